This design comes from an exercise in tuning for small area on the open sky130 flow, not from production work.
RTL that was checked went through simulation tests only; none was proved equivalent to the original.
Order is by start time. A run may have started before the one above it ended, and the first run may already hold edits.
Some runs may be left out. An edit can pass the tests and still lose a function that they never use.
Only the layout flow was run in runs 1 to 6; the RTL was not checked for function there.
Power and IR drop assume default switching activity.

==> flow/run.sh <==
#!/bin/bash
# synth_recipe.tcl (not shown) runs the flow's synth.tcl, then flattens the netlist and writes it again
# the make line also repeats each setting of config.mk as NAME=value (left out here)
make -C /OpenROAD-flow-scripts/flow DESIGN_CONFIG=/design/flow/config.mk WORK_HOME=/design/flow/orfs CLKGATE_MAP_FILE= SYNTH_SCRIPT=/design/flow/synth_recipe.tcl finish
==> flow/config.mk <==
export PLATFORM = sky130hd
export DESIGN_NAME = lidar_ground_segmentation_top
export DESIGN_NICKNAME = lidar_ground_segmentation_top
export VERILOG_FILES = /design/flow/design.v
export SDC_FILE = /design/flow/constraint.sdc
export NUM_CORES = 4
export LEC_CHECK = 0
export CAP_MARGIN = 20
export CORE_MARGIN = 2
export CORE_UTILIZATION = 40
export SLEW_MARGIN = 20
==> flow/constraint.sdc <==
create_clock -name core_clock -period 10.0 [get_ports {clk}]
set_input_delay 2.0000 -clock core_clock [delete_from_list [all_inputs] [get_ports {clk}]]
set_output_delay 2.0000 -clock core_clock [all_outputs]
set_load 0.01 [all_outputs]
==> flow/design.v <==
module window_buffer #(parameter DATA_WIDTH = 16)(
    input wire clk,
    input wire rst_n,
    input wire valid_in,
    input wire [DATA_WIDTH-1:0] data_in,
    output reg [DATA_WIDTH-1:0] p0, p1, p2, p3, p4,
    output reg valid_out
);
    reg [2:0] counter;
    always @(posedge clk or negedge rst_n) begin
        if (!rst_n) begin
            p0 <= 0; p1 <= 0; p2 <= 0; p3 <= 0; p4 <= 0;
            valid_out <= 0; counter <= 0;
        end else if (valid_in) begin
            p4 <= p3; p3 <= p2; p2 <= p1; p1 <= p0; p0 <= data_in;
            if (counter < 5) counter <= counter + 1;
            else valid_out <= 1;
        end
    end
endmodule
module savitzky_golay_filter #(parameter DATA_WIDTH = 16)(
    input wire clk, rst_n, valid_in,
    input wire signed [DATA_WIDTH-1:0] p0, p1, p2, p3, p4,
    output reg signed [DATA_WIDTH-1:0] filtered_val,
    output reg valid_out
);
    reg signed [DATA_WIDTH+5:0] sum;
    always @(posedge clk or negedge rst_n) begin
        if (!rst_n) begin
            sum <= 0; filtered_val <= 0; valid_out <= 0;
        end else if (valid_in) begin
            sum <= (17 * p2) + (12 * p3) + (12 * p1) - (3 * p4) - (3 * p0);
            filtered_val <= sum >>> 5; 
            valid_out <= 1;
        end else valid_out <= 0;
    end
endmodule
module segmentation_logic #(parameter DATA_WIDTH = 16, parameter SLOPE_THRESHOLD = 8)(
    input wire clk, rst_n, valid_in,
    input wire signed [DATA_WIDTH-1:0] current_z,
    input wire [DATA_WIDTH-1:0] current_r,
    output reg is_ground,
    output reg valid_out
);
    reg signed [DATA_WIDTH-1:0] prev_z;
    reg [DATA_WIDTH-1:0] prev_r;
    reg [DATA_WIDTH-1:0] delta_z, delta_r;
    always @(posedge clk or negedge rst_n) begin
        if (!rst_n) begin
            prev_z <= 0; prev_r <= 0; is_ground <= 0; valid_out <= 0;
        end else if (valid_in) begin
            prev_z <= current_z;
            prev_r <= current_r;
            delta_z = (current_z > prev_z) ? (current_z - prev_z) : (prev_z - current_z);
            delta_r = (current_r > prev_r) ? (current_r - prev_r) : (prev_r - current_r);
            if (delta_z < (delta_r * SLOPE_THRESHOLD)) 
                is_ground <= 1'b1; 
            else 
                is_ground <= 1'b0;
            valid_out <= 1'b1;
        end else valid_out <= 0;
    end
endmodule
module lidar_ground_segmentation_top #(parameter DATA_WIDTH = 16)(
    input wire clk,
    input wire rst_n,
    input wire data_valid_in,
    input wire [DATA_WIDTH-1:0] raw_z_in,
    input wire [DATA_WIDTH-1:0] raw_r_in,
    output wire segmentation_result,
    output wire result_valid
);
    wire [DATA_WIDTH-1:0] w_p0, w_p1, w_p2, w_p3, w_p4;
    wire buffer_valid, filter_valid;
    wire [DATA_WIDTH-1:0] filtered_z;
    window_buffer #(.DATA_WIDTH(DATA_WIDTH)) u_buffer (
        .clk(clk), .rst_n(rst_n), .valid_in(data_valid_in), .data_in(raw_z_in),
        .p0(w_p0), .p1(w_p1), .p2(w_p2), .p3(w_p3), .p4(w_p4),
        .valid_out(buffer_valid)
    );
    savitzky_golay_filter #(.DATA_WIDTH(DATA_WIDTH)) u_filter (
        .clk(clk), .rst_n(rst_n), .valid_in(buffer_valid),
        .p0(w_p0), .p1(w_p1), .p2(w_p2), .p3(w_p3), .p4(w_p4),
        .filtered_val(filtered_z),
        .valid_out(filter_valid)
    );
    segmentation_logic #(.DATA_WIDTH(DATA_WIDTH)) u_seg (
        .clk(clk), .rst_n(rst_n), .valid_in(filter_valid),
        .current_z(filtered_z), .current_r(raw_r_in), 
        .is_ground(segmentation_result), .valid_out(result_valid)
    );
endmodule
==> results of run 1 <==
## stage by stage
stage / cells / utilization / area, um2 / hold slack, ns / setup WS [ns]
after floorplan: 1601 / - / 15100 / 0.385 / 3.47
after global placement: 2115 / 0.427 / 16000 / 0.463 / 2.88
after detailed placement: 2115 / 0.427 / 16000 / 0.467 / 2.76
after CTS: 2145 / 0.443 / 16600 / 0.485 / 2.72
after global routing: 2145 / 0.443 / 16600 / 0.504 / 2.29
final: 2145 / 0.443 / 16600 / 0.478 / 2.79
## synth_stat cells (2+ instances only)
master | count | area share
dfrtp_1 | 151 | 0.25
nand2_1 | 105 | 0.026
nand3_1 | 18 | 0.0060
o21ai_0 | 108 | 0.036
o21a_1 | 18 | 0.0089
buf_2 | 10 | 0.0033
or2_2 | 4 | 0.0017
nor3_1 | 13 | 0.0043
inv_1 | 314 | 0.078
clkbuf_1 | 18 | 0.0045
a31oi_1 | 5 | 0.0021
nand4_1 | 3 | 0.0012
a21boi_0 | 2 | 0.00099
and3_1 | 8 | 0.0033
fa_1 | 91 | 0.12
nor2_1 | 49 | 0.012
ha_1 | 251 | 0.21
a41oi_1 | 2 | 0.0012
buf_1 | 6 | 0.0015
a211oi_1 | 12 | 0.0060
a2111oi_0 | 3 | 0.0017
o211ai_1 | 10 | 0.0050
a31o_2 | 2 | 0.0012
or3_1 | 4 | 0.0017
and2_1 | 4 | 0.0017
nand2b_1 | 11 | 0.0046
nor2b_1 | 15 | 0.0062
buf_4 | 3 | 0.0015
a21o_1 | 35 | 0.017
o21bai_1 | 10 | 0.0050
mux2_2 | 83 | 0.062
xor2_1 | 33 | 0.019
o31ai_1 | 4 | 0.0020
a21oi_1 | 89 | 0.029
xnor2_1 | 58 | 0.034
nor3b_1 | 2 | 0.00099
mux2i_1 | 16 | 0.011
## cells by family after synthesis
kind of cell	count (synthesis)
AOI/OAI and AO/OA	324
buffers and inverters	351
muxes	99
adders and majority gates	342
and+or+nand+nor	243
xor gates and xnor gates	91
DFF	151
## worst max path at each step
stage	from	endpoint	cells past startpoint	slack [ns]
final	u_buffer.p1[1]	u_filter.sum[20]	28	2.79
after CTS	u_buffer.p1[1]	u_filter.sum[20]	28	2.72
after floorplan	u_buffer.p1[1]	u_filter.sum[20]	28	3.47
after global placement	u_buffer.p1[1]	u_filter.sum[20]	28	2.88
after global routing	u_buffer.p4[2]	u_filter.sum[20]	29	2.29
after detailed placement	u_buffer.p1[1]	u_filter.sum[20]	28	2.76
## final cells by class
cell class / count / area (um2) / area share
clock buffer: 22 / 474 / 0.0286
clock inverter: 8 / 123 / 0.00740
sequential: 151 / 3780 / 0.228
multi-input combinational: 1099 / 9990 / 0.603
inverter: 314 / 1180 / 0.0711
tap: 511 / 639 / 0.0386
timing repair buffer: 40 / 393 / 0.0237
## worst min-delay path, delay by kind of cell, from the launching register on
kind / cells / cell delay (ns)
AO/OA/AOI/OAI: 1 / 0.06
AND/OR/NAND/NOR: 1 / 0.05
flip-flops: 1 / 0.34
## metal layers
metal  global-route usage  vias to the layer above  wire length, um
met2                0.268                       92            13700
met3               0.0264                       28              706
met4               0.0485                        0              442
met5                    0                        -                0
met1                0.218                     5092            14900
li1                     -                     5342                -
## flip-flops by register name (all words and copies together), names as in the netlist
signal                 count
u_buffer.p0               16
u_buffer.p1               16
u_buffer.p2               16
u_buffer.p3               16
u_buffer.p4               16
u_filter.filtered_val     16
u_filter.sum              16
u_seg.prev_r              16
u_seg.prev_z              16
u_buffer.counter           3
u_buffer.valid_out         1
u_filter.valid_out         1
u_seg.is_ground            1
u_seg.valid_out            1
==> flow_summary.json, run 1 <==
{
  "status": "finished clean",
  "async_flop_share": 1.00,
  "setup_tns_ns": 0,
  "r2r-start": "u_buffer.p1[1]",
  "fmax_mhz": 139,
  "grt-ovfl-total": 0,
  "grt_pass1_wl_um": 51000,
  "criticalPathCategory": "flop to flop",
  "setup_viol": 0,
  "antenna_found_initial": 0,
  "fin_nets": 2000,
  "min_from": "u_filter.sum[14]",
  "r2r-end": "u_filter.sum[20]",
  "hold_viol": 0,
  "io_pins": 37,
  "cts.reportedPaths.clkPinSlew_ns": 0.07,
  "yosys.area_share.xor_xnor": 0.0528,
  "crit_path_end_kind": "flop",
  "syn_nets": 1978,
  "gp_congestion": 0.854,
  "cts_resized": 0,
  "antenna_cells": 0,
  "slowest_delay_ns": 0.53,
  "root_buffer": "clkbuf_16",
  "start_util": 0.404,
  "synth_cells": 1601,
  "synth_fa_ha_area_frac": 0.329,
  "synth.avg_cell_area_um2": 9.44,
  "worst-path-buf-inv": 5,
  "drc_errors": 0,
  "synth_compound_area_frac": 0.133,
  "drt_iter0_markers": 417,
  "row_count": 71,
  "drtPass1Iterations": 5,
  "ys_seq_area_frac": 0.250,
  "mostFrequentLayoutCell": "inv_1",
  "start_kind": "flop",
  "port_buffers": 36,
  "hold_depth": 2,
  "whs_endpoint": "u_filter.filtered_val[9]",
  "rsz0062_at_grt": "false",
  "clock_sinks": 151,
  "track_usage": 0.162,
  "tightest_slew_ns": 0.982,
  "cts_setup_buffers": 0,
  "syn2layout_area_growth_pct": 9.72,
  "cts_hold_buf": 0,
  "synth_edf_count": 0,
  "worstHoldPathType": "flop to flop",
  "ys.flop_type": "dfrtp_1",
  "yosysWarningCount": 3,
  "htreeDepth": 4,
  "netlist-cell-type-count": 68,
  "dieArea_um2": 39300,
  "worstPathArrival_ns": 7.54,
  "ant_nets": 0,
  "cts_buffers": 17,
  "fillers": 3641,
  "synth_top_family_by_area": "adder cells",
  "required_ns": 10.33,
  "period_share": 0.721,
  "critical_path.slowest_cell": "fa_1",
  "r2r_cells": 28,
  "cts_tree": "done",
  "cpLargestDelayFamily": "adder cells",
  "via_per_inst": 4.92,
  "path_max_fanout": 4,
  "vias": 10554,
  "final_cell_mix": "inv_1 (314), ha_1 (251), dfrtp_1 (150)",
  "die_w_um": 198,
  "drt_wl_total_um": 29700,
  "core_um2": 37400,
  "final-max-slew-violation-count": 0,
  "ys_seq_elements": 151,
  "clk_latency_ns": 0.45,
  "wl_per_cell_um": 13.9,
  "hpwl_um": 23800,
  "fp.dieH_um": 198,
  "first_global_vias": 10742,
  "fin_skew_ns": 0.0144,
  "cts_buffer_depth": 2,
  "regToRegSetupSlack_ns": 2.79,
  "maxSlewHeadroom": 0.346,
  "period_needed_ns": 7.21,
  "synthMuxAreaShare": 0.0725,
  "synthSimpleGateAreaFrac": 0.0745,
  "max-cap-violations": 0,
  "grt_max_degree": 88,
  "mappedNetlistArea_um2": 15100,
  "drive_gt1_frac": 0.0814
}
Power of run 1 is not shown: default switching activity piles up to over one toggle a cycle in this logic, so the estimate is an artifact.
==> run 2: changes to the inputs <==
==> flow/design.v (replaced) <==
module lidar_fa (input wire a, b, c, output wire s, co);
    assign s  = a ^ b ^ c;
    assign co = (a & b) | (a & c) | (b & c);
endmodule
module lidar_ha (input wire a, b, output wire s, co);
    assign s  = a ^ b;
    assign co = a & b;
endmodule
module lidar_ground_segmentation_top #(parameter DATA_WIDTH = 16)(
    input wire clk,
    input wire rst_n,
    input wire data_valid_in,
    input wire [DATA_WIDTH-1:0] raw_z_in,
    input wire [DATA_WIDTH-1:0] raw_r_in,
    output wire segmentation_result,
    output wire result_valid
);
    genvar i;
    reg [3:0] st;
    wire st_inc = ~st[3] & (data_valid_in | (st[2] & st[1]));
    always @(posedge clk or negedge rst_n) begin
        if (!rst_n) st <= 4'd0;
        else if (st_inc) st <= st + 4'd1;
    end
    wire run = st[3] | st[0];
    reg [15:0] p0, p1, p2, p3, p4;
    always @(posedge clk) begin
        if (data_valid_in) begin
            p4 <= p3; p3 <= p2; p2 <= p1; p1 <= p0;
            p0 <= {~raw_z_in[15], raw_z_in[14:0]};
        end
    end
    wire [16:0] u, v;
    wire [16:0] cu, cv;
    lidar_ha hu0 (.a(p1[0]), .b(p3[0]), .s(u[0]), .co(cu[1]));
    lidar_ha hv0 (.a(p0[0]), .b(p4[0]), .s(v[0]), .co(cv[1]));
    generate for (i = 1; i < 16; i = i + 1) begin : g_uv
        lidar_fa fu (.a(p1[i]), .b(p3[i]), .c(cu[i]), .s(u[i]), .co(cu[i+1]));
        lidar_fa fv (.a(p0[i]), .b(p4[i]), .c(cv[i]), .s(v[i]), .co(cv[i+1]));
    end endgenerate
    assign u[16] = cu[16];
    assign v[16] = cv[16];
    wire [19:0] w;
    wire [19:0] cw;
    assign w[0] = v[0];
    assign w[1] = v[1] ^ v[0];
    assign cw[2] = ~(v[1] | v[0]);
    generate for (i = 2; i < 17; i = i + 1) begin : g_w
        lidar_fa fw (.a(u[i-2]), .b(~v[i]), .c(cw[i]), .s(w[i]), .co(cw[i+1]));
    end endgenerate
    lidar_ha hw17 (.a(u[15]), .b(cw[17]), .s(w[17]), .co(cw[18]));
    lidar_ha hw18 (.a(u[16]), .b(cw[18]), .s(w[18]), .co(w[19]));
    wire [20:0] t;
    wire [20:0] ct;
    assign t[0] = w[0];
    lidar_ha ht1 (.a(w[1]), .b(w[0]), .s(t[1]), .co(ct[2]));
    generate for (i = 2; i < 20; i = i + 1) begin : g_t
        lidar_fa ft (.a(w[i]), .b(w[i-1]), .c(ct[i]), .s(t[i]), .co(ct[i+1]));
    end endgenerate
    assign t[20] = w[19] ^ ct[20];
    wire [16:0] z = {p2[15], ~p2[15], p2[14:0]};
    wire [20:0] r17;
    wire [20:0] cr;
    assign r17[3:0] = z[3:0];
    lidar_ha hr4 (.a(z[4]), .b(z[0]), .s(r17[4]), .co(cr[5]));
    generate for (i = 5; i < 17; i = i + 1) begin : g_r
        lidar_fa fr (.a(z[i]), .b(z[i-4]), .c(cr[i]), .s(r17[i]), .co(cr[i+1]));
    end endgenerate
    generate for (i = 17; i < 20; i = i + 1) begin : g_r2
        lidar_ha hr (.a(z[i-4]), .b(cr[i]), .s(r17[i]), .co(cr[i+1]));
    end endgenerate
    assign r17[20] = z[16] ^ cr[20];
    wire [20:5] s;
    wire [21:0] cs;
    assign cs[1] = t[0] & r17[0];
    generate for (i = 1; i < 5; i = i + 1) begin : g_s0
        assign cs[i+1] = (t[i] & r17[i]) | (t[i] & cs[i]) | (r17[i] & cs[i]);
    end endgenerate
    generate for (i = 5; i < 20; i = i + 1) begin : g_s
        lidar_fa fs (.a(t[i]), .b(r17[i]), .c(cs[i]), .s(s[i]), .co(cs[i+1]));
    end endgenerate
    assign s[20] = t[20] ^ r17[20] ^ cs[20];
    wire [15:0] g = s[20:5];
    reg [15:0] a, bn;
    always @(posedge clk) begin
        a  <= g;
        bn <= ~(a & {16{run}});
    end
    wire [15:0] d;
    wire [16:0] cd;
    assign d[0]  = ~(a[0] ^ bn[0]);
    assign cd[1] = a[0] | bn[0];
    generate for (i = 1; i < 16; i = i + 1) begin : g_d
        lidar_fa fd (.a(a[i]), .b(bn[i]), .c(cd[i]), .s(d[i]), .co(cd[i+1]));
    end endgenerate
    wire sgn = (a[15] & bn[15]) | (a[15] & ~cd[15]) | (bn[15] & ~cd[15]);
    wire [12:0] y = d[15:3] ^ {13{sgn}};
    wire inc = sgn & ~(d[2] | d[1] | d[0]);
    wire [12:0] q = y + {12'd0, inc};
    reg [12:0] qn;
    always @(posedge clk) qn <= ~(q & {13{run}});
    reg [15:0] prn;    
    always @(posedge clk) prn <= ~(raw_r_in & {16{run}});
    wire [15:0] dm;    
    wire [16:0] cm;
    lidar_ha hm0 (.a(raw_r_in[0]), .b(prn[0]), .s(dm[0]), .co(cm[1]));
    generate for (i = 1; i < 16; i = i + 1) begin : g_m
        lidar_fa fm (.a(raw_r_in[i]), .b(prn[i]), .c(cm[i]), .s(dm[i]), .co(cm[i+1]));
    end endgenerate
    wire gt = cm[16];                        
    wire [15:0] nq = {3'b111, qn};
    wire [16:0] kp, kn;
    assign kp[0] = 1'b1;
    assign kn[0] = 1'b0;
    generate for (i = 0; i < 16; i = i + 1) begin : g_c
        assign kp[i+1] = (dm[i] & nq[i]) | (kp[i] & (dm[i] | nq[i]));
        assign kn[i+1] = (~dm[i] & nq[i]) | (kn[i] & (~dm[i] | nq[i]));
    end endgenerate
    reg is_ground;
    always @(posedge clk) is_ground <= gt ? kp[16] : kn[16];
    assign segmentation_result = is_ground;
    assign result_valid = st[3];
endmodule
--- a/flow/config.mk
+++ b/flow/config.mk
@@ -10,2 +10,4 @@
 export CORE_UTILIZATION = 40
 export SLEW_MARGIN = 20
+export SYNTH_HIERARCHICAL = 1
+export SYNTH_MINIMUM_KEEP_SIZE = 0
==> run 2 against run 1 <==
  * Die area decreased by 48%
  * Clock skew decreased by 0.0064 ns
  * Core utilization up 4.7 points
  * Final area down 44%
  * Wire length down 59%
  * Worst setup slack worse by 2.5 ns
  * Non-clock buffer count rose by 13
  * Final cell count down 61%
  * Register-to-register slack worse by 2.5 ns
  * Flip-flop and latch count fell by 5
  * Global-route usage down 2.9 points
  * Sequential share of layout area up 18 points
  * Largest cell class unchanged
==> flow_summary.json, run 2 <==
{
  "synth_top_cell_by_area": "edfxtp_1",
  "antenna_cells": 0,
  "setup_viol": 0,
  "final_cells": 832,
  "synth_most_common_cell": "fa_1",
  "synth_edf_count": 80,
  "netlist-cell-type-count": 52,
  "yosysWarningCount": 7,
  "clock_sinks": 146,
  "path_max_fanout": 2,
  "grt_max_degree": 62,
  "hpwl_um": 9060,
  "fin_nets": 755,
  "hold_depth": 1,
  "grt_pass1_wl_um": 20900,
  "fin_skew_ns": 0.00796,
  "die_w_um": 143,
  "start_kind": "flop",
  "ys_seq_area_frac": 0.486,
  "hold_viol": 0,
  "cts_buffer_depth": 2,
  "tightest_slew_ns": 0.831,
  "r2r-end": "a[15]",
  "async_flop_share": 0.0274,
  "layout_setup_ws_ns": 0.267,
  "grt-ovfl-total": 0,
  "yosys-top-cells-area": "edfxtp_1 (31%), fa_1 (31%), dfxtp_1 (16%)",
  "fmax_mhz": 103,
  "antenna_found_initial": 0,
  "status": "finished clean",
  "gp_congestion": 0.837,
  "clk_latency_ns": 0.42,
  "regToRegSetupSlack_ns": 0.27,
  "htreeDepth": 4,
  "period_share": 0.973,
  "drc_errors": 0,
  "core_um2": 18800,
  "min_from": "a[0]",
  "r2r_cells": 27,
  "mappedNetlistArea_um2": 7700,
  "row_count": 50,
  "syn2layout_area_growth_pct": 19.5,
  "mostFrequentLayoutCell": "fa_1",
  "final_cell_mix": "fa_1 (81), edfxtp_1 (80), dfxtp_1 (62)",
  "criticalPathCategory": "flop to flop",
  "fp.dieH_um": 143,
  "io_pins": 37,
  "r2r-start": "p0[0]",
  "worstPathArrival_ns": 10.03,
  "required_ns": 10.30,
  "drt_wl_total_um": 12100,
  "drive_gt1_frac": 0.174,
  "drt_iter0_markers": 163,
  "first_global_vias": 4475,
  "fin_area_um2": 9200,
  "dp_slack_ns": -0.322,
  "vias": 4075,
  "synth_cells": 519,
  "cts_buffers": 17,
  "ys_seq_elements": 146,
  "start_util": 0.410,
  "dieArea_um2": 20400,
  "track_usage": 0.133,
  "root_buffer": "clkbuf_16",
  "drtPass1Iterations": 4,
  "port_buffers": 36,
  "syn_nets": 689,
  "placedInstanceArea_um2": 8440,
  "via_per_inst": 4.90,
  "whs_endpoint": "bn[0]",
  "synthTopCellsByCount": "fa_1 (120), edfxtp_1 (80), dfxtp_1 (62)",
  "synth.avg_cell_area_um2": 14.8,
  "ys.flop_type": "edfxtp_1",
  "dp_cells": 798,
  "crit_path_end_kind": "flop",
  "final-max-slew-violation-count": 0,
  "cts_tree": "done",
  "ant_nets": 0,
  "period_needed_ns": 9.73,
  "max-cap-violations": 0,
  "wl_per_cell_um": 14.5,
  "worstHoldPathType": "flop to flop",
  "maxSlewHeadroom": 0.446,
  "synth.top_cell.area_share": 0.312,
  "cts.reportedPaths.clkPinSlew_ns": 0.06
}
[run 2: critical path, cell delays in order, from the launching register on]
cell and delay [ns]:
edfxtp_1 0.39, ha_1 0.23, fa_2 0.35, fa_2 0.34, fa_1 0.38, fa_1 0.38
fa_1 0.39, fa_2 0.35, fa_2 0.52, inv_1 0.05, fa_1 0.40, fa_2 0.36
fa_2 0.38, fa_2 0.36, fa_2 0.35, fa_1 0.41, fa_2 0.36, fa_2 0.37
fa_2 0.34, fa_1 0.49, fa_2 0.41, fa_2 0.35, fa_2 0.36, fa_1 0.47
fa_2 0.42, xnor2_2 0.14, xnor2_1 0.13, xnor2_1 0.13
[run 2: metal layers]
layer,GRT usage,up-vias,share of wire
li1,-,1897,-
met1,0.164,2078,0.43
met2,0.220,77,0.51
met3,0.0409,23,0.041
met4,0.0500,0,0.019
met5,0,-,0
[run 2: cell families after synthesis]
group                      synth area share
AOI/OAI and AO/OA                    0.0522
xor gates and xnor gates             0.0239
adders and majority gates             0.348
buffers and inverters                0.0206
DFF                                   0.486
muxes                               0.00390
and+or+nand+nor                      0.0656
[run 2: worst max-delay path by stage]
| stage | end | slack, ns | cells past startpoint | startpoint |
|---|---|---|---|---|
| 6_report | a[15] | 0.27 | 27 | p0[0] |
| 5_1_grt | a[15] | -0.01 | 27 | p0[0] |
| 4_1_cts | a[15] | 0.008 | 27 | p0[0] |
| 3_5_place_dp | a[15] | -0.32 | 27 | p0[0] |
| 3_3_place_gp | a[15] | -0.17 | 27 | p0[0] |
| 2_1_floorplan | a[15] | 0.08 | 27 | p0[0] |
[run 2: layout make-up]
class | instances | area [um2]
fillers | 1620 | 9570
multi-input cells | 331 | 3900
flip-flops and latches | 146 | 3740
repair buffers | 53 | 485
clock buffers | 19 | 433
well taps | 234 | 293
clock inverters | 13 | 206
inverters | 36 | 135
[run 2: repair_timing]
action / in CTS / in global routing
hold buffers: 0 / 0
gates resized for setup: 29 / 11
setup buffers: 2 / 0
pin swaps: 14 / 7
endpoints found under the setup margin: 1 / 1
[run 2: modules after synthesis, one instance, submodules excluded]
module	cells	area (um2)	copies in the design
lidar_ha	1	12.5	10
lidar_fa	1	20.0	120
lidar_ground_segmentation_top	389	5170	1
[run 2: through the flow]
| stage | setup TNS [ns] | utilization | hold slack (ns) |
|---|---|---|---|
| CTS | 0 | 0.488 | 0.380 |
| floorplan | 0 | - | 0.358 |
| global placement | -0.173 | 0.450 | 0.365 |
| detailed placement | -0.322 | 0.450 | 0.367 |
| global route | -0.0117 | 0.490 | 0.400 |
| finish | 0 | 0.490 | 0.379 |
Power of run 2 is not shown: the default activity estimate is doubtful for this run.
==> run 3: changes to the inputs <==
--- a/flow/config.mk
+++ b/flow/config.mk
@@ -9,4 +9,7 @@
 export CORE_MARGIN = 2
 export CORE_UTILIZATION = 40
+export CTS_BUF_LIST = sky130_fd_sc_hd__clkbuf_8
+export CTS_CLUSTER_DIAMETER = 200
+export CTS_CLUSTER_SIZE = 50
 export SLEW_MARGIN = 20
 export SYNTH_HIERARCHICAL = 1
==> run 3 against run 2 <==
  * Still clean
  * Core utilization is 0.89 points lower
  * Clock skew up 0.0050 ns
  * Sequential share of layout area up 0.75 points
  * Non-clock buffer count grew 2
  * First-iteration DRC count grew 20%
  * Flip-flop and latch count is the same
  * Count of clock-buffer cells in the layout shrank 2
  * Die area did not move
  * Register-to-register slack is essentially flat
  * Via count down 0.29%
  * Critical path type unchanged
  * Highest routed layer unchanged
==> flow_summary.json, run 3 <==
{
  "synth.avg_cell_area_um2": 14.8,
  "hold_viol": 0,
  "slowest_delay_ns": 0.52,
  "clock_sinks": 146,
  "timing.hold.ws_ns": 0.386,
  "syn2layout_area_growth_pct": 17.3,
  "synth_cells": 519,
  "cts.reportedPaths.clkPinSlew_ns": 0.08,
  "maxSlewHeadroom": 0.448,
  "vias": 4063,
  "core_um2": 18800,
  "gp_congestion": 0.837,
  "yosys-top-cells-area": "edfxtp_1 (31%), fa_1 (31%), dfxtp_1 (16%)",
  "io_pins": 37,
  "grt_pass1_wl_um": 20600,
  "mostFrequentLayoutCell": "edfxtp_1",
  "setup_tns_ns": 0,
  "mappedNetlistArea_um2": 7700,
  "max-cap-violations": 0,
  "synth_edf_count": 80,
  "yosysWarningCount": 7,
  "fmax_mhz": 103,
  "clk_latency_ns": 0.44,
  "final-max-slew-violation-count": 0,
  "layout_setup_ws_ns": 0.256,
  "worst-path-buf-inv": 1,
  "path_max_fanout": 2,
  "syn_nets": 689,
  "synth_most_common_cell": "fa_1",
  "ys.flop_type": "edfxtp_1",
  "setup_viol": 0,
  "drt_wl_total_um": 12000,
  "grt_max_degree": 62,
  "start_kind": "flop",
  "hold_depth": 1,
  "netlist-cell-type-count": 52,
  "utilization": 0.481,
  "dp_slack_ns": -0.322,
  "drive_gt1_frac": 0.183,
  "r2r_cells": 27,
  "wl_per_cell_um": 14.3,
  "drt_iter0_markers": 196,
  "critical_path.slowest_cell": "fa_2",
  "fin_skew_ns": 0.0130,
  "async_flop_share": 0.0274,
  "hpwl_um": 9060,
  "dieArea_um2": 20400,
  "whs_endpoint": "bn[0]",
  "first_global_vias": 4437,
  "antenna_cells": 0,
  "htreeDepth": 4,
  "tightest_slew_ns": 0.828,
  "period_share": 0.974,
  "worstHoldPathType": "flop to flop",
  "r2r-start": "p0[0]",
  "grt-ovfl-total": 0,
  "min_from": "a[0]",
  "fp.dieH_um": 143,
  "drtPass1Iterations": 4,
  "start_util": 0.410,
  "port_buffers": 36,
  "ys_seq_elements": 146,
  "via_per_inst": 4.87,
  "final_cell_mix": "edfxtp_1 (80), fa_1 (77), dfxtp_1 (62)",
  "root_buffer": "clkbuf_8",
  "ys_seq_area_frac": 0.486,
  "synth.top_cell.area_share": 0.312,
  "regToRegSetupSlack_ns": 0.26,
  "fin_nets": 757,
  "crit_path_end_kind": "flop",
  "die_w_um": 143,
  "drc_errors": 0,
  "crit_top_cell": "fa_2",
  "row_count": 50,
  "criticalPathCategory": "flop to flop",
  "worstPathArrival_ns": 10.11,
  "cts_buffers": 17,
  "status": "finished clean",
  "period_needed_ns": 9.74,
  "ant_nets": 0,
  "cpLargestDelayFamily": "adder cells",
  "synthTopCellsByCount": "fa_1 (120), edfxtp_1 (80), dfxtp_1 (62)",
  "r2r-end": "a[15]",
  "synth_top_cell_by_area": "edfxtp_1",
  "cts_tree": "done",
  "antenna_found_initial": 0,
  "cts_buffer_depth": 2,
  "required_ns": 10.37,
  "track_usage": 0.131
}
==> run 3: worst register-to-register path, stage by stage, from the launching register on <==
cell and delay, ns:
edfxtp_1 0.39, ha_1 0.23, fa_2 0.35, fa_2 0.52
inv_1 0.05, fa_2 0.36, fa_2 0.36, fa_1 0.49
fa_2 0.41, fa_1 0.41, fa_1 0.38, fa_1 0.39
fa_2 0.35, fa_2 0.35, fa_1 0.38, fa_1 0.40
fa_2 0.35, fa_2 0.35, fa_2 0.35, fa_2 0.37
fa_2 0.35, fa_2 0.35, fa_2 0.47, fa_2 0.41
fa_2 0.41, xnor2_2 0.14, xnor2_1 0.18, xnor2_1 0.13
==> run 3: timing repair <==
item                                    4_1_cts  5_1_grt
buffers inserted                              3        1
endpoints found under the setup margin        1        1
pin swaps                                    16        6
endpoints found under the hold margin         0        0
hold buffers                                  0        0
resized for setup                            34       10
==> run 3: cells by family after synthesis <==
| family | count (synthesis) | share of synthesized area |
|---|---|---|
| compound gates | 57 | 0.0522 |
| xor+xnor | 21 | 0.0239 |
| fa+ha+maj | 143 | 0.348 |
| buf+inv | 42 | 0.0206 |
| flops | 146 | 0.486 |
| mux | 3 | 0.00390 |
| simple gates | 107 | 0.0656 |
==> run 3: modules after synthesis (local to each module, per instance) <==
module	area [um2]	cells	copies in the design	flops+latches
lidar_fa	20.0	1	120	0
lidar_ha	12.5	1	10	0
lidar_ground_segmentation_top	5170	389	1	146
==> run 3: per-stage QoR <==
stage | instance area, um2 | cells
6_report | 9030 | 834
5_1_grt | 9030 | 834
4_1_cts | 8990 | 833
3_5_place_dp | 8440 | 798
3_3_place_gp | 8440 | 798
2_1_floorplan | 7700 | 519
==> run 3: layout make-up <==
type                    count  area [um2]
well taps                 234         293
clock buffers              17         234
repair buffers             55         500
clock inverters            15         214
inverters                  36         135
multi-input cells         331        3910
fillers                  1654        9740
flip-flops and latches    146        3740
==> run 3: worst max-delay path by stage <==
stage / from / endpoint / depth (start not counted)
final: p0[0] / a[15] / 27
after detailed placement: p0[0] / a[15] / 27
after floorplan: p0[0] / a[15] / 27
after global routing: p0[0] / a[15] / 27
after global placement: p0[0] / a[15] / 27
after CTS: p0[0] / a[15] / 27
==> run 3: routing by layer <==
layer | GRT usage | wire [um]
met2 | 0.216 | 6050
met5 | 0 | 0
met4 | 0.0500 | 221
met1 | 0.163 | 5170
met3 | 0.0399 | 518
Power of run 3 is not shown: the default activity estimate is doubtful for this run.
==> run 4: changes to the inputs <==
==> flow/flow/run.sh (new file) <==
#!/bin/bash
# Standard ORFS layout with smaller port buffers and a clock tree without
# dummy loads. Each step's full output goes to a log file in this folder.
set -euo pipefail
bash standard.sh \
  "BUFFER_PORTS_ARGS=-buffer_cell sky130_fd_sc_hd__buf_1" \
  "CTS_ARGS=-sink_clustering_enable -repair_clock_nets -dont_use_dummy_load -buf_list sky130_fd_sc_hd__clkbuf_8 -sink_clustering_size 30 -sink_clustering_max_diameter 100" \
  finish > standard_flow.log 2>&1
==> flow/standard.sh (new file) <==
#!/bin/bash
# synth_recipe.tcl (not shown) runs the flow's synth.tcl, then flattens the netlist and writes it again
# the make line also repeats each setting of config.mk as NAME=value (left out here)
make -C /OpenROAD-flow-scripts/flow DESIGN_CONFIG=/design/flow/config.mk WORK_HOME=/design/flow/orfs CLKGATE_MAP_FILE= SYNTH_SCRIPT=/design/flow/synth_recipe.tcl "${@:-finish}"
--- a/flow/config.mk
+++ b/flow/config.mk
@@ -9,7 +9,4 @@
 export CORE_MARGIN = 2
 export CORE_UTILIZATION = 40
-export CTS_BUF_LIST = sky130_fd_sc_hd__clkbuf_8
-export CTS_CLUSTER_DIAMETER = 200
-export CTS_CLUSTER_SIZE = 50
 export SLEW_MARGIN = 20
 export SYNTH_HIERARCHICAL = 1
removed: flow/run.sh
==> run 4 against run 3 <==
  * Synthesized cell count is the same
  * Largest cell class unchanged
  * Die area stayed put
  * Worst setup slack improved by 0.037 ns
==> flow_summary.json, run 4 <==
{
  "worstHoldPathType": "flop to flop",
  "clk_latency_ns": 0.44,
  "fin_skew_ns": 0.0247,
  "via_per_inst": 4.93,
  "min_from": "a[0]",
  "highest_layer": "met4",
  "max-cap-violations": 0,
  "yosys-top-cells-area": "edfxtp_1 (31%), fa_1 (31%), dfxtp_1 (16%)",
  "final-max-slew-violation-count": 0,
  "cts.reportedPaths.clkPinSlew_ns": 0.07,
  "ys.flop_type": "edfxtp_1",
  "synth_most_common_cell": "fa_1",
  "dieArea_um2": 20400,
  "core_um2": 18800,
  "crit_top_cell": "fa_2",
  "antenna_cells": 0,
  "slowest_delay_ns": 0.52,
  "fillers": 1681,
  "cpLargestDelayFamily": "adder cells",
  "setup_tns_ns": 0,
  "antenna_found_initial": 0,
  "htreeDepth": 4,
  "syn2layout_area_growth_pct": 11.8,
  "clock_sinks": 146,
  "hpwl_um": 9310,
  "r2r_cells": 27,
  "hold_depth": 1,
  "vias": 4035,
  "status": "finished clean",
  "grt_pass1_wl_um": 20600,
  "track_usage": 0.132,
  "netlist-cell-type-count": 52,
  "regToRegSetupSlack_ns": 0.29,
  "synth_cells": 519,
  "route.met2.wl_um": 6080,
  "grt_max_degree": 62,
  "wl_per_cell_um": 14.5,
  "critical_path.slowest_cell": "fa_2",
  "start_kind": "flop",
  "cts_tree": "done",
  "path_max_fanout": 2,
  "r2r-end": "a[15]",
  "synth_edf_count": 80,
  "yosysWarningCount": 7,
  "drt_iter0_markers": 131,
  "ant_nets": 0,
  "worst-path-buf-inv": 1,
  "ys_seq_elements": 146,
  "wl_met1_um": 5240,
  "tightest_slew_ns": 0.803,
  "mostFrequentLayoutCell": "edfxtp_1",
  "fin_nets": 757,
  "syn_nets": 689,
  "fmax_mhz": 103,
  "drive_gt1_frac": 0.176,
  "first_global_vias": 4384,
  "root_buffer": "clkbuf_8",
  "hold_viol": 0,
  "setup_viol": 0,
  "required_ns": 10.37,
  "drc_errors": 0,
  "routed-wl-met3_um": 398,
  "async_flop_share": 0.0274,
  "synth.avg_cell_area_um2": 14.8,
  "drtPass1Iterations": 4,
  "final_cell_mix": "edfxtp_1 (80), fa_1 (73), dfxtp_1 (62)",
  "die_w_um": 143,
  "mappedNetlistArea_um2": 7700,
  "rsz0062_at_grt": "false",
  "synth_top_cell_by_area": "edfxtp_1",
  "period_needed_ns": 9.71,
  "gp_congestion": 0.843,
  "whs_endpoint": "bn[0]",
  "cts_buffer_depth": 2,
  "drt_wl_total_um": 11900,
  "start_util": 0.410,
  "worstPathArrival_ns": 10.08,
  "synthTopCellsByCount": "fa_1 (120), edfxtp_1 (80), dfxtp_1 (62)",
  "period_share": 0.971,
  "r2r-start": "p0[0]",
  "row_count": 50,
  "port_buffers": 36,
  "ys_seq_area_frac": 0.486,
  "synth.top_cell.area_share": 0.312,
  "crit_path_end_kind": "flop",
  "fp.dieH_um": 143,
  "criticalPathCategory": "flop to flop",
  "grt-ovfl-total": 0,
  "maxSlewHeadroom": 0.465,
  "cts_buffers": 17,
  "io_pins": 37
}
-- run 4: changes by cell type in the layout (fill, tap and decap cells not counted), sizes merged --
cell | before | now
bufinv | 5 | 0
clkbuf | 17 | 18
buf | 20 | 54
clkdlybuf4s50 | 35 | 0
inv | 40 | 36
clkinv | 5 | 0
clkinvlp | 1 | 0
-- run 4: worst max-delay path by stage --
stage,start,to,slack (ns),cells after the start
5_1_grt,p0[0],a[15],0.02,27
3_3_place_gp,p4[0],a[15],-0.13,27
3_5_place_dp,p0[0],a[15],-0.37,27
6_report,p0[0],a[15],0.29,27
2_1_floorplan,p0[0],a[15],0.08,27
4_1_cts,p0[0],a[15],0.02,27
-- run 4: kinds of logic (layout without fill, tap and decap cells) --
kind of cell / count (synthesis) / after routing / share of synthesized area
simple gates: 107 / 107 / 0.0656
compound gates: 57 / 57 / 0.0522
flops: 146 / 146 / 0.486
fa+ha+maj: 143 / 143 / 0.348
mux: 3 / 3 / 0.00390
xor+xnor: 21 / 21 / 0.0239
buf+inv: 42 / 108 / 0.0206
-- run 4: routing by layer --
metal,up-vias,GRT usage
met5,-,0
met4,0,0.0464
met3,17,0.0402
met2,57,0.222
met1,2081,0.161
li1,1880,-
-- run 4: area by class of cell --
type	instances	area, um2	area share
clock buffers	17	234	0.0272
inverters	36	135	0.0157
multi-input cells	331	3930	0.456
flip-flops and latches	146	3740	0.435
well taps	234	293	0.0340
repair buffers	55	282	0.0327
-- run 4: modules after synthesis, one instance, submodules excluded --
module / flops+latches / cells / area (um2) / times used
lidar_fa: 0 / 1 / 20.0 / 120
lidar_ground_segmentation_top: 146 / 389 / 5170 / 1
lidar_ha: 0 / 1 / 12.5 / 10
-- run 4: through the flow --
| step | util | std cells | area [um2] | hold WS, ns | setup WS, ns |
|---|---|---|---|---|---|
| detailed placement | 0.438 | 799 | 8230 | 0.375 | -0.371 |
| finish | 0.459 | 819 | 8610 | 0.394 | 0.293 |
| global route | 0.459 | 819 | 8610 | 0.416 | 0.0158 |
| floorplan | - | 519 | 7700 | 0.358 | 0.0776 |
| global placement | 0.438 | 799 | 8230 | 0.365 | -0.135 |
| CTS | 0.457 | 819 | 8580 | 0.392 | 0.0181 |
-- run 4: what timing repair did --
action,in CTS,in global routing
hold buffers,0,0
endpoints found under the setup margin,1,1
pin swaps,17,5
setup buffers,3,0
resized for setup,35,14
Power of run 4 is not shown: the default activity estimate is doubtful for this run.
==> run 5: changes to the inputs <==
--- a/flow/config.mk
+++ b/flow/config.mk
@@ -9,4 +9,5 @@
 export CORE_MARGIN = 2
 export CORE_UTILIZATION = 40
+export GPL_TIMING_DRIVEN = 0
 export SLEW_MARGIN = 20
 export SYNTH_HIERARCHICAL = 1
==> run 5 against run 4 <==
  * Sequential share of layout area barely moved
  * Critical endpoint unchanged
  * First-iteration DRC count rose by 15%
  * Clock skew fell by 0.0039 ns
  * Flip-flop and latch count did not move
==> flow_summary.json, run 5 <==
{
  "status": "finished clean",
  "cts.reportedPaths.clkPinSlew_ns": 0.07,
  "ys_seq_area_frac": 0.486,
  "synthTopCellsByCount": "fa_1 (120), edfxtp_1 (80), dfxtp_1 (62)",
  "cts_tree": "done",
  "fillers": 1681,
  "drt_iter0_markers": 151,
  "netlist-cell-type-count": 52,
  "slowest_delay_ns": 0.57,
  "required_ns": 10.37,
  "synth.avg_cell_area_um2": 14.8,
  "fp.dieH_um": 143,
  "clock_sinks": 146,
  "path_max_fanout": 2,
  "max-cap-violations": 0,
  "port_buffers": 36,
  "drt_wl_total_um": 11900,
  "worstHoldPathType": "flop to flop",
  "crit_path_end_kind": "flop",
  "r2r-start": "p0[0]",
  "fin_skew_ns": 0.0208,
  "mappedNetlistArea_um2": 7700,
  "core_um2": 18800,
  "die_w_um": 143,
  "start_util": 0.410,
  "fin_nets": 756,
  "setup_viol": 0,
  "htreeDepth": 4,
  "antenna_cells": 0,
  "synth_edf_count": 80,
  "antenna_found_initial": 0,
  "tightest_slew_ns": 0.624,
  "mostFrequentLayoutCell": "edfxtp_1",
  "synth_top_cell_by_area": "edfxtp_1",
  "synth.top_cell.area_share": 0.312,
  "synth_most_common_cell": "fa_1",
  "cts_hold_buf": 0,
  "grt_pass1_wl_um": 20900,
  "worstPathArrival_ns": 10.06,
  "cts_buffers": 17,
  "clk_latency_ns": 0.44,
  "grt_max_degree": 31,
  "start_kind": "flop",
  "criticalPathCategory": "flop to flop",
  "syn_nets": 689,
  "cts_buffer_depth": 2,
  "whs_endpoint": "bn[0]",
  "r2r_cells": 27,
  "yosys.area_share.xor_xnor": 0.0239,
  "io_pins": 37,
  "dieArea_um2": 20400,
  "drc_errors": 0,
  "wl_per_cell_um": 14.6,
  "cpLargestDelayFamily": "adder cells",
  "worst-path-buf-inv": 1,
  "regToRegSetupSlack_ns": 0.31,
  "yosys-top-cells-area": "edfxtp_1 (31%), fa_1 (31%), dfxtp_1 (16%)",
  "yosysWarningCount": 7,
  "crit_top_cell": "fa_2",
  "final_cell_mix": "edfxtp_1 (80), fa_1 (68), dfxtp_1 (62)",
  "grt-ovfl-total": 0,
  "synth_fa_ha_area_frac": 0.348,
  "hold_viol": 0,
  "timing.hold.ws_ns": 0.388,
  "r2r-end": "a[15]",
  "row_count": 50,
  "synthMuxAreaShare": 0.00390,
  "period_needed_ns": 9.69,
  "final-max-slew-violation-count": 0,
  "via_per_inst": 4.88,
  "period_share": 0.969,
  "ys.flop_type": "edfxtp_1",
  "drtPass1Iterations": 4,
  "synth_cells": 519,
  "hold_depth": 1,
  "ys_seq_elements": 146,
  "drive_gt1_frac": 0.175,
  "synthSimpleGateAreaFrac": 0.0656,
  "min_from": "a[0]",
  "critical_path.slowest_cell": "fa_2",
  "gp_congestion": 0.807,
  "async_flop_share": 0.0274,
  "synth_compound_area_frac": 0.0522,
  "syn2layout_area_growth_pct": 11.9,
  "first_global_vias": 4483,
  "track_usage": 0.133,
  "vias": 3993,
  "rsz0062_at_grt": "true",
  "ant_nets": 0,
  "hpwl_um": 9350,
  "synth_top_family_by_area": "adder cells",
  "maxSlewHeadroom": 0.584,
  "fmax_mhz": 103,
  "root_buffer": "clkbuf_8"
}
-- run 5: cell counts after synthesis --
No cell type changed its count.
-- run 5: modules after synthesis (local to each module, per instance) --
module | cells inside | area [um2] | flip-flops and latches
lidar_ground_segmentation_top | 389 | 5170 | 146
lidar_fa | 1 | 20.0 | 0
lidar_ha | 1 | 12.5 | 0
-- run 5: layer usage --
metal	up-vias	wire length, um	GRT usage
li1	1885	-	-
met2	68	6000	0.219
met3	22	343	0.0335
met5	-	0	0
met1	2018	5300	0.166
met4	0	257	0.0631
-- run 5: cell type report --
type	instances	area, um2	area share
inverter	36	135	0.0157
multi-input combinational	331	3940	0.457
sequential	146	3740	0.434
buffer	6	23.8	0.00276
timing repair buffer	48	251	0.0292
tap	234	293	0.0340
clock buffer	17	234	0.0271
-- run 5: how the worst max path moves through the flow --
stage               startpoint     to  slack, ns  cells after the start
finish                   p0[0]  a[15]       0.31                     27
global route             p0[0]  a[15]     -0.003                     27
CTS                      p0[0]  a[15]       0.02                     27
detailed placement       p0[0]  a[15]      -0.56                     27
global placement         p0[0]  a[15]      -0.39                     27
floorplan                p0[0]  a[15]       0.08                     27
-- run 5: kinds of logic after synthesis --
group	count (synthesis)
AO/OA/AOI/OAI	57
AND/OR/NAND/NOR	107
multiplexers	3
adder cells (fa/ha/maj)	143
XOR/XNOR	21
flip-flops	146
buffers and inverters	42
-- run 5: through the flow --
step / area [um2] / setup TNS (ns) / cells / worst slack (ns) / utilization
floorplan: 7700 / 0 / 519 / 0.0776 / -
global placement: 8130 / -0.422 / 789 / -0.391 / 0.433
detailed placement: 8170 / -0.751 / 791 / -0.558 / 0.435
CTS: 8580 / 0 / 818 / 0.0155 / 0.457
global route: 8620 / -0.00262 / 818 / -0.00262 / 0.459
finish: 8620 / 0 / 818 / 0.314 / 0.459
-- run 5: worst register-to-register path, cell delays in order, from the launching register on --
cell and delay [ns]:
edfxtp_1 0.42, ha_2 0.21, fa_2 0.36, fa_2 0.36, fa_2 0.35, fa_1 0.40
fa_2 0.53, inv_1 0.05, fa_2 0.57, fa_2 0.44, fa_1 0.45, fa_2 0.35
fa_1 0.38, fa_1 0.38, fa_1 0.39, fa_2 0.35, fa_2 0.35, fa_2 0.34
fa_2 0.35, fa_2 0.35, fa_2 0.35, fa_2 0.34, fa_2 0.35, fa_2 0.39
fa_2 0.36, xnor2_2 0.15, xnor2_1 0.18, xnor2_1 0.13
-- run 5: timing repair --
action,4_1_cts,5_1_grt
pin swaps,16,17
setup buffers,10,0
setup endpoints to repair,2,1
resized for setup,39,15
Power of run 5 is not shown: the default activity estimate is doubtful for this run.
==> run 6: changes to the inputs <==
--- a/flow/config.mk
+++ b/flow/config.mk
@@ -8,5 +8,5 @@
 export CAP_MARGIN = 20
 export CORE_MARGIN = 2
-export CORE_UTILIZATION = 40
+export CORE_UTILIZATION = 65
 export GPL_TIMING_DRIVEN = 0
 export SLEW_MARGIN = 20
==> run 6 against run 5 <==
  * Global-route usage up 7.5 points
  * Synthesized cell count unchanged
  * Via count up 0.40%
  * Flip-flop and latch count unchanged
  * Final cell count down 11%
  * Core utilization up 28 points
  * Hold slack worse by 0.024 ns
  * Critical path depth unchanged
  * Critical endpoint unchanged
==> flow_summary.json, run 6 <==
{
  "status": "finished clean",
  "multiInputGateArea_um2": 3940,
  "final-max-slew-violation-count": 0,
  "cts.reportedPaths.clkPinSlew_ns": 0.07,
  "htreeDepth": 4,
  "cts_buffer_depth": 2,
  "clock_sinks": 146,
  "drt_iter0_markers": 295,
  "utilization": 0.744,
  "cts_hold_buf": 0,
  "antenna_found_initial": 0,
  "row_count": 39,
  "period_share": 0.972,
  "synth_edf_count": 80,
  "period_needed_ns": 9.72,
  "io_pins": 37,
  "antenna_cells": 0,
  "core_um2": 11500,
  "regArea_um2": 3740,
  "yosysWarningCount": 7,
  "setup_viol": 0,
  "via_per_inst": 5.48,
  "routed-wl-met3_um": 409,
  "syn_nets": 689,
  "die_w_um": 113,
  "worstHoldPathType": "flop to flop",
  "critical_path.slowest_cell": "fa_2",
  "fin_skew_ns": 0.0286,
  "start_util": 0.671,
  "async_flop_share": 0.0274,
  "cts_buffers": 17,
  "crit_path_end_kind": "flop",
  "ys_seq_area_frac": 0.486,
  "wl_per_cell_um": 15.6,
  "port_buffers": 36,
  "drtPass1Iterations": 4,
  "route.met2.wl_um": 5930,
  "fin_nets": 760,
  "tightest_slew_ns": 0.556,
  "fmax_mhz": 103,
  "cts_tree": "done",
  "mappedNetlistArea_um2": 7700,
  "hold_viol": 0,
  "wl_met1_um": 4900,
  "ys.flop_type": "edfxtp_1",
  "setup_tns_ns": 0,
  "synthTopCellsByCount": "fa_1 (120), edfxtp_1 (80), dfxtp_1 (62)",
  "first_global_vias": 4353,
  "max-cap-violations": 0,
  "worstPathArrival_ns": 10.05,
  "vias": 4009,
  "fp.dieH_um": 113,
  "root_buffer": "clkbuf_8",
  "grt_max_degree": 40,
  "ys_seq_elements": 146,
  "maxSlewHeadroom": 0.629,
  "timing.hold.ws_ns": 0.364,
  "dp_slack_ns": -0.521,
  "worst-path-buf-inv": 1,
  "synth_top_cell_by_area": "edfxtp_1",
  "synth_cells": 519,
  "grt_pass1_wl_um": 20100,
  "slowest_delay_ns": 0.58,
  "crit_top_cell": "fa_2",
  "final_cell_mix": "edfxtp_1 (80), fa_1 (72), dfxtp_1 (62)",
  "grt-ovfl-total": 0,
  "syn2layout_area_growth_pct": 10.8,
  "path_max_fanout": 2,
  "drive_gt1_frac": 0.175,
  "synth.top_cell.area_share": 0.312,
  "start_kind": "flop",
  "mostFrequentLayoutCell": "edfxtp_1",
  "layout_setup_ws_ns": 0.278,
  "synth.avg_cell_area_um2": 14.8,
  "drc_errors": 0,
  "criticalPathCategory": "flop to flop",
  "drt_wl_total_um": 11400,
  "cpLargestDelayFamily": "adder cells",
  "synth_most_common_cell": "fa_1",
  "clk_latency_ns": 0.46,
  "ant_nets": 0,
  "required_ns": 10.33,
  "highest_layer": "met4",
  "dieArea_um2": 12700,
  "netlist-cell-type-count": 52,
  "track_usage": 0.208,
  "hpwl_um": 8990,
  "fillers": 731,
  "yosys-top-cells-area": "edfxtp_1 (31%), fa_1 (31%), dfxtp_1 (16%)",
  "gp_congestion": 0.789
}
[run 6: cell families after synthesis]
family | share of synthesized area
DFF | 0.486
xor gates and xnor gates | 0.0239
adders and majority gates | 0.348
AOI/OAI and AO/OA | 0.0522
muxes | 0.00390
buffers and inverters | 0.0206
and+or+nand+nor | 0.0656
[run 6: repair_timing]
action / 4_1_cts / 5_1_grt
pin swaps: 14 / 5
endpoints found under the setup margin: 2 / 1
buffers inserted: 10 / 4
resized for setup: 41 / 10
[run 6: worst paths after layout]
check                      start  endpoint  slack (ns)  cells past startpoint
setup / recovery           p0[0]     a[15]        0.28                     27
hold / removal              a[0]     bn[0]        0.36                      1
setup reg to reg           p0[0]     a[15]        0.28                     27
hold reg to reg             a[0]     bn[0]        0.36                      1
max in group asynchronous  rst_n     st[3]        8.46                      1
min in group asynchronous  rst_n     st[1]        1.36                      1
[run 6: metrics by stage]
step	instance area, um2	instances
floorplan	7700	519
global placement	8010	698
detailed placement	8060	700
CTS	8470	727
global route	8530	731
finish	8530	731
[run 6: final cells by class]
| cell class | instances | share of cell area |
|---|---|---|
| inverter | 36 | 0.0158 |
| tap | 143 | 0.0210 |
| sequential | 146 | 0.439 |
| clock buffer | 17 | 0.0274 |
| buffer | 6 | 0.00279 |
| timing repair buffer | 52 | 0.0330 |
| multi-input combinational | 331 | 0.461 |
[run 6: worst reg2reg max path, delay by kind of cell (launching register included)]
| family | cells | cell delay (ns) |
|---|---|---|
| xor+xnor | 3 | 0.44 |
| flops | 1 | 0.40 |
| buf+inv | 1 | 0.06 |
| fa+ha+maj | 23 | 8.71 |
[run 6: per-module statistics from Yosys (local to each module, per instance)]
| module | cell area [um2] | flip-flops and latches | times used | cells inside |
|---|---|---|---|---|
| lidar_ha | 12.5 | 0 | 10 | 1 |
| lidar_fa | 20.0 | 0 | 120 | 1 |
| lidar_ground_segmentation_top | 5170 | 146 | 1 | 389 |
[run 6: routing by layer]
layer / track usage / up-vias
met1: 0.270 / 2039
met5: 0 / -
met2: 0.343 / 61
li1: - / 1889
met4: 0.0756 / 0
met3: 0.0584 / 20
Power of run 6 is not shown: the default activity estimate is doubtful for this run.
==> run 7: changes to the inputs <==
==> flow/design.v (replaced) <==
module lidar_fa (input wire a, b, c, output wire s, co);
    assign s  = a ^ b ^ c;
    assign co = (a & b) | (a & c) | (b & c);
endmodule
module lidar_ha (input wire a, b, output wire s, co);
    assign s  = a ^ b;
    assign co = a & b;
endmodule
module lg_maj3 (input wire a, b, c, output wire y);
    assign y = (a & b) | (a & c) | (b & c);
endmodule
module lg_inv (input wire a, output wire y);
    assign y = ~a;
endmodule
module lg_nand2 (input wire a, b, output wire y);
    assign y = ~(a & b);
endmodule
module lg_nor2 (input wire a, b, output wire y);
    assign y = ~(a | b);
endmodule
module lg_and2 (input wire a, b, output wire y);
    assign y = a & b;
endmodule
module lg_or2 (input wire a, b, output wire y);
    assign y = a | b;
endmodule
module lg_or3 (input wire a, b, c, output wire y);
    assign y = a | b | c;
endmodule
module lg_xor2 (input wire a, b, output wire y);
    assign y = a ^ b;
endmodule
module lg_xnor2 (input wire a, b, output wire y);
    assign y = ~(a ^ b);
endmodule
module lidar_ground_segmentation_top #(parameter DATA_WIDTH = 16)(
    input wire clk,
    input wire rst_n,
    input wire data_valid_in,
    input wire [DATA_WIDTH-1:0] raw_z_in,
    input wire [DATA_WIDTH-1:0] raw_r_in,
    output wire segmentation_result,
    output wire result_valid
);
    genvar i;
    reg [3:0] st;
    wire st_inc = ~st[3] & (data_valid_in | (st[2] & st[1]));
    always @(posedge clk or negedge rst_n) begin
        if (!rst_n) st <= 4'd0;
        else if (st_inc) st <= st + 4'd1;
    end
    wire run;
    lg_or2 g_run (.a(st[3]), .b(st[0]), .y(run));
    wire zin15;
    lg_inv g_zin (.a(raw_z_in[15]), .y(zin15));
    reg [15:0] p0, p1, p2, p3, p4;
    always @(posedge clk) begin
        if (data_valid_in) begin
            p4 <= p3; p3 <= p2; p2 <= p1; p1 <= p0;
            p0 <= {zin15, raw_z_in[14:0]};
        end
    end
    wire [16:0] u, v, cu, cv;
    lidar_ha hu0 (.a(p1[0]), .b(p3[0]), .s(u[0]), .co(cu[1]));
    lidar_ha hv0 (.a(p0[0]), .b(p4[0]), .s(v[0]), .co(cv[1]));
    generate for (i = 1; i < 16; i = i + 1) begin : g_uv
        lidar_fa fu (.a(p1[i]), .b(p3[i]), .c(cu[i]), .s(u[i]), .co(cu[i+1]));
        lidar_fa fv (.a(p0[i]), .b(p4[i]), .c(cv[i]), .s(v[i]), .co(cv[i+1]));
    end endgenerate
    assign u[16] = cu[16];
    assign v[16] = cv[16];
    wire [19:0] w, cw;
    wire [16:2] vn;
    assign w[0] = v[0];
    lg_xor2 g_w1 (.a(v[1]), .b(v[0]), .y(w[1]));
    lg_nor2 g_cw2 (.a(v[1]), .b(v[0]), .y(cw[2]));
    generate for (i = 2; i < 17; i = i + 1) begin : g_w
        lg_inv gi (.a(v[i]), .y(vn[i]));
        lidar_fa fw (.a(u[i-2]), .b(vn[i]), .c(cw[i]), .s(w[i]), .co(cw[i+1]));
    end endgenerate
    lidar_ha hw17 (.a(u[15]), .b(cw[17]), .s(w[17]), .co(cw[18]));
    lidar_ha hw18 (.a(u[16]), .b(cw[18]), .s(w[18]), .co(w[19]));
    wire [16:0] z;
    assign z[16] = p2[15];
    lg_inv g_z15 (.a(p2[15]), .y(z[15]));
    assign z[14:0] = p2[14:0];
    wire [20:0] r, cr;
    assign r[3:0] = z[3:0];
    lidar_ha hr4 (.a(z[4]), .b(z[0]), .s(r[4]), .co(cr[5]));
    generate for (i = 5; i < 17; i = i + 1) begin : g_r
        lidar_fa fr (.a(z[i]), .b(z[i-4]), .c(cr[i]), .s(r[i]), .co(cr[i+1]));
    end endgenerate
    generate for (i = 17; i < 20; i = i + 1) begin : g_r2
        lidar_ha hr (.a(z[i-4]), .b(cr[i]), .s(r[i]), .co(cr[i+1]));
    end endgenerate
    wire [20:1] xs;
    wire [20:2] xc;
    generate for (i = 1; i < 20; i = i + 1) begin : g_x
        lidar_fa fx (.a(w[i]), .b(w[i-1]), .c(r[i]), .s(xs[i]), .co(xc[i+1]));
    end endgenerate
    wire [20:1] sc;
    wire [20:5] s;
    lg_and2 g_sc1 (.a(w[0]), .b(r[0]), .y(sc[1]));
    lg_and2 g_sc2 (.a(xs[1]), .b(sc[1]), .y(sc[2]));
    generate for (i = 2; i < 5; i = i + 1) begin : g_sl
        lg_maj3 gm (.a(xs[i]), .b(xc[i]), .c(sc[i]), .y(sc[i+1]));
    end endgenerate
    generate for (i = 5; i < 20; i = i + 1) begin : g_s
        lidar_fa fs (.a(xs[i]), .b(xc[i]), .c(sc[i]), .s(s[i]), .co(sc[i+1]));
    end endgenerate
    wire e1, e2, e3;
    lg_xor2 g_e1 (.a(z[16]), .b(cr[20]), .y(e1));
    lg_xor2 g_e2 (.a(e1), .b(w[19]), .y(e2));
    lg_xor2 g_e3 (.a(e2), .b(xc[20]), .y(e3));
    lg_xor2 g_e4 (.a(e3), .b(sc[20]), .y(s[20]));
    reg [15:0] a, bn;
    wire [15:0] bnd;
    generate for (i = 0; i < 16; i = i + 1) begin : g_bn
        lg_nand2 gn (.a(a[i]), .b(run), .y(bnd[i]));
    end endgenerate
    always @(posedge clk) begin
        a  <= s[20:5];
        bn <= bnd;
    end
    wire [15:0] d;
    wire [16:0] cd;
    lg_xnor2 g_d0 (.a(a[0]), .b(bn[0]), .y(d[0]));
    lg_or2 g_cd1 (.a(a[0]), .b(bn[0]), .y(cd[1]));
    generate for (i = 1; i < 16; i = i + 1) begin : g_d
        lidar_fa fd (.a(a[i]), .b(bn[i]), .c(cd[i]), .s(d[i]), .co(cd[i+1]));
    end endgenerate
    wire cd15n, sgn;
    lg_inv g_cd15 (.a(cd[15]), .y(cd15n));
    lg_maj3 g_sgn (.a(a[15]), .b(bn[15]), .c(cd15n), .y(sgn));
    wire [12:0] o, un, qv, qnd;
    lg_or3 g_o0 (.a(d[0]), .b(d[1]), .c(d[2]), .y(o[0]));
    generate for (i = 1; i < 13; i = i + 1) begin : g_o
        lg_or2 go (.a(o[i-1]), .b(d[i+2]), .y(o[i]));
    end endgenerate
    generate for (i = 0; i < 13; i = i + 1) begin : g_q
        lg_nand2 gu (.a(sgn), .b(o[i]), .y(un[i]));
        lg_xnor2 gq (.a(d[i+3]), .b(un[i]), .y(qv[i]));
        lg_nand2 gg (.a(qv[i]), .b(run), .y(qnd[i]));
    end endgenerate
    reg [12:0] qn;
    always @(posedge clk) qn <= qnd;
    wire [15:0] prd;
    generate for (i = 0; i < 16; i = i + 1) begin : g_pr
        lg_nand2 gp (.a(raw_r_in[i]), .b(run), .y(prd[i]));
    end endgenerate
    reg [15:0] prn;
    always @(posedge clk) prn <= prd;
    wire [15:0] dm;    
    wire [16:0] cm;
    lidar_ha hm0 (.a(raw_r_in[0]), .b(prn[0]), .s(dm[0]), .co(cm[1]));
    generate for (i = 1; i < 16; i = i + 1) begin : g_m
        lidar_fa fm (.a(raw_r_in[i]), .b(prn[i]), .c(cm[i]), .s(dm[i]), .co(cm[i+1]));
    end endgenerate
    wire [12:0] q;
    wire [16:1] kp, kq;
    lg_or2 g_kp1 (.a(dm[0]), .b(qn[0]), .y(kp[1]));
    lg_inv g_q0 (.a(qn[0]), .y(q[0]));
    lg_or2 g_kq1 (.a(dm[0]), .b(q[0]), .y(kq[1]));
    generate for (i = 1; i < 13; i = i + 1) begin : g_k
        lg_inv gi (.a(qn[i]), .y(q[i]));
        lg_maj3 gp (.a(dm[i]), .b(qn[i]), .c(kp[i]), .y(kp[i+1]));
        lg_maj3 gq (.a(dm[i]), .b(q[i]), .c(kq[i]), .y(kq[i+1]));
    end endgenerate
    generate for (i = 13; i < 16; i = i + 1) begin : g_k2
        lg_or2 gp (.a(dm[i]), .b(kp[i]), .y(kp[i+1]));
        lg_and2 gq (.a(dm[i]), .b(kq[i]), .y(kq[i+1]));
    end endgenerate
    wire gt = cm[16];    
    reg is_ground;
    always @(posedge clk) is_ground <= gt ? kp[16] : ~kq[16];
    assign segmentation_result = is_ground;
    assign result_valid = st[3];
endmodule
--- a/flow/config.mk
+++ b/flow/config.mk
@@ -8,6 +8,5 @@
 export CAP_MARGIN = 20
 export CORE_MARGIN = 2
-export CORE_UTILIZATION = 65
-export GPL_TIMING_DRIVEN = 0
+export CORE_UTILIZATION = 40
 export SLEW_MARGIN = 20
 export SYNTH_HIERARCHICAL = 1
==> run 7 against run 6 <==
  * Count of clock-buffer cells in the layout unchanged
  * Final area down 4.5%
  * Synthesized cell count down 13%
  * Fmax down 0.20%
  * Global-route usage down 9.2 points
  * Worst setup slack worse by 0.020 ns
  * Sequential share of layout area up 2.1 points
  * Critical path depth down 2
  * Via count down 16%
  * Wire length down 11%
  * Core utilization down 29 points
==> flow_summary.json, run 7 <==
{
  "cts_hold_buf": 0,
  "synth_top_cell_by_area": "fa_1",
  "yosys-top-cells-area": "fa_1 (33%), edfxtp_1 (33%), dfxtp_1 (17%)",
  "cts_tree": "done",
  "worstHoldPathType": "flop to flop",
  "core_um2": 18000,
  "port_buffers": 36,
  "min_from": "a[2]",
  "netlist-cell-type-count": 21,
  "start_util": 0.408,
  "final-max-slew-violation-count": 0,
  "ant_nets": 0,
  "fin_nets": 685,
  "grtUsageMet2": 0.188,
  "setup_tns_ns": 0,
  "r2r-start": "p0[0]",
  "via_per_inst": 4.52,
  "final_cell_mix": "fa_1 (98), edfxtp_1 (80), dfxtp_1 (62)",
  "cts_buffers": 17,
  "synth.top_cell.area_share": 0.330,
  "required_ns": 10.31,
  "ys_seq_elements": 146,
  "ys.flop_type": "edfxtp_1",
  "fp.dieH_um": 140,
  "top_usage_layer": "met2",
  "vias": 3372,
  "async_flop_share": 0.0274,
  "drc_errors": 0,
  "drive_gt1_frac": 0.157,
  "first_global_vias": 3730,
  "mostFrequentLayoutCell": "fa_1",
  "criticalPathCategory": "flop to flop",
  "grt-ovfl-total": 0,
  "mappedNetlistArea_um2": 7350,
  "critical_path.slowest_cell": "fa_1",
  "crit_path_end_kind": "flop",
  "met3_usage": 0.0320,
  "slowest_delay_ns": 0.53,
  "max-cap-violations": 0,
  "yosysWarningCount": 7,
  "r2r-end": "a[15]",
  "setup_viol": 0,
  "start_kind": "flop",
  "hold_viol": 0,
  "clk_latency_ns": 0.45,
  "syn_nets": 619,
  "die_w_um": 140,
  "syn2layout_area_growth_pct": 10.9,
  "period_share": 0.974,
  "htreeDepth": 4,
  "wl_per_cell_um": 13.6,
  "drtPass1Iterations": 4,
  "grt_max_degree": 80,
  "track_usage": 0.116,
  "antenna_found_initial": 0,
  "crit_top_cell": "fa_1",
  "root_buffer": "clkbuf_8",
  "ys_seq_area_frac": 0.509,
  "fmax_mhz": 103,
  "synth_most_common_cell": "fa_1",
  "io_pins": 37,
  "cts.reportedPaths.clkPinSlew_ns": 0.08,
  "cts_buffer_depth": 2,
  "synth_edf_count": 80,
  "synth.avg_cell_area_um2": 16.2,
  "drt_iter0_markers": 125,
  "synth_cells": 453,
  "hold_depth": 1,
  "path_max_fanout": 2,
  "clock_sinks": 146,
  "hpwl_um": 7630,
  "grt_use_met1": 0.147,
  "antenna_cells": 0,
  "status": "finished clean",
  "maxSlewHeadroom": 0.344,
  "synthTopCellsByCount": "fa_1 (121), edfxtp_1 (80), dfxtp_1 (62)",
  "gp_congestion": 0.746,
  "dieArea_um2": 19500,
  "r2r_cells": 25,
  "fillers": 1617,
  "drt_wl_total_um": 10200,
  "row_count": 49,
  "grt_pass1_wl_um": 17600,
  "whs_endpoint": "bn[2]",
  "regToRegSetupSlack_ns": 0.26,
  "period_needed_ns": 9.74,
  "fin_skew_ns": 0.0270,
  "tightest_slew_ns": 0.984,
  "worstPathArrival_ns": 10.05
}
run 7: changes by cell type after synthesis, moves of 7 or more:
cell     previous run  this run
o21ai_0            11         1
a21oi_1            15         1
nor2b_1             7         0
maj3_2              5        28
or2_1               1        19
nand3_1             7         0
run 7: metal layers:
layer,share of wire,vias to the layer above,wire length (um)
met5,0,-,0
met4,0.017,0,175
met3,0.031,15,320
met2,0.50,45,5090
met1,0.45,1725,4590
li1,-,1587,-
run 7: worst max path at each step:
stage | end | slack, ns | start | cells past startpoint
detailed placement | a[15] | -0.08 | p0[0] | 25
CTS | a[15] | 0.04 | p0[0] | 25
global placement | a[15] | 0.04 | p0[0] | 25
floorplan | a[15] | 0.32 | p0[0] | 25
global route | a[15] | -0.02 | p0[0] | 25
finish | a[15] | 0.26 | p0[0] | 25
run 7: modules after synthesis (local to each module, per instance), excerpt:
module / flip-flops and latches / cell area [um2] / cells inside
lg_xor2: 0 / 8.76 / 1
lidar_ha: 0 / 12.5 / 1
lg_or3: 0 / 6.26 / 1
lg_or2: 0 / 6.26 / 1
lidar_fa: 0 / 20.0 / 1
lg_maj3: 0 / 11.3 / 1
lg_inv: 0 / 3.75 / 1
run 7: logic make-up (layout without fill, tap and decap cells):
logic type | after synthesis | after routing | share of synthesized area
XOR/XNOR | 20 | 20 | 0.0238
buffers and inverters | 31 | 95 | 0.0158
adder cells (fa/ha/maj) | 159 | 159 | 0.390
flip-flops | 146 | 146 | 0.509
AND/OR/NAND/NOR | 91 | 91 | 0.0562
AO/OA/AOI/OAI | 6 | 6 | 0.00528
run 7: critical path, delay by kind of cell, from the launching register on:
kind,cells,cell delay [ns]
buffers and inverters,1,0.05
XOR/XNOR,1,0.16
adder cells (fa/ha/maj),23,8.97
flip-flops,1,0.40
run 7: stage by stage:
stage / utilization / hold WS, ns / instances / instance area [um2] / setup WS [ns]
floorplan: - / 0.388 / 453 / 7350 / 0.321
global placement: 0.432 / 0.395 / 720 / 7790 / 0.0436
detailed placement: 0.432 / 0.404 / 720 / 7790 / -0.0836
CTS: 0.449 / 0.398 / 743 / 8100 / 0.0403
global route: 0.452 / 0.404 / 746 / 8150 / -0.0174
finish: 0.452 / 0.392 / 746 / 8150 / 0.258
run 7: layout make-up:
cell class	count	area [um2]	area share
Multi-Input combinational cell	276	3550	0.435
Clock buffer	17	234	0.0287
Sequential cell	146	3740	0.459
Timing Repair Buffer	47	221	0.0272
Inverter	31	116	0.0143
Tap cell	229	287	0.0352
run 7: what timing repair did:
action / in CTS / in global routing
setup buffers: 6 / 3
setup endpoints to repair: 2 / 2
resized for setup: 12 / 11
pin swaps: 7 / 7
gates cloned: 0 / 0
Power of run 7 is not shown: the default activity estimate is doubtful for this run.
==> run 8: changes to the inputs <==
--- a/flow/design.v
+++ b/flow/design.v
@@ -27,4 +27,13 @@
 module lg_or3 (input wire a, b, c, output wire y);
     assign y = a | b | c;
+endmodule
+module lg_nor4 (input wire a, b, c, d, output wire y);
+    assign y = ~(a | b | c | d);
+endmodule
+module lg_nand4 (input wire a, b, c, d, output wire y);
+    assign y = ~(a & b & c & d);
+endmodule
+module lg_mux2 (input wire a, b, s, output wire y);
+    assign y = s ? b : a;
 endmodule
 module lg_xor2 (input wire a, b, output wire y);
@@ -133,5 +142,5 @@
     lg_inv g_cd15 (.a(cd[15]), .y(cd15n));
     lg_maj3 g_sgn (.a(a[15]), .b(bn[15]), .c(cd15n), .y(sgn));
-    wire [12:0] o, un, qv, qnd;
+    wire [12:0] o, un, qnd;
     lg_or3 g_o0 (.a(d[0]), .b(d[1]), .c(d[2]), .y(o[0]));
     generate for (i = 1; i < 13; i = i + 1) begin : g_o
@@ -140,6 +149,5 @@
     generate for (i = 0; i < 13; i = i + 1) begin : g_q
         lg_nand2 gu (.a(sgn), .b(o[i]), .y(un[i]));
-        lg_xnor2 gq (.a(d[i+3]), .b(un[i]), .y(qv[i]));
-        lg_nand2 gg (.a(qv[i]), .b(run), .y(qnd[i]));
+        lg_xor2 gq (.a(d[i+3]), .b(un[i]), .y(qnd[i]));
     end endgenerate
     reg [12:0] qn;
@@ -147,5 +155,5 @@
     wire [15:0] prd;
     generate for (i = 0; i < 16; i = i + 1) begin : g_pr
-        lg_nand2 gp (.a(raw_r_in[i]), .b(run), .y(prd[i]));
+        lg_inv gp (.a(raw_r_in[i]), .y(prd[i]));
     end endgenerate
     reg [15:0] prn;
@@ -172,6 +180,15 @@
     end endgenerate
     wire gt = cm[16];    
+    wire [3:0] rz;
+    wire rnz, kqn, ig1, ig;
+    generate for (i = 0; i < 4; i = i + 1) begin : g_rz
+        lg_nor4 gz (.a(raw_r_in[4*i]), .b(raw_r_in[4*i+1]), .c(raw_r_in[4*i+2]), .d(raw_r_in[4*i+3]), .y(rz[i]));
+    end endgenerate
+    lg_nand4 g_rnz (.a(rz[0]), .b(rz[1]), .c(rz[2]), .d(rz[3]), .y(rnz));
+    lg_inv g_kqn (.a(kq[16]), .y(kqn));
+    lg_mux2 g_ig1 (.a(kqn), .b(kp[16]), .s(gt), .y(ig1));
+    lg_mux2 g_ig (.a(rnz), .b(ig1), .s(st[3]), .y(ig));
     reg is_ground;
-    always @(posedge clk) is_ground <= gt ? kp[16] : ~kq[16];
+    always @(posedge clk) is_ground <= ig;
     assign segmentation_result = is_ground;
     assign result_valid = st[3];
==> flow/flow/run.sh (replaced) <==
#!/bin/bash
# Standard ORFS layout with three changes: combinational cells that synthesis
# mapped at drive 2 or 4 start at drive 1 (timing repair upsizes them where
# needed), ports get the smallest buffer, and the clock tree has no dummy
# loads. Each step's full output goes to a log file in this folder.
set -euo pipefail
RES=orfs/results/sky130hd/lidar_ground_segmentation_top/base
bash standard.sh synth > flow_synth.log 2>&1
cp $RES/1_2_yosys.v flow_synth_netlist.v
sed -i -E 's/\bsky130_fd_sc_hd__(maj3|nor4|nand4|nor3|nand3|nor2|nand2|and2|or2|and3|or3|and4|or4|mux2|mux2i|a21o|a31o|o21a|a21oi|o21ai|xor2|xnor2|inv|buf)_(2|4) /sky130_fd_sc_hd__\1_1 /' $RES/1_2_yosys.v
bash standard.sh \
  "BUFFER_PORTS_ARGS=-buffer_cell sky130_fd_sc_hd__buf_1" \
  "CTS_ARGS=-sink_clustering_enable -repair_clock_nets -dont_use_dummy_load -buf_list sky130_fd_sc_hd__clkbuf_8" \
  finish > flow_layout.log 2>&1
==> run 8 against run 7 <==
  * Critical endpoint unchanged
  * Critical path depth unchanged
  * Die area down 0.47%
  * Flip-flop and latch count unchanged
  * Synthesized cell count fell by 1.5%
  * Sequential share of layout area rose by 0.44 points
  * Area after synthesis is 0.48% lower
  * Clock skew decreased by 0.013 ns
==> flow_summary.json, run 8 <==
{
  "status": "finished clean",
  "antenna_cells": 0,
  "grtUsageMet2": 0.186,
  "antenna_found_initial": 0,
  "max-cap-violations": 0,
  "fin_nets": 673,
  "r2r-start": "p0[0]",
  "drtPass1Iterations": 4,
  "criticalPathCategory": "flop to flop",
  "yosysWarningCount": 7,
  "crit_path_end_kind": "flop",
  "clock_sinks": 146,
  "hold_viol": 0,
  "ys_seq_elements": 146,
  "start_util": 0.407,
  "final_cells": 734,
  "worstHoldPathType": "flop to flop",
  "regToRegSetupSlack_ns": 0.26,
  "cts_buffer_depth": 2,
  "grt_use_met1": 0.150,
  "drive_gt1_frac": 0.0891,
  "grt-ovfl-total": 0,
  "netlist-cell-type-count": 23,
  "yosys_area_um2": 7380,
  "final-max-slew-violation-count": 0,
  "io_pins": 37,
  "die_w_um": 139,
  "dp_cells": 712,
  "r2r_cells": 25,
  "yosys-top-cells-area": "fa_1 (33%), edfxtp_1 (33%), dfxtp_1 (17%)",
  "synth.avg_cell_area_um2": 16.4,
  "drt_wl_total_um": 10100,
  "dp_slack_ns": -0.107,
  "min_from": "a[7]",
  "wl_per_cell_um": 13.8,
  "leakagePower_nw": 3.08,
  "drt_iter0_markers": 120,
  "hold_depth": 1,
  "first_global_vias": 3664,
  "vias": 3305,
  "row_count": 49,
  "drc_errors": 0,
  "whs_endpoint": "bn[7]",
  "fp.dieH_um": 139,
  "grt_max_degree": 54,
  "start_kind": "flop",
  "hpwl_um": 7960,
  "period_share": 0.974,
  "final_cell_mix": "fa_1 (101), edfxtp_1 (80), dfxtp_1 (62)",
  "path_max_fanout": 2,
  "tightest_slew_ns": 0.652,
  "synth_most_common_cell": "fa_1",
  "syn2layout_area_growth_pct": 10.3,
  "power_density_nw_per_um2": 318,
  "ys_seq_area_frac": 0.507,
  "core_um2": 18000,
  "r2r-end": "a[15]",
  "gp_congestion": 0.751,
  "required_ns": 10.32,
  "synth.top_cell.area_share": 0.328,
  "mostFrequentLayoutCell": "fa_1",
  "fin_area_um2": 8070,
  "rsz0062_at_grt": "false",
  "fmax_mhz": 103,
  "syn_nets": 612,
  "maxSlewHeadroom": 0.566,
  "grt_pass1_wl_um": 17600,
  "ys.flop_type": "edfxtp_1",
  "ant_nets": 0,
  "setup_tns_ns": 0,
  "synthTopCellsByCount": "fa_1 (121), edfxtp_1 (80), dfxtp_1 (62)",
  "clk_latency_ns": 0.43,
  "layout_setup_ws_ns": 0.259,
  "top_usage_layer": "met2",
  "root_buffer": "clkbuf_8",
  "period_needed_ns": 9.74,
  "mappedNetlistArea_um2": 7310,
  "cts_hold_buf": 0,
  "htreeDepth": 4,
  "dieArea_um2": 19400,
  "synth_cells": 446,
  "ir_drop_mv": 0.146,
  "fin_skew_ns": 0.0141,
  "synth_edf_count": 80,
  "utilization": 0.449,
  "setup_viol": 0,
  "total_power_mw": 2.57,
  "met3_usage": 0.0406,
  "via_per_inst": 4.50,
  "worstPathArrival_ns": 10.06,
  "timing.hold.ws_ns": 0.408,
  "async_flop_share": 0.0274,
  "placedInstanceArea_um2": 7750,
  "track_usage": 0.117,
  "port_buffers": 36,
  "cts_tree": "done",
  "cts_buffers": 17,
  "cts.reportedPaths.clkPinSlew_ns": 0.07,
  "synth_top_cell_by_area": "fa_1"
}
==> run 8: cell count changes in the layout (fill, tap and decap cells not counted), moves of 2 or more <==
cell,change
nand2_1,-30
xor2_1,+13
maj3_1,+28
xnor2_1,-13
buf_4,-5
fa_1,+3
mux2_1,+2
nor4_1,+4
maj3_2,-28
fa_2,-3
inv_1,+17
==> run 8: modules after synthesis (local to each module, per instance), excerpt <==
module / times used / cells
lg_nor4: 4 / 1
lg_nand2: 29 / 1
lg_xnor2: 1 / 1
lidar_fa: 121 / 1
lg_or2: 19 / 1
lg_mux2: 2 / 1
lidar_ha: 9 / 1
lidar_ground_segmentation_top: 1 / 159
lg_and2: 5 / 1
lg_nand4: 1 / 1
lg_xor2: 18 / 1
==> run 8: critical path, stage by stage, from the launching register on <==
cell and delay (ns):
edfxtp_1 0.41, ha_2 0.22, fa_1 0.38, fa_1 0.39, fa_1 0.38, fa_1 0.38, fa_1 0.39, fa_2 0.36
fa_1 0.39, fa_2 0.53, inv_1 0.05, fa_2 0.57, fa_1 0.45, fa_2 0.40, fa_1 0.38, fa_1 0.39
fa_1 0.39, fa_1 0.39, fa_1 0.39, fa_1 0.40, fa_2 0.36, fa_1 0.38, fa_1 0.40, fa_2 0.36
fa_2 0.34, xor2_1 0.16
==> run 8: how the worst max path moves through the flow <==
stage	startpoint	endpoint	slack (ns)	cells past startpoint
floorplan	p0[0]	a[15]	0.32	25
global placement	p0[0]	a[15]	0.06	25
detailed placement	p0[0]	a[15]	-0.11	25
CTS	p0[0]	a[15]	0.01	25
global route	p0[0]	a[15]	0.009	25
finish	p0[0]	a[15]	0.26	25
==> run 8: layer usage <==
metal	routed length, um	vias up	share of wire
met5	0	-	0
met1	4580	1700	0.45
met3	377	6	0.037
li1	-	1555	-
met4	97	0	0.0096
met2	5060	44	0.50
==> run 8: kinds of logic (layout without fill, tap and decap cells) <==
family	after synthesis	after routing	share of synthesized area
mux	2	2	0.00407
xor+xnor	20	20	0.0237
flops	146	146	0.507
buf+inv	48	107	0.0244
simple gates	66	66	0.0483
fa+ha+maj	159	159	0.388
compound gates	5	5	0.00458
==> run 8: cell type report <==
class / count / area [um2]
timing repair buffer: 42 / 184
tap: 229 / 287
clock buffer: 17 / 234
inverter: 48 / 180
multi-input combinational: 252 / 3440
fill: 1587 / 9890
sequential: 146 / 3740
==> run 8: repair_timing <==
action                                  in CTS  in global routing
cloned                                       0                  0
pin swaps                                    7                  2
gates resized for setup                     13                  8
endpoints found under the setup margin       2                  2
buffers inserted                             5                  0
==> run 8: where the power goes <==
| part | switching, mW | total (mW) | internal (mW) |
|---|---|---|---|
| Combinational | 0.644 | 1.32 | 0.680 |
| Sequential | 0.0945 | 0.917 | 0.822 |
| Clock | 0.179 | 0.328 | 0.150 |
| Total | 0.917 | 2.57 | 1.65 |

[separate check: timing with driven ports]
How much do the figures lean on ideal ports? The routed layouts below were timed once more, with nothing changed but the port constraints. Step 1 assumes that a clkbuf_16 drives the clock port and a buf_2 every other input. Step 2 adds t to the input delays and takes it off the output delays; t is the mean of the earliest and latest rising clock arrival at the registers after step 1. Input paths then give back, and output paths get back, about the clock's delay inside the block. a / b / c = ideal ports / drivers / drivers and shift; a / b = the first two.
run	shift t [ns]	setup slack, ns	worst setup path at the end	slew at the worst register clock pin (ns)	pins driven straight from the clock port
run 1	0.494	2.795 / 2.795 / 2.795	register to register	0.07 / 0.07	1
run 2	0.454	0.267 / 0.267 / 0.267	register to register	0.06 / 0.06	1
run 3	0.472	0.256 / 0.256 / 0.256	register to register	0.08 / 0.08	1
run 4	0.468	0.293 / 0.293 / 0.293	register to register	0.08 / 0.08	1
run 5	0.465	0.314 / 0.314 / 0.314	register to register	0.08 / 0.08	1
run 6	0.481	0.278 / 0.278 / 0.278	register to register	0.09 / 0.09	1
run 7	0.468	0.258 / 0.258 / 0.258	register to register	0.08 / 0.08	1
run 8	0.463	0.259 / 0.259 / 0.259	register to register	0.07 / 0.07	1
After both steps every run listed still meets setup and hold.
